Source: an optimization exercise on an open RTL-to-GDS flow (aim: small area). Production flows keep margins and buffers that such runs may drop.
Only simulation tests tie the RTL to the original design; equivalence was not proved.
Runs are listed by start time; runs that overlapped did not see each other's results, and the first one shown may already differ from the original design.
The series may have gaps, and a smaller design here may also do less where the tests do not look.
The flow treats the clock pin as an ideal source. Dropping or thinning the clock tree relies on that and would not hold on a real chip.
Power figures rest on the tool's default switching activity, not on a simulated workload.

`flow/config.mk`:
```
export PLATFORM = sky130hd
export DESIGN_NAME = Topmodule
export DESIGN_NICKNAME = Topmodule
export VERILOG_FILES = /design/flow/design.v
export SDC_FILE = /design/flow/constraint.sdc
export NUM_CORES = 4
export LEC_CHECK = 0
export CAP_MARGIN = 20
export CORE_MARGIN = 2
export CORE_UTILIZATION = 40
export SLEW_MARGIN = 20
```
`flow/constraint.sdc`:
```
create_clock -name core_clock -period 12.0 [get_ports {Clk}]
set_input_delay 2.4000 -clock core_clock [delete_from_list [all_inputs] [get_ports {Clk}]]
set_output_delay 2.4000 -clock core_clock [all_outputs]
set_load 0.01 [all_outputs]
```
`flow/design.v`:
```
`timescale 1ns / 1ps
module Scrambler(
    input wire Clk,
    input wire Reset,
	 input wire En,
    input MAC_Data,
    output wire Scrambled_data
    );
	 reg [6:0] seed;              
	 wire Xored_seed = seed[3] ^ seed [6];
	 assign Scrambled_data = Xored_seed ^ MAC_Data;	
	 always@ (posedge Clk)begin
		if (Reset || ~En) begin
			seed <= 7'b1111111; 			 
		end
		else if (En)begin
			seed <= {seed[5:0] , Xored_seed};
		end
	 end
endmodule
`timescale 1ns / 1ps
module Scrambler_control(
    input wire Clk,
    input wire MAC_Data,
    input wire Reset,
	 input wire En,
    output reg Out
    );
	 wire Scrambled_data;
	 reg start_scramble ;
	 reg [6:0] Preamble_signal_length;
	 reg [11:0] FIFO;
	 Scrambler scrambler (
    .Clk(Clk), 
    .Reset(Reset), 
    .En(start_scramble), 
    .MAC_Data(FIFO[0]), 
    .Scrambled_data(Scrambled_data)
    );
	 always@(posedge Clk) begin
		 if (~En || Reset ) begin
			Out <= 1'b0;	 
			Preamble_signal_length <= 7'b0;
			start_scramble <= 1'b0;
			FIFO <= 12'b0; 
		 end
		 else if ( Preamble_signal_length < 7'd12 )begin
			Out <= 1'b1;
			FIFO[Preamble_signal_length] <= MAC_Data;
			Preamble_signal_length <= Preamble_signal_length + 1'b1;
		 end
		 else if ( Preamble_signal_length < 7'd36 ) begin
			Out <= FIFO[0];
			FIFO <= {MAC_Data,FIFO[11:1]};
			Preamble_signal_length <= Preamble_signal_length + 1'b1; 
		 end
		 else if ( Preamble_signal_length < 7'd84 ) begin
			start_scramble <= 1'b1;	 
			Out <= Scrambled_data;
			FIFO <={MAC_Data,FIFO[11:1]};
			Preamble_signal_length <= Preamble_signal_length + 1'b1; 
		 end 
		 else begin 
			Out <= 1'b0;
			FIFO <= 12'b0;	 
		 end
	 end
endmodule
`timescale 1ns / 1ps
module Encoder(
    input wire Data,
    input wire Clk,
    input wire Reset,
	 input wire EN,
    output wire Out
    );
	 parameter datalen = 48;
	 parameter indexsize = $clog2(2*datalen); 
	 parameter FIFOsize =100;
	 reg [FIFOsize:1] FIFO,NextFIFO;  
	 reg [6:1] shift;
	 reg [indexsize:1] in_index;
    always@ (Data , FIFO , shift , in_index)begin	
			NextFIFO = FIFO >> 1;
			if (in_index >= 1 && in_index <= FIFOsize)
				NextFIFO[in_index] = (Data ^ shift[1] ^ shift[2] ^ shift[4] ^ shift[5 ]);
			if (in_index+1 <= FIFOsize)
				NextFIFO[in_index+1] = (Data ^ shift[1] ^ shift[4] ^ shift[5] ^ shift[6]);
	 end
	 always@ (posedge Clk)begin
		if(Reset == 1'b1 || ~EN)begin
			shift <= 6'b0;  
			FIFO <= {FIFOsize{1'b0}};
			in_index <= {indexsize{1'b0}};
		end
		else begin
			FIFO <= NextFIFO;
			in_index <= in_index + 1'b1;
			shift <= {Data,shift[6:2]};
		end
	 end
	 assign Out = FIFO[1];
endmodule
`timescale 1ns / 1ps
module convencoder_control(
    input Clk,
    input Reset,
    input En,
	 input Data,
    output kout
    );
	 wire encoded_data;
	 reg start_endcode ;
	 reg [5:0] Signal_length;
	 reg [3:0] Preamble_detection;
	 reg [8:0] Data_lenght;
	 wire enable;
	 Encoder conv (
    .Data(Data), 
    .Clk(Clk), 
    .Reset(Reset), 
    .EN(start_endcode), 
    .Out(encoded_data));
	 always@ (posedge Clk)begin
		if (Reset || ~En)begin 
			start_endcode <= 1'b0;
			Preamble_detection <= 4'b0;
			Signal_length <= 6'b0;
		   Data_lenght <= 9'b0;
		end
		else if (Preamble_detection < 4'd12 && Preamble_detection != 12 )begin
			if (Data)begin
				Preamble_detection <= Preamble_detection + 1'b1;
			end
			else begin
				Preamble_detection <= 4'b0;
				end
		end
		else if (Signal_length < 5'd24) begin
			Signal_length <=  Signal_length + 1'b1;
		end	
		else if(Data_lenght < 96 ) begin
			start_endcode <=1;
			Data_lenght <= Data_lenght + 1'b1;
		end
		else
			start_endcode <=0;
	 end
	 assign enable = (Signal_length == 24)? 1'b1: 1'b0;
	 assign kout = (Reset || ~En)? 1'b0 :
						(Preamble_detection < 4'd12)?((Data)?1'b1:1'b0):
						(Signal_length < 5'd24)? Data:
						(Data_lenght < 96)?encoded_data:1'b0;
endmodule
`timescale 1ns / 1ps
module interleaver(
	 input wire Clk,
	 input wire Data,
	 input wire Reset,
	 input wire EN,
	 input wire [11:0] Size,
	 output wire Out
	 );
	 parameter Ncbps = 48;
	 parameter Nbpsc = 1;
	 parameter coding_rate = 1/2;
	 parameter OFDM_symbol = 1/2;
	 reg [96:1] in_data;			 
	 wire [2:0] sym_size;		 
	 wire [8:0] index;			 
	 reg [7:0] counter;			 
	 reg [6:0] index_out;		 
	 wire [1:0] s;					 
	 reg [6:0]temp_k;				 
	 reg [6:0]temp_x;				 
	 reg [6:0]temp_i;				 
	 integer j;
	 assign s = (Nbpsc/2 > 1)?Nbpsc/2:1;     
	 assign sym_size = (counter < 95)? 2'd0:   
							 (counter < 143)? 2'd1:
							 (counter < 191)? 2'd2:2'd3;
	 always@ (posedge Clk) begin
		if (~EN || Reset)begin															 
			in_data <= 96'b0;
			counter <= 8'b0;
			index_out <= 7'b0;
			temp_k <= 7'b0;
		end
		else if(counter < 192) begin			 
			if (counter < 96)												 
				in_data[counter+1] <= Data;													 
			if(counter >= 47)
				index_out <= index_out + 1'b1;  
			else
				temp_k <= temp_k + 1'b1;  													  
			counter <= counter + 1'b1;
		end	
		else
			counter <= 8'd200; 																 
	 end  
	 assign index = lut(index_out-48*sym_size) + 48*sym_size +1; 	 
	 assign Out = (counter < 40) ? 1'b0:												 
					  (counter < 143)? in_data[index] : 1'b0;
	 function [6:0] lut;
		input [6:0] a;
		reg [6:0] f_i;
		reg [6:0] f_x;
		begin
			f_i = (Ncbps>>4)*(a[3:0])+(a>>4);
			f_x = (s == 1)? 1'b0:(f_i+Ncbps-((86*Ncbps)/256));
			lut = (a < 48) ? s*(f_i>>(s-1))+f_x : 7'd0;
		end
	 endfunction
endmodule
`timescale 1ns / 1ps
module control_interleaver(
    input Clk,
    input Reset,
    input En,
	 input Data,
    output reg Out
    );
	 wire interleaved_data ;
	 reg start_Interleaver ;
	 reg [5:0] Signal_length;
	 reg [3:0] Preamble_detection;
	 reg [8:0] Data_lenght;
	 reg [8:0] counter;
	 wire enable;
	 reg [35:0] shiftreg; 
	 wire [11:0] size;
	 assign size = 96;
	 reg [5:0] out_index;
	interleaver interleaver (
    .Clk(Clk), 
    .Data(Data), 
    .Reset(Reset), 
    .EN(start_Interleaver), 
    .Size(size), 
    .Out(interleaved_data)
    );
	 always@ (posedge Clk)begin
		if (Reset || ~En)begin 
			start_Interleaver <= 1'b0;
			Preamble_detection <= 4'b0;
			Signal_length <= 6'b0;
		   Data_lenght <= 9'b0;
			counter <= 9'b0;
			shiftreg <= 36'b0;
			Out <= 1'b0;
			out_index <= 6'b0;
		end
		else if (Preamble_detection < 4'd12 )begin
			if (Data)begin
				Preamble_detection <= Preamble_detection + 1'b1;
				Out <= 1'b0;
				shiftreg[Preamble_detection] <= 1'b1;
			end
			else begin
				Preamble_detection <= 4'b0;
				Out <= 1'b0;
				shiftreg[Preamble_detection] <= 1'b0;
				end
		end
		else if (Signal_length < 5'd24) begin
			Signal_length <=  Signal_length + 1'b1;
			shiftreg[Preamble_detection + Signal_length] <= Data;
			if (Signal_length > 5'd1)begin
				Out <= shiftreg[out_index];
				out_index <= out_index + 1'b1;
			end
		end	
		else if (Data_lenght < 9'd96 && counter < 14)begin
			counter <= counter + 1'b1;
			start_Interleaver <=1;
			Out <= shiftreg[out_index];
			out_index <= out_index + 1'b1;
		end
		else if(Data_lenght < 9'd96 && counter < 192 ) begin
			Out <= interleaved_data ;
			start_Interleaver <=1;
			Data_lenght <= Data_lenght + 1'b1;
		end
		else
			Out <= 1'b0;
	 end
	 assign enable = (Signal_length == 24)? 1'b1: 1'b0;
endmodule
`timescale 1ns / 1ps
module deinterleaver(
	 input wire Clk,
	 input wire Data,
	 input wire Reset,
	 input wire EN,
	 input wire [11:0] Size,
	 output wire Out
	 );
	 parameter Ncbps = 48;
	 parameter Nbpsc = 1;
	 parameter x = 16/Ncbps;
	 reg [96:1] in_data;
	 wire [2:0] sym_size;
	 wire [8:0] index;
	 reg [7:0] counter;
	 reg [6:0] k;
	 reg [6:0] index_out;
	 wire [1:0] s;
	 reg [6:0]temp_k;
	 reg [6:0]temp_x;
	 reg [6:0]temp_i;
	 integer j;
	 assign s = (Nbpsc/2 > 1)?Nbpsc/2:1;     
	 assign sym_size = (counter < 95)? 2'd0:
							 (counter < 143)? 2'd1:
							 (counter < 191)? 2'd2:2'd3;
	 always@ (posedge Clk) begin
		if (~EN || Reset)begin
			in_data <= 96'b0;
			counter <= 8'b0;
			index_out <= 7'b0;
			temp_k <= 7'b0;
		end
		else if(counter < 192) begin
			if (counter < 96)												 
				in_data[counter+1] <= Data;
			if(counter >= 47)
				index_out <= index_out + 1'b1;
			else
				temp_k <= temp_k + 1'b1; 
			counter <= counter + 1'b1;
		end	
		else
			counter <= 8'd200;
	 end  
	 assign index = (counter < 160)? lut(index_out-48*sym_size) + 48*sym_size +1 : 1'b0; 
	 assign Out = (counter < 40) ? 1'b0:
					  (counter < 143)? in_data[index] : 1'b0;
	 function [6:0] lut;
		input [6:0] a;
		begin
			lut = (a < 48) ? 16*a - (Ncbps-1)*((a*86)/256) : 7'd0;
		end
	 endfunction
endmodule
`timescale 1ns / 1ps
module control_deinterleaver(
    input Clk,
    input Reset,
    input En,
	 input Data,
    output reg Out
    );
	 wire deinterleaved_data ;
	 reg start_Denterleaver ;
	 reg [5:0] Signal_length;
	 reg [3:0] Preamble_detection;
	 reg [8:0] Data_lenght;
	 reg [8:0] counter;
	 wire enable;
	 reg [35:0] shiftreg; 
	 wire [11:0] size;
	 assign size = 96;
	 reg [5:0] out_index;
	 deinterleaver deinterleaver (
    .Clk(Clk), 
    .Data(Data), 
    .Reset(Reset), 
    .EN(start_Denterleaver), 
    .Size(size), 
    .Out(deinterleaved_data)
    );
	 always@ (posedge Clk)begin
		if (Reset || ~En)begin 
			start_Denterleaver <= 1'b0;
			Preamble_detection <= 4'b0;
			Signal_length <= 6'b0;
		   Data_lenght <= 9'b0;
			counter <= 9'b0;
			shiftreg <= 36'b0;
			Out <= 1'b0;
			out_index <= 6'b0;
		end
		else if (Preamble_detection < 4'd12 )begin
			if (Data)begin
				Preamble_detection <= Preamble_detection + 1'b1;
				Out <= 1'b0;
				shiftreg[Preamble_detection] <= 1'b1;
			end
			else begin
				Preamble_detection <= 4'b0;
				Out <= 1'b0;
				shiftreg[Preamble_detection] <= 1'b0;
				end
		end
		else if (Signal_length < 5'd24) begin
			Signal_length <=  Signal_length + 1'b1;
			shiftreg[Preamble_detection + Signal_length] <= Data;
			end
		else if (Data_lenght < 9'd96 && counter < 48)begin
			counter <= counter + 1'b1;
			start_Denterleaver <=1;
			if (counter > 12)begin
				Out <= shiftreg[out_index];
				out_index <= out_index + 1'b1;
			end
		end
		else if(Data_lenght < 9'd96 && counter < 192 ) begin
			Out <= deinterleaved_data ;
			start_Denterleaver <=1;
			Data_lenght <= Data_lenght + 1'b1;
		end
		else
			Out <= 1'b0;
	 end
	 assign enable = (Signal_length == 24)? 1'b1: 1'b0;
endmodule
`timescale 1ns / 1ps
module Viterbidecoder(
    input wire Data,
    input wire Clk,
	 input wire EN,
    input wire Reset,
    output wire Out
    );
	 parameter in_size = 96;
	 parameter out_sise = 48;
	 reg flag_outputmod;									 
	 reg [47:0] outreg;     							 
	 reg [10:1] counter; 								 
	 reg [in_size-1:0] FIFO;							 
	 reg [6:1] CS,NS;        
	 reg [2:1] out0,out1,cost0,cost1;   			  
	 reg flag;												  
	 always@ (posedge Clk) begin
		if (Reset == 1'b1 || ~EN)	begin
			CS <= 6'b0;
			outreg <=48'b0;
			flag_outputmod <=0;
			counter <= 10'b0;
			FIFO <= {in_size{1'b0}};
			flag <=0;
		end
		else if ( counter < in_size && flag == 0 ) begin
			FIFO[counter] <= Data;
			if (counter == in_size -1)
				flag <=1;
			else	
				counter <= counter + 1'b1;
		end
		else if ( counter < 2*in_size && flag == 1)begin
					if (counter >= in_size && counter < in_size + 48)	 
						outreg[counter-in_size] <= CS[6];
					CS <= NS;
				   FIFO <= FIFO >> 2;
					counter <= counter + 1;
		end
		else if ( counter < (2*in_size+out_sise) && flag == 1) begin
			 flag_outputmod <=1;
			 outreg <= outreg>>1;
		end
	 end
	always@(*) begin
			out0[1] = 1'b0 ^ CS[1] ^ CS[2] ^ CS[4] ^ CS[5];
			out0[2] = 1'b0 ^ CS[1] ^ CS[4] ^ CS[5] ^ CS[6];
			cost0 = (FIFO[1]^out0[1]) + (FIFO[2]^out0[2]);
			out1[1] = 1'b1 ^ CS[1] ^ CS[2] ^ CS[4] ^ CS[5];
			out1[2] = 1'b1 ^ CS[1] ^ CS[4] ^ CS[5] ^ CS[6];
			cost1 = (FIFO[1]^out1[1]) + (FIFO[2]^out1[2]); 
			if(cost0 <= cost1)
				NS = {1'b0,CS[6:2]};
			else
				NS = {1'b1,CS[6:2]};
	end
	 assign Out = outreg[0];
endmodule
`timescale 1ns / 1ps
module viterbicontrol(
    input Clk,
    input Reset,
    input En,
	 input Data,
    output reg Out
    );
	 wire viterbied_data ;
	 reg start_Viterbi ;
	 reg [5:0] Signal_length;
	 reg [3:0] Preamble_detection;
	 reg [8:0] Data_lenght;
	 reg [8:0] counter;
	 wire enable;
	 reg [35:0] shiftreg; 
	 Viterbidecoder Viterbi (
    .Data(Data), 
    .Clk(Clk), 
    .EN(start_Viterbi), 
    .Reset(Reset), 
    .Out(viterbied_data)
    );
	 always@ (posedge Clk)begin
		if (Reset || ~En)begin 
			start_Viterbi <= 1'b0;
			Preamble_detection <= 4'b0;
			Signal_length <= 6'b0;
		   Data_lenght <= 9'b0;
			counter <= 9'b0;
			shiftreg <= 36'b0;
			Out <= 1'b0;
		end
		else if (Preamble_detection < 4'd12 )begin
			if (Data)begin
				Preamble_detection <= Preamble_detection + 1'b1;
				Out <= 1'b0;
				shiftreg[Preamble_detection] <= 1'b1;
			end
			else begin
				Preamble_detection <= 4'b0;
				Out <= 1'b0;
				shiftreg[Preamble_detection] <= 1'b0;
				end
		end
		else if (Signal_length < 5'd24) begin
			Signal_length <=  Signal_length + 1'b1;
			Out <= 1'b0;
			shiftreg[Preamble_detection + Signal_length] <= Data;
		end	
		else if (Data_lenght < 9'd96 && counter < 156)begin
			Out <= 1'b0;
			start_Viterbi <=1;
			Data_lenght <= Data_lenght + 1'b1;
			counter <= counter + 1'b1;
		end
		else if(counter < 156)
			counter <= counter + 1'b1;
		else if (Signal_length == 5'd24 && counter < 192) begin
			Out <= shiftreg[0];
			shiftreg <= shiftreg >> 1 ;
			counter <= counter + 1'b1;
			Data_lenght <= 9'b0;		
		end
		else if(Data_lenght < 9'd96 && counter == 192 ) begin
			Out <= viterbied_data ;
			start_Viterbi <=1;
			Data_lenght <= Data_lenght + 1'b1;
		end
		else
			Out <= 1'b0;
	 end
	 assign enable = (Signal_length == 24)? 1'b1: 1'b0;
endmodule
`timescale 1ns / 1ps
module Descrambler(
    input wire Clk,
    input wire Reset,
    input wire Scrambled_Data,
    input wire En,
    output wire Descrambled_Data
    );
	 reg [2:0] counter_intial_seed;
	 reg [6:0] seed;
	 assign Descrambled_Data = (counter_intial_seed > 7'd6)?Scrambled_Data^seed[6]^seed[3]:1'b0;
	 always@(posedge Clk)begin
		if( ~En || Reset )begin
			seed <= 7'b0;
			counter_intial_seed <= 3'b0;
		end
		else if ( En )begin 
			if (counter_intial_seed < 3'd7)begin
				seed <= {seed[5:0],Scrambled_Data};
				counter_intial_seed <= counter_intial_seed+1;
			end 
			else 
				seed <= { seed[5:0] , seed[6]^seed[3] };
		end
	 end
endmodule
`timescale 1ns / 1ps
module Descrambler_control(
    input Clk,
    input Reset,
    input En,
	 input Data,
    output reg Out
    );
	 wire Descrambled_data;
	 reg start_Descramble ;
	 reg [5:0] Signal_length;
	 reg [3:0] Preamble_detection;
	 reg [6:0] Data_lenght;
	Descrambler descrambler (
		 .Clk(Clk), 
		 .Reset(Reset), 
		 .Scrambled_Data(Data), 
		 .En(start_Descramble), 
		 .Descrambled_Data(Descrambled_data)
		 ); 
	 always@ (posedge Clk)begin
		if (Reset || ~En)begin 
			start_Descramble <= 1'b0;
			Preamble_detection <= 4'b0;
			Signal_length <= 6'b0;
		   Data_lenght <= 7'b0;
			Out <= 1'b0;
		end
		else if (Preamble_detection < 4'd12 )begin
			if (Data)begin
				Preamble_detection <= Preamble_detection + 1'b1;
				Out <= 1'b0;
			end
			else
				Preamble_detection <= 4'b0;
		end
		else if (Signal_length < 5'd24) begin
			Signal_length <=  Signal_length + 1'b1;
			Out <= Data;
		end	
		else if(Data_lenght < 6'd48 ) begin
			Out <= Descrambled_data;
			start_Descramble <=1;
			Data_lenght <= Data_lenght + 1'b1;
		end
		else
			Out <= 1'b0;
	 end
endmodule
`timescale 1ns / 1ps
module Topmodule(
    input wire Clk,
    input wire Data,
    input wire Reset,
    input wire En,
    output reg Out
    );
	 wire Out_scrambler;
	 wire Out_descrambler;
	 wire Out_convendcoder;
	 wire Out_viterbi;
	 wire Out_interleaver;
	 wire Out_deinterleaver;
	 reg [9:0] counter;
	 Scrambler_control Scrambler (
    .Clk(Clk), 
    .MAC_Data(Data), 
    .Reset(Reset), 
    .En(En), 
    .Out(Out_scrambler)
    );
	 convencoder_control convendcoder (
    .Clk(Clk), 
    .Reset(Reset), 
    .En(En), 
    .Data(Out_scrambler), 
    .kout(Out_convendcoder)
    );
	 control_interleaver interleaved (
    .Clk(Clk), 
    .Reset(Reset), 
    .En(En), 
    .Data(Out_convendcoder), 
    .Out(Out_interleaver)
    );
	 control_deinterleaver deinterleaved (
    .Clk(Clk), 
    .Reset(Reset), 
    .En(En), 
    .Data(Out_interleaver), 
    .Out(Out_deinterleaver) 
    );
	 viterbicontrol vit (
    .Data(Out_deinterleaver), 
    .Clk(Clk), 
    .En(En), 
    .Reset(Reset), 
    .Out(Out_viterbi)
    );
	 Descrambler_control Descrambler (
    .Clk(Clk),  
    .Reset(Reset), 
    .En(En), 
    .Data(Out_viterbi), 
    .Out(Out_descrambler)
    );
	always@ (posedge Clk)begin
		if(~En || Reset) begin
			Out <= 1'b0;
			counter <= 10'b0;
		end
		else 
			Out <= Out_descrambler;
	end
endmodule
```
`flow/run.sh`:
```
#!/bin/bash
# synth_recipe.tcl (not shown) runs the flow's synth.tcl, then flattens the netlist and writes it again
# the make line also repeats each setting of config.mk as NAME=value (left out here)
make -C /OpenROAD-flow-scripts/flow DESIGN_CONFIG=/design/flow/config.mk WORK_HOME=/design/flow/orfs CLKGATE_MAP_FILE= SYNTH_SCRIPT=/design/flow/synth_recipe.tcl finish
```
==> summary.txt, run 1 <==
I/O pins: 5
worst hold start: Scrambler.scrambler.seed[1]
First-pass DRT Iterations: 6
WL/cell: 18.0 um
drt total wl: 130 mm
worst min path class: reg -> reg
Slew @ Worst Pin: 1.20 ns
Yosys cell types: 103
hold-fix buffers at CTS: 0
nets: 5789
Max Cap Viol: 0
Synth Area in Compound Gates: 0.212
I/O Buffers: 4
post-place setup slack: 0.931 ns
post-synthesis mux area share: 0.0823
largest family of logic cells by synthesized area: simple AND/OR/NAND/NOR gates
total grt overflow: 0
crit share post-route: 0.915
DP HPWL: 83.0 mm
critical path launch point type: flip-flop
vias: 42300
share of flip-flops with an asynchronous set or reset: 0
via-per-instance ratio: 5.88
final hold vios: 0
Post-Synth Simple-Gate Area: 0.224
placed cells: 7011
Initial Util: 0.404
CTS Root Cell: clkbuf_16
Crit. End Element: flip-flop
post-synthesis cell count: 5866
post-synth net total: 6054
Crit Path Max Fanout: 14
largest net degree at the start of global routing: 98
crit path kind: reg -> reg
antenna-violating nets left: 0
Clock transition at path regs: 0.06 ns
sequential area share after synthesis: 0.338
cell mode on critical path: ha_1
clock skew: 0.0210 ns
Total GRT Usage: 0.211
CTS buffer count: 94
Seq cells post-synth: 783
max_slew headroom: 0.188
Hold Path Cell Cnt: 1
post-CTS resize count: 0
non-filler cells, final: 7190
filler instances: 11300
num rows: 124
setup TNS: 0 ns
Synth Area in Adders: 0.0536
TritonCTS clock tree: built
synthesis-to-layout area growth: 9.01%
WP buf/inv: 7
Synth Area in XOR/XNOR: 0.0413
Endpoint, Worst Hold: Scrambler.scrambler.seed[2]
Worst Slack Setup Final: 1.01 ns
reg2reg start: deinterleaved.deinterleaver.counter[0]
status: finished clean
Ys Warns: 13
Worst R2R Path Depth: 44
EDFF count, synth: 0
die height: 344 um
Top Family by Delay on Critical Path: adder cells
r2r setup slk: 1.01 ns
initial antenna violation count: 1
share of cells above drive strength 1: 0.0766
Most used DFF post-synth: dfxtp_1
crit path DAT: 11.55 ns
H-Tree Depth: 3
clock latency on the worst-skew pair: 0.67 ns
unrepaired setup endpoints after global routing: false
Core Area: 115000 um2
Worst path max stage delay: 0.59 ns
synthesized cell area: 46300 um2
Max Freq: 0.0910 GHz
first-pass GRT wire length: 210 mm
vias in the first global route: 38600
clock sink count: 783
final setup vio count: 0
slowest CP cell: dfxtp_1
Worst R2R End: deinterleaved.Out
Detailed Route Iter0 Violations: 3715
Critical Path RT: 12.57 ns
Post-CTS Setup Inserts: 0
full die area: 119000 um2
minimum clock period: 10.99 ns
Slew Viols, Final: 0
Mapped Avg Cell Area: 7.90 um2
CTS max path bufs: 3
die width: 344 um
gpl congestion: 0.884
DRC: 0
## worst reg2reg max path: cells and delay by family (launching register included)
| family | cells | cell delay, ns |
|---|---|---|
| XOR/XNOR | 4 | 1.28 |
| AO/OA/AOI/OAI | 5 | 1.23 |
| buffers and inverters | 7 | 0.42 |
| flip-flops | 1 | 0.59 |
| AND/OR/NAND/NOR | 15 | 2.57 |
| adder cells (fa/ha/maj) | 13 | 4.78 |
## how the worst max path moves through the flow
stage	start	depth (start not counted)	end
after detailed placement	deinterleaved.deinterleaver.counter[0]	44	deinterleaved.Out
after global placement	deinterleaved.deinterleaver.counter[0]	44	deinterleaved.Out
after CTS	deinterleaved.deinterleaver.counter[0]	44	deinterleaved.Out
final	deinterleaved.deinterleaver.counter[0]	44	deinterleaved.Out
after floorplan	deinterleaved.deinterleaver.counter[0]	44	deinterleaved.Out
after global routing	deinterleaved.deinterleaver.counter[0]	44	deinterleaved.Out
## cell usage in the layout (no fill, tap or decap), drive strengths merged, types with 112 or more instances in the layout
| cell | synthesis | final |
|---|---|---|
| dfxtp | 783 | 783 |
| nand2 | 780 | 780 |
| nor2 | 540 | 540 |
| a21oi | 520 | 520 |
| o21ai | 414 | 414 |
| nand3 | 248 | 248 |
| mux2i | 229 | 229 |
| ha | 160 | 160 |
| inv | 140 | 146 |
| nor3 | 137 | 137 |
| clkbuf | 372 | 133 |
| a31oi | 122 | 122 |
| xnor2 | 112 | 112 |
## registers in the layout, indices dropped and copies added, names as in the netlist, 10 cells and up, named ones only
| name | count |
|---|---|
| Scrambler.FIFO | 12 |
| convendcoder.conv.FIFO | 100 |
| deinterleaved.deinterleaver.in_data | 96 |
| deinterleaved.shiftreg | 19 |
| interleaved.interleaver.in_data | 96 |
| interleaved.shiftreg | 19 |
| vit.Viterbi.FIFO | 95 |
| vit.Viterbi.counter | 10 |
| vit.Viterbi.outreg | 48 |
| vit.shiftreg | 19 |
## kinds of logic after synthesis
group / Yosys count
and+or+nand+nor: 2211
AOI/OAI and AO/OA: 1580
DFF: 783
buffers and inverters: 574
muxes: 326
xor gates and xnor gates: 208
adders and majority gates: 184
## per-stage QoR
stage               cell area [um2]   util  hold slack (ns)
global route                  50500  0.440            0.423
CTS                           50400  0.439            0.407
finish                        50500  0.440            0.406
floorplan                     46300      -            0.386
detailed placement            47200  0.412            0.396
global placement              47200  0.411            0.390
## cells in the mapped netlist (14+ instances only)
library cell,number,area share
o21a_1,18,0.0029
clkbuf_1,372,0.030
and3_1,41,0.0055
a21o_1,38,0.0062
o21ai_0,400,0.043
and2_1,57,0.0077
nor4_1,35,0.0047
nor2b_1,32,0.0043
inv_1,139,0.011
mux2_2,57,0.014
nand2_1,779,0.063
nor4_2,20,0.0054
nor2_1,535,0.043
buf_1,28,0.0023
dfxtp_1,783,0.34
nand4_1,103,0.014
mux4_2,38,0.018
nor3_1,130,0.014
a31oi_1,122,0.016
mux2i_1,229,0.049
o221ai_1,20,0.0038
fa_1,24,0.010
nand3b_1,14,0.0023
o211ai_1,39,0.0063
buf_2,20,0.0022
nand3_1,248,0.027
a21oi_1,519,0.056
a32o_1,15,0.0032
nand2b_1,52,0.0070
or3_1,87,0.012
a221oi_1,56,0.011
a211oi_1,84,0.014
a32oi_1,16,0.0030
ha_1,160,0.043
xnor2_1,110,0.021
o22ai_1,19,0.0026
o31ai_1,55,0.0089
xor2_1,90,0.017
## per-layer routing
| metal | global-route usage | vias to the layer above | share of wire |
|---|---|---|---|
| li1 | - | 20600 | - |
| met2 | 0.332 | 1192 | 0.45 |
| met4 | 0.0567 | 0 | 0.023 |
| met1 | 0.303 | 20200 | 0.48 |
| met5 | 0 | - | 0 |
| met3 | 0.0284 | 214 | 0.056 |
## area by class of cell
type,instances,area [um2],share of cell area
Multi-Input combinational cell,4509,28600,0.567
Sequential cell,783,15700,0.310
Clock buffer,133,2740,0.0543
Tap cell,1512,1890,0.0375
Timing Repair Buffer,70,588,0.0116
Inverter,143,537,0.0106
Clock inverter,39,450,0.00892
Antenna cell,1,2.50,0.0000496
Power of run 1 is not shown: the default activity estimate is doubtful for this run.
==> run 2: changes to the inputs <==
==> flow/design.v (replaced) <==
module Topmodule(
    input wire Clk,
    input wire Data,
    input wire Reset,
    input wire En,
    output reg Out
    );
    wire rst = Reset | ~En;
    reg [8:0] cnt;
    wire sat = cnt[8] & cnt[7];             
    always @(posedge Clk)
        if (rst) cnt <= 9'd0;
        else if (!sat) cnt <= cnt + 1'b1;
    reg [68:0] r;
    wire ins = (cnt < 9'd69);
    wire clr = (cnt >= 9'd276) && (cnt <= 9'd300);
    always @(posedge Clk)
        r <= {r[67:0], ins ? Data : (r[68] & ~clr)};
    reg [4:0] q;                            
    always @(posedge Clk)
        q <= {q[3:0], Out};
    wire cs6 = Out, cs5 = q[0], cs4 = q[1], cs2 = q[3], cs1 = q[4];
    wire o1 = cs1 ^ cs2 ^ cs4 ^ cs5;
    wire o2 = cs1 ^ cs4 ^ cs5 ^ cs6;
    wire [4:0] u = cnt[4:0];
    wire sigw = (cnt >= 9'd272) && (cnt <= 9'd294);
    wire datw = (cnt >= 9'd320) && (cnt <= 9'd343);
    wire l26 = r[65], l25 = r[66], l24 = r[67], l23 = r[68];
    wire l22 = r[0],  l21 = r[1],  l20 = r[2],  l19 = r[3];
    wire e3 = r[19], e2 = r[20], e1 = r[21], e0 = r[22];
    wire em1 = r[23], em2 = r[24], em3 = r[25], em4 = r[26];
    wire A25 = l25 ^ l23 ^ l22 ^ l20 ^ l19;
    wire B25 = l25 ^ l24 ^ l23 ^ l22 ^ l19;
    wire A26 = l26 ^ l24 ^ l23 ^ l21 ^ l20;
    wire B26 = l26 ^ l25 ^ l24 ^ l23 ^ l20;
    wire A3  = e3 ^ e1 ^ e0 ^ em2 ^ em3;
    wire B2  = e2 ^ e1 ^ e0 ^ em1 ^ em4;
    localparam [23:0] K1 = 24'b110000010011111100000011;
    localparam [23:0] K2 = 24'b101111000111011001110010;
    reg p1, p2;                             
    always @(*) begin
        case (u)
            5'd0, 5'd3, 5'd6, 5'd9, 5'd12, 5'd15, 5'd18, 5'd21: begin p1 = 1'b1; p2 = 1'b0; end
            5'd1, 5'd4, 5'd7, 5'd10, 5'd13, 5'd16, 5'd19, 5'd22: begin p1 = 1'b0; p2 = 1'b1; end
            default: begin p1 = 1'b0; p2 = 1'b0; end
        endcase
    end
    wire F1 = ((u == 5'd1) ? A26 : p1 ? A25 : B2) ^ K1[u];
    wire F2 = ((u == 5'd0 || u == 5'd1) ? B26 : p2 ? B25 : A3) ^ K2[u];
    wire b  = (F1 ^ o1) & (F2 ^ o2);
    always @(posedge Clk)
        Out <= ~rst & ((sigw & r[64]) | (datw & b));
endmodule
==> run 2 against run 1 <==
Effect of this change:
- die area down 94%
- wire length down 97%
- first-iteration DRC count fell by 99%
- synthesized area down 94%
- register-to-register slack improved by 8.8 ns
- flip-flop and latch count down 697
- clock skew shrank 0.011 ns
- synthesized cell count down 96%
- maximum frequency increased to 2.7 times the previous value
- via count is 96% lower
- highest routed layer unchanged
==> summary.txt, run 2 <==
status: finished clean
num rows: 30
sequential area share after synthesis: 0.621
synthesis-to-layout area growth: 10.7%
Leak: 0.00122 uW
drt total wl: 3.95 mm
CTS Root Cell: clkbuf_8
Most used DFF post-synth: dfxtp_1
cell with the most instances after synthesis: dfxtp_1
Ys Warns: 1
Crit Path Max Fanout: 11
post-place setup slack: 7.55 ns
placed cells: 305
top cells by area, synth: dfxtp_1, xnor2_1, ha_1
total grt overflow: 0
Mapped Avg Cell Area: 12.2 um2
first-pass GRT wire length: 7.00 mm
post-synth top area cell: dfxtp_1
EDFF count, synth: 0
Worst path max stage delay: 0.41 ns
nets: 247
WL/cell: 12.3 um
hold-fix buffers at CTS: 0
synthesized cell area: 2770 um2
cells along the critical path: clkdlybuf4s50_1 > nand2b_1 > a21oi_1 > inv_1 > ha_1 > nor4_1 > a211o_1 > o22ai_2
Post-DP Area: 2870 um2
Critical Path RT: 12.22 ns
biggest registers after layout: r (69), cnt (9), q (5)
Worst R2R Path Depth: 9
post-synthesis cell count: 228
share of cells above drive strength 1: 0.108
non-filler cells, final: 321
r2r setup slk: 9.78 ns
clock skew: 0.0103 ns
Max Freq: 0.244 GHz
post-CTS resize count: 0
full die area: 7610 um2
final instance area: 3070 um2
crit share post-route: 0.341
# diodes: 0
Worst Setup EP: p1
vias in the first global route: 1468
setup TNS: 0 ns
I/O pins: 5
die width: 87.2 um
gpl congestion: 0.752
Detailed Route Iter0 Violations: 51
top post-synthesis cells by count: dfxtp_1, xnor2_1, nand2_1, nor2_1, xor2_1
DRC: 0
final setup vio count: 0
Initial Util: 0.410
antenna-violating nets left: 0
max_slew headroom: 0.528
clock sink count: 86
CTS buffer count: 9
Seq cells post-synth: 86
clock latency on the worst-skew pair: 0.35 ns
Worst VDD drop: 0.0558 mV
critical path launch point type: input pin
crit path kind: in -> reg
Largest Register: r
most common cell after layout, fill and taps aside: dfxtp_1
share of flip-flops with an asynchronous set or reset: 0
CTS max path bufs: 2
vias: 1528
reg2reg start: cnt[1]
minimum clock period: 4.10 ns
worst min path class: reg -> reg
initial antenna violation count: 0
Crit. End Element: flip-flop
die height: 87.2 um
post-synth net total: 239
Crit path depth: 8
final design utilization: 0.454
unrepaired setup endpoints after global routing: false
PD cells: 168 nW/um2
Slew Viols, Final: 0
Top Family by Delay on Critical Path: simple AND/OR/NAND/NOR gates
leading cell types in the layout, fill and taps excluded: dfxtp_1, xnor2_1, nand2_1, nor2_1
final hold vios: 0
TritonCTS clock tree: built
Worst R2R End: p1
share of the synthesized area in the top cell type: 0.621
max FFs per register: 69
Core Area: 6760 um2
Worst Setup SP: Reset
via-per-instance ratio: 4.76
Clock transition at path regs: 0.09 ns
largest net degree at the start of global routing: 16
DP HPWL: 2.65 mm
Worst Slack Setup Final: 7.90 ns
Total GRT Usage: 0.123
Slew @ Worst Pin: 0.691 ns
Post-CTS Setup Inserts: 0
WP buf/inv: 2
First-pass DRT Iterations: 4
H-Tree Depth: 3
Yosys cell types: 48
I/O Buffers: 4
slowest CP cell: clkdlybuf4s50_1
Max Cap Viol: 0
crit path DAT: 4.32 ns
-- run 2: cell type report --
cell class / instances / area [um2]
Clock buffer: 10 / 128
Clock inverter: 6 / 71.3
Fill cell: 620 / 3690
Inverter: 8 / 30.0
Multi-Input combinational cell: 127 / 978
Sequential cell: 86 / 1720
Tap cell: 80 / 100
Timing Repair Buffer: 4 / 40.0
-- run 2: worst register-to-register path, cell delays in order (launching register included) --
cell and delay, ns:
dfxtp_1 0.53, inv_1 0.15, ha_1 0.34, nand2_1 0.08
a21oi_1 0.21, inv_1 0.07, ha_1 0.22, nor4_1 0.28
a211o_1 0.14, o22ai_2 0.07
-- run 2: power breakdown --
part | internal [uW] | total, uW | switching [uW] | leakage (uW)
clock network | 97.6 | 196 | 98.9 | 0.0000931
logic | 10.5 | 19.0 | 8.52 | 0.000411
registers | 295 | 299 | 4.29 | 0.000714
-- run 2: worst min-delay path by stage --
| stage | endpoint | depth (start not counted) | from |
|---|---|---|---|
| after floorplan | q[3] | 0 | q[2] |
| after global placement | r[34] | 0 | r[33] |
| after detailed placement | r[51] | 0 | r[50] |
| after CTS | r[18] | 0 | r[17] |
| after global routing | r[59] | 0 | r[58] |
| final | r[28] | 0 | r[27] |
-- run 2: kinds of logic after synthesis --
| family | after synthesis | share of synthesized area |
|---|---|---|
| simple gates | 55 | 0.111 |
| compound gates | 31 | 0.0813 |
| xor+xnor | 28 | 0.107 |
| fa+ha+maj | 7 | 0.0316 |
| flops | 86 | 0.621 |
| buf+inv | 15 | 0.0257 |
| mux | 6 | 0.0226 |
-- run 2: routing by layer --
metal | GRT usage | part of all wire | up-vias
li1 | - | - | 794
met1 | 0.172 | 0.53 | 704
met2 | 0.167 | 0.41 | 22
met3 | 0.0427 | 0.036 | 8
met4 | 0.0629 | 0.022 | 0
met5 | 0 | 0 | -
-- run 2: stage by stage --
step	hold slack [ns]	total power [uW]
5_1_grt	0.331	537
4_1_cts	0.326	522
2_1_floorplan	0.310	320
6_report	0.321	515
3_5_place_dp	0.312	325
3_3_place_gp	0.311	325
==> run 3: changes to the inputs <==
==> flow/design.v (replaced) <==
module Topmodule(
    input wire Clk,
    input wire Data,
    input wire Reset,
    input wire En,
    output reg Out
    );
    wire rst = Reset | ~En;
    reg [8:0] cnt;
    wire sat = cnt[8] & cnt[7];
    always @(posedge Clk)
        if (rst) cnt <= 9'd0;
        else if (!sat) cnt <= cnt + 1'b1;
    reg [6:0] L;
    always @(posedge Clk)
        L <= {L[5:0], Data};
    reg [53:0] r;
    wire ins0  = (cnt <= 9'd47);
    wire in0   = Data & (cnt >= 9'd25);
    wire ins6  = (cnt <= 9'd22);
    wire ins30 = (cnt >= 9'd47) && (cnt <= 9'd70);
    wire b;
    always @(posedge Clk)
        r <= {r[52:30], ins30 ? b : r[29], r[28:6], ins6 ? Data : r[5], r[4:0], ins0 ? in0 : r[53]};
    wire l26 = Data, l25 = L[0], l24 = L[1], l23 = L[2];
    wire l22 = L[3], l21 = L[4], l20 = L[5], l19 = L[6];
    wire e3  = r[22], e2  = r[23], e1  = r[24], e0  = r[25];
    wire em1 = r[26], em2 = r[27], em3 = r[28], em4 = r[29];
    wire A25 = l25 ^ l23 ^ l22 ^ l20 ^ l19;
    wire B25 = l25 ^ l24 ^ l23 ^ l22 ^ l19;
    wire A26 = l26 ^ l24 ^ l23 ^ l21 ^ l20;
    wire B26 = l26 ^ l25 ^ l24 ^ l23 ^ l20;
    wire A3  = e3 ^ e1 ^ e0 ^ em2 ^ em3;
    wire B2  = e2 ^ e1 ^ e0 ^ em1 ^ em4;
    wire cs6 = r[30] & (cnt >= 9'd48);
    wire cs5 = r[31] & (cnt >= 9'd49);
    wire cs4 = r[32] & (cnt >= 9'd50);
    wire cs2 = r[34] & (cnt >= 9'd52);
    wire cs1 = r[35] & (cnt >= 9'd53);
    wire o1 = cs1 ^ cs2 ^ cs4 ^ cs5;
    wire o2 = cs1 ^ cs4 ^ cs5 ^ cs6;
    wire [8:0] jj = cnt - 9'd47;           
    wire [4:0] u = jj[4:0];
    localparam [23:0] K1 = 24'b110000010011111100000011;
    localparam [23:0] K2 = 24'b101111000111011001110010;
    reg p1, p2;                             
    always @(*) begin
        case (u)
            5'd0, 5'd3, 5'd6, 5'd9, 5'd12, 5'd15, 5'd18, 5'd21: begin p1 = 1'b1; p2 = 1'b0; end
            5'd1, 5'd4, 5'd7, 5'd10, 5'd13, 5'd16, 5'd19, 5'd22: begin p1 = 1'b0; p2 = 1'b1; end
            default: begin p1 = 1'b0; p2 = 1'b0; end
        endcase
    end
    wire F1 = ((u == 5'd1) ? A26 : p1 ? A25 : B2) ^ K1[u];
    wire F2 = ((u == 5'd0 || u == 5'd1) ? B26 : p2 ? B25 : A3) ^ K2[u];
    assign b = (F1 ^ o1) & (F2 ^ o2);
    always @(*)
        Out = ((cnt >= 9'd273) && (cnt <= 9'd295) && r[8]) |
              ((cnt >= 9'd321) && (cnt <= 9'd344) && r[33]);
endmodule
==> run 3 against run 2 <==
Effect of this change:
- still clean on timing, DRC and antenna
- clock skew is 0.0055 ns lower
- first-iteration DRC count is 55% higher
- synthesized area is 1.9% lower
- flip-flop and latch count is 16 lower
- core utilization is 0.11 points lower
==> summary.txt, run 3 <==
critical path launch point type: flip-flop
post-synth net total: 272
setup TNS: 0 ns
Power, Total: 506 uW
Initial Util: 0.407
Yosys cell types: 55
M3 GR Usage: 0.0429
clock sink count: 70
top cells by area, synth: dfxtp_1, xnor2_1, xor2_1
leading cell types in the layout, fill and taps excluded: dfxtp_1, xnor2_1, nand2_1, nor2_1, xor2_1
crit path kind: reg -> out
Detailed Route Iter0 Violations: 79
register area: 1400 um2
crit share post-route: 0.441
largest net degree at the start of global routing: 26
Most used DFF post-synth: dfxtp_1
minimum clock period: 5.29 ns
met1 Usage GRT: 0.196
met2 capacity usage during global routing: 0.201
H-Tree Depth: 3
Worst R2R End: r[30]
Largest Register: r
clock skew: 0.00478 ns
cell with the most instances after synthesis: dfxtp_1
Worst Setup EP: Out
Worst Setup SP: cnt[0]
final hold vios: 0
First-pass DRT Iterations: 5
post-synth top area cell: dfxtp_1
top post-synthesis cells by count: dfxtp_1, xnor2_1, nand2_1, nor2_1, xor2_1
CTS buffer count: 9
sequential area share after synthesis: 0.515
most common cell after layout, fill and taps aside: dfxtp_1
initial antenna violation count: 0
non-filler cells, final: 344
EDFF count, synth: 0
WL/cell: 13.7 um
die height: 86.5 um
Critical Path RT: 9.60 ns
area occupied by multi-input gates: 1220 um2
Crit. End Element: primary output
Slew Viols, Final: 0
full die area: 7480 um2
Mapped Avg Cell Area: 10.4 um2
vias in the first global route: 1679
I/O pins: 5
num rows: 30
filler instances: 642
DP HPWL: 3.22 mm
gpl congestion: 0.824
max FFs per register: 54
post-synthesis cell count: 261
PD cells: 167 nW/um2
vias: 1763
die width: 86.5 um
Ys Warns: 1
share of cells above drive strength 1: 0.0795
Slew @ Worst Pin: 0.880 ns
first-pass GRT wire length: 8.08 mm
Max Freq: 0.189 GHz
Leak: 0.00114 uW
drt total wl: 4.70 mm
Crit Path Max Fanout: 16
Clock transition at path regs: 0.07 ns
Seq cells post-synth: 70
biggest registers after layout: r (54), cnt (9), L (7)
Post-CTS Setup Inserts: 0
hold-fix buffers at CTS: 0
via-per-instance ratio: 5.13
Worst R2R Path Depth: 9
crit path DAT: 2.89 ns
Worst VDD drop: 0.0953 mV
nets: 270
r2r setup slk: 8.51 ns
TritonCTS clock tree: built
worst min path class: reg -> reg
placed cells: 328
most used routing layer in global routing: met2
max_slew headroom: 0.413
CTS Root Cell: clkbuf_8
share of the synthesized area in the top cell type: 0.515
status: finished clean
share of flip-flops with an asynchronous set or reset: 0
total grt overflow: 0
Max Cap Viol: 0
I/O Buffers: 4
synthesized cell area: 2720 um2
synthesis-to-layout area growth: 11.3%
Core Area: 6680 um2
# diodes: 0
CTS max path bufs: 2
reg2reg start: cnt[0]
Total GRT Usage: 0.143
DRC: 0
unrepaired setup endpoints after global routing: false
clock latency on the worst-skew pair: 0.34 ns
antenna-violating nets left: 0
Hold WS: 0.327 ns
final setup vio count: 0
post-CTS resize count: 0
-- run 3: worst min path at each step --
stage                     startpoint     to  cells after the start
final                          r[14]  r[15]                      0
after global routing           r[11]  r[12]                      0
after CTS                      r[14]  r[15]                      0
after detailed placement       r[40]  r[41]                      0
after global placement          r[0]   r[1]                      0
after floorplan                 r[9]  r[10]                      0
-- run 3: final cells by class --
class / count / share of cell area
clock buffer: 11 / 0.0467
tap: 80 / 0.0331
timing repair buffer: 4 / 0.0132
sequential: 70 / 0.463
inverter: 5 / 0.00620
multi-input combinational: 169 / 0.403
clock inverter: 5 / 0.0351
-- run 3: power by group --
| part | switching [uW] | internal [uW] | leakage [uW] |
|---|---|---|---|
| combinational | 14.3 | 16.7 | 0.000440 |
| sequential | 5.58 | 243 | 0.000585 |
| clock | 83.0 | 144 | 0.000120 |
-- run 3: cell families after synthesis --
logic type | count (synthesis) | share of synthesized area
adder cells (fa/ha/maj) | 7 | 0.0322
multiplexers | 4 | 0.0152
flip-flops | 70 | 0.515
AO/OA/AOI/OAI | 50 | 0.125
AND/OR/NAND/NOR | 71 | 0.147
XOR/XNOR | 37 | 0.129
buffers and inverters | 22 | 0.0363
-- run 3: critical path, stage by stage (launching register included) --
cell	delay, ns
dfxtp_1	0.67
ha_1	0.35
or4_4	0.18
nor2_4	0.04
or3b_2	0.46
a21o_1	0.18
o211ai_1	0.10
clkdlybuf4s50_1	0.57
-- run 3: metrics by stage --
step	util	setup slack, ns	area, um2
finish	0.453	6.71	3030
global route	0.453	6.56	3030
CTS	0.453	6.68	3030
detailed placement	0.416	7.09	2780
global placement	0.416	7.11	2780
floorplan	-	7.72	2720
-- run 3: layer usage --
metal | share of wire | up-vias | wire length (um)
li1 | - | 913 | -
met1 | 0.51 | 818 | 2400
met2 | 0.44 | 24 | 2070
met3 | 0.032 | 8 | 152
met4 | 0.017 | 0 | 78
met5 | 0 | - | 0
==> run 4: changes to the inputs <==
--- a/flow/design.v
+++ b/flow/design.v
@@ -6,19 +6,20 @@
     output reg Out
     );
     wire rst = Reset | ~En;
+    localparam [8:0] X = 9'd9;
     reg [8:0] cnt;
     wire sat = cnt[8] & cnt[7];
     always @(posedge Clk)
-        if (rst) cnt <= 9'd0;
+        if (rst) cnt <= X;
         else if (!sat) cnt <= cnt + 1'b1;
     reg [6:0] L;
     always @(posedge Clk)
         L <= {L[5:0], Data};
     reg [53:0] r;
-    wire ins0  = (cnt <= 9'd47);
-    wire in0   = Data & (cnt >= 9'd25);
-    wire ins6  = (cnt <= 9'd22);
-    wire ins30 = (cnt >= 9'd47) && (cnt <= 9'd70);
+    wire ins0  = (cnt <= X+9'd47);
+    wire in0   = Data & (cnt >= X+9'd25);
+    wire ins6  = (cnt <= X+9'd22);
+    wire ins30 = (cnt >= X+9'd47) && (cnt <= X+9'd70);
     wire b;
     always @(posedge Clk)
         r <= {r[52:30], ins30 ? b : r[29], r[28:6], ins6 ? Data : r[5], r[4:0], ins0 ? in0 : r[53]};
@@ -32,14 +33,14 @@
     wire B26 = l26 ^ l25 ^ l24 ^ l23 ^ l20;
     wire A3  = e3 ^ e1 ^ e0 ^ em2 ^ em3;
     wire B2  = e2 ^ e1 ^ e0 ^ em1 ^ em4;
-    wire cs6 = r[30] & (cnt >= 9'd48);
-    wire cs5 = r[31] & (cnt >= 9'd49);
-    wire cs4 = r[32] & (cnt >= 9'd50);
-    wire cs2 = r[34] & (cnt >= 9'd52);
-    wire cs1 = r[35] & (cnt >= 9'd53);
+    wire cs6 = r[30] & (cnt >= X+9'd48);
+    wire cs5 = r[31] & (cnt >= X+9'd49);
+    wire cs4 = r[32] & (cnt >= X+9'd50);
+    wire cs2 = r[34] & (cnt >= X+9'd52);
+    wire cs1 = r[35] & (cnt >= X+9'd53);
     wire o1 = cs1 ^ cs2 ^ cs4 ^ cs5;
     wire o2 = cs1 ^ cs4 ^ cs5 ^ cs6;
-    wire [8:0] jj = cnt - 9'd47;           
+    wire [8:0] jj = cnt - X - 9'd47;           
     wire [4:0] u = jj[4:0];
     localparam [23:0] K1 = 24'b110000010011111100000011;
     localparam [23:0] K2 = 24'b101111000111011001110010;
@@ -55,6 +56,6 @@
     wire F2 = ((u == 5'd0 || u == 5'd1) ? B26 : p2 ? B25 : A3) ^ K2[u];
     assign b = (F1 ^ o1) & (F2 ^ o2);
     always @(*)
-        Out = ((cnt >= 9'd273) && (cnt <= 9'd295) && r[8]) |
-              ((cnt >= 9'd321) && (cnt <= 9'd344) && r[33]);
+        Out = ((cnt >= X+9'd273) && (cnt <= X+9'd295) && r[8]) |
+              ((cnt >= X+9'd321) && (cnt <= X+9'd344) && r[33]);
 endmodule
==> flow/flow/run.sh (new file) <==
#!/bin/bash
# Standard ORFS layout with three changes:
#  - the combinational part of the standard synthesis is re-mapped for area
#    (registers, their names and cell types untouched) before floorplanning;
#  - clock tree synthesis uses small clock buffers and no dummy loads;
#  - port buffers are the smallest buffer.
# Each tool's output goes to a log file of its own in the work folder.
set -euo pipefail
W=$(pwd)
R=$W/orfs/results/$FLOW_PLATFORM/Topmodule/base
export CTS_ARGS="-sink_clustering_enable -repair_clock_nets -dont_use_dummy_load -sink_clustering_size 30 -sink_clustering_max_diameter 200 -buf_list \"sky130_fd_sc_hd__clkbuf_2 sky130_fd_sc_hd__clkbuf_4\""
export BUFFER_PORTS_ARGS="-buffer_cell sky130_fd_sc_hd__buf_1"
bash standard.sh synth > $W/flow_synth.log 2>&1
cp $R/1_2_yosys.v $W/standard_1_2_yosys.v
REMAP_NETLIST=$R/1_2_yosys.v REMAP_ABC=$W/flow/remap.abc \
  yosys -c $W/flow/remap.tcl > $W/flow_remap.log 2>&1
touch $R/1_2_yosys.v
bash standard.sh finish > $W/flow_finish.log 2>&1
==> flow/flow/remap.abc (new file) <==
strash
&get -n
&deepsyn -T 30
&put
&get -n
&st
&dch
&nf -R 1000
&put
==> flow/flow/remap.tcl (new file) <==
# Re-map the combinational logic of the standard synthesis for area.
# The registers (their instances, names and cell types) are kept as they are.
yosys -import
set lib $::env(FLOW_HOME)/platforms/sky130hd/lib/sky130_fd_sc_hd__tt_025C_1v80.lib
set net $::env(REMAP_NETLIST)
read_liberty -ignore_miss_func $lib
read_verilog $net
hierarchy -top $::env(FLOW_TOP)
blackbox sky130_fd_sc_hd__dfxtp_1
flatten
opt_clean -purge
tee -o remap_before.stat stat -liberty $lib
abc -liberty $lib -dont_use *lpflow* -dont_use *probe* -script $::env(REMAP_ABC)
opt_clean -purge
hilomap -singleton -hicell sky130_fd_sc_hd__conb_1 HI -locell sky130_fd_sc_hd__conb_1 LO
insbuf -buf sky130_fd_sc_hd__buf_4 A X
opt_clean -purge
tee -o remap_after.stat stat -liberty $lib
write_verilog -noattr -nohex -nodec $net
==> flow/standard.sh (new file) <==
#!/bin/bash
# synth_recipe.tcl (not shown) runs the flow's synth.tcl, then flattens the netlist and writes it again
# the make line also repeats each setting of config.mk as NAME=value (left out here)
make -C /OpenROAD-flow-scripts/flow DESIGN_CONFIG=/design/flow/config.mk WORK_HOME=/design/flow/orfs CLKGATE_MAP_FILE= SYNTH_SCRIPT=/design/flow/synth_recipe.tcl "${@:-finish}"
removed: flow/run.sh
==> run 4 against run 3 <==
Effect of this change:
- synthesized area fell by 23%
- clock skew grew 0.025 ns
- die area down 22%
- worst hold slack worse by 0.015 ns
- final cell count shrank 23%
- core utilization shrank 0.89 points
- sequential share of layout area rose by 16 points
- largest cell class unchanged
- setup slack better by 0.98 ns
- clock power fell by 57%
- first-iteration DRC count increased by 1.3%
- count of clock-buffer cells in the layout shrank 2
- critical path type unchanged
==> summary.txt, run 4 <==
status: finished clean
first-pass GRT wire length: 5.54 mm
final instance area: 2250 um2
H-Tree Depth: 3
Mapped Avg Cell Area: 11.4 um2
Detailed Route Iter0 Violations: 80
post-synthesis cell count: 183
filler instances: 506
via-per-instance ratio: 4.65
CTS buffer count: 9
worst hold start: r[44]
post-CTS resize count: 0
post-synth net total: 187
synthesis-to-layout area growth: 8.16%
First-pass DRT Iterations: 4
WP buf/inv: 1
Worst VDD drop: 0.0952 mV
largest net degree at the start of global routing: 15
crit path DAT: 1.92 ns
area occupied by multi-input gates: 676 um2
Total GRT Usage: 0.125
most common cell after layout, fill and taps aside: dfxtp_1
clock latency on the worst-skew pair: 0.40 ns
WL/cell: 11.6 um
gpl congestion: 0.813
CTS Root Cell: clkbuf_4
# diodes: 0
crit share post-route: 0.360
total grt overflow: 0
Ys Warns: 1
Worst Setup SP: cnt[2]
Clock transition at path regs: 0.08 ns
share of cells above drive strength 1: 0.0459
vias: 1238
Max Freq: 0.232 GHz
final hold vios: 0
drt total wl: 3.09 mm
crit path kind: reg -> out
Largest Register: r
Slew Viols, Final: 0
register area: 1400 um2
DP HPWL: 2.03 mm
minimum clock period: 4.32 ns
PD cells: 165 nW/um2
TritonCTS clock tree: built
nets: 202
clock skew: 0.0303 ns
die height: 76.2 um
worst min path class: reg -> reg
num rows: 26
max_slew headroom: 0.617
Hold WS: 0.312 ns
Core Area: 5070 um2
Top Family by Delay on Critical Path: simple AND/OR/NAND/NOR gates
initial antenna violation count: 0
Worst path max stage delay: 0.42 ns
Max Cap Viol: 0
Leak: 0.000844 uW
antenna-violating nets left: 0
cells along the critical path: or2_0 > o21ai_0 > a222oi_1 > nor4b_1 > buf_1
slowest CP cell: dfxtp_1
hold-fix buffers at CTS: 0
Post-DP Area: 2190 um2
CTS max path bufs: 2
vias in the first global route: 1207
Crit. End Element: primary output
final setup vio count: 0
I/O Buffers: 4
setup TNS: 0 ns
Critical Path RT: 9.60 ns
DRC: 0
Slew @ Worst Pin: 0.567 ns
Crit Path Max Fanout: 12
clock sink count: 70
I/O pins: 5
reg2reg start: cnt[0]
max FFs per register: 54
Post-CTS Setup Inserts: 0
unrepaired setup endpoints after global routing: false
full die area: 5800 um2
Initial Util: 0.411
biggest registers after layout: r (54), cnt (9), L (7)
critical path launch point type: flip-flop
leading cell types in the layout, fill and taps excluded: dfxtp_1, nand2_1, nor2_1, xnor2_1
die width: 76.2 um
synthesized cell area: 2080 um2
run 4: through the flow:
stage	util	instances	setup slack [ns]	power, uW
2_1_floorplan	-	183	8.21	275
3_3_place_gp	0.431	257	8.14	281
3_5_place_dp	0.431	257	8.11	281
4_1_cts	0.444	266	7.67	380
5_1_grt	0.444	266	7.53	393
6_report	0.444	266	7.68	372
run 4: final cells by class:
class,instances,share of cell area
tap,70,0.0388
sequential,70,0.622
timing repair buffer,4,0.00666
inverter,2,0.00333
clock buffer,9,0.0300
multi-input combinational,111,0.300
run 4: power by group:
part | internal (uW) | switching [uW] | total (uW)
registers | 243 | 6.00 | 249
clock network | 34.8 | 61.9 | 96.8
logic | 13.3 | 13.2 | 26.5
run 4: path summary, 6_finish.rpt:
path              endpoint  slack (ns)  cells past startpoint
setup / recovery       Out        7.68                      5
hold reg to reg      r[45]        0.31                      0
hold / removal       r[45]        0.31                      0
setup reg to reg     r[30]        9.77                     11
run 4: layer usage:
| layer | GRT usage | part of all wire | up-vias | wire length (um) |
|---|---|---|---|---|
| met5 | 0 | 0 | - | 0 |
| met4 | 0.0709 | 0.029 | 0 | 89 |
| met3 | 0.0616 | 0.049 | 9 | 152 |
| met2 | 0.171 | 0.41 | 25 | 1270 |
| met1 | 0.160 | 0.51 | 557 | 1580 |
| li1 | - | - | 647 | - |
==> run 5: changes to the inputs <==
--- a/flow/flow/run.sh
+++ b/flow/flow/run.sh
@@ -8,7 +8,7 @@
 set -euo pipefail
 W=$(pwd)
 R=$W/orfs/results/$FLOW_PLATFORM/Topmodule/base
-export CTS_ARGS="-sink_clustering_enable -repair_clock_nets -dont_use_dummy_load -sink_clustering_size 30 -sink_clustering_max_diameter 200 -buf_list \"sky130_fd_sc_hd__clkbuf_2 sky130_fd_sc_hd__clkbuf_4\""
+export CTS_ARGS="-sink_clustering_enable -repair_clock_nets -dont_use_dummy_load -sink_clustering_size 30 -sink_clustering_max_diameter 200 -buf_list sky130_fd_sc_hd__clkbuf_4"
 export BUFFER_PORTS_ARGS="-buffer_cell sky130_fd_sc_hd__buf_1"
 bash standard.sh synth > $W/flow_synth.log 2>&1
 cp $R/1_2_yosys.v $W/standard_1_2_yosys.v
==> run 5 against run 4 <==
Effect of this change:
- clock skew did not move
- register-to-register slack barely moved
- core utilization did not move
- synthesized area did not move
- count of clock-buffer cells in the layout did not move
- largest power group unchanged
- still clean on timing, DRC and antenna
==> summary.txt, run 5 <==
r2r setup slk: 9.77 ns
Slew @ Worst Pin: 0.567 ns
slowest CP cell: dfxtp_1
TritonCTS clock tree: built
CTS Root Cell: clkbuf_4
clock skew: 0.0303 ns
met3 WL post-DR: 152 um
Core Area: 5070 um2
status: finished clean
share of cells above drive strength 1: 0.0459
vias in the first global route: 1207
via-per-instance ratio: 4.65
die width: 76.2 um
post-CTS resize count: 0
Worst VDD drop: 0.0952 mV
max FFs per register: 54
final hold vios: 0
Largest Register: r
Ys Warns: 1
CTS buffer count: 9
Leak: 0.000844 uW
synthesized cell area: 2080 um2
antenna-violating nets left: 0
first-pass GRT wire length: 5.54 mm
Post-CTS Setup Inserts: 0
Worst path max stage delay: 0.42 ns
I/O Buffers: 4
crit path kind: reg -> out
final setup vio count: 0
full die area: 5800 um2
# diodes: 0
Top Family by Delay on Critical Path: simple AND/OR/NAND/NOR gates
largest net degree at the start of global routing: 15
First-pass DRT Iterations: 4
leading cell types in the layout, fill and taps excluded: dfxtp_1, nand2_1, nor2_1, xnor2_1
critical path launch point type: flip-flop
I/O pins: 5
routed metal-1 wire length: 1.58 mm
max_slew headroom: 0.617
non-filler cells, final: 266
H-Tree Depth: 3
synthesis-to-layout area growth: 8.16%
total grt overflow: 0
minimum clock period: 4.32 ns
WP buf/inv: 1
WL/cell: 11.6 um
hold-fix buffers at CTS: 0
drt total wl: 3.09 mm
biggest registers after layout: r (54), cnt (9), L (7)
Critical Path RT: 9.60 ns
Max Freq: 0.232 GHz
Crit. End Element: primary output
Clock transition at path regs: 0.08 ns
unrepaired setup endpoints after global routing: false
Mapped Avg Cell Area: 11.4 um2
DRC: 0
num rows: 26
Initial Util: 0.411
Crit Path Max Fanout: 12
clock sink count: 70
vias: 1238
crit share post-route: 0.360
DP HPWL: 2.03 mm
crit path DAT: 1.92 ns
Hold Path Cell Cnt: 0
clock latency on the worst-skew pair: 0.40 ns
met2 wire len: 1.27 mm
gpl congestion: 0.813
initial antenna violation count: 0
worst min path class: reg -> reg
post-synthesis cell count: 183
CTS max path bufs: 2
placed cells: 257
Crit path depth: 5
PD cells: 165 nW/um2
most common cell after layout, fill and taps aside: dfxtp_1
post-synth net total: 187
Worst R2R Path Depth: 11
Top Metal Used: met4
nets: 202
cells along the critical path: or2_0 > o21ai_0 > a222oi_1 > nor4b_1 > buf_1
Slew Viols, Final: 0
Total GRT Usage: 0.125
Max Cap Viol: 0
Detailed Route Iter0 Violations: 80
die height: 76.2 um
setup TNS: 0 ns
==> run 5: where the power goes <==
part | switching (uW) | internal [uW] | total [uW]
Combinational | 13.2 | 13.3 | 26.5
Clock | 61.9 | 34.8 | 96.8
Sequential | 6.00 | 243 | 249
==> run 5: cell type report <==
class | instances | area [um2]
fill | 506 | 2820
timing repair buffer | 4 | 15.0
tap | 70 | 87.6
clock buffer | 9 | 67.6
sequential | 70 | 1400
inverter | 2 | 7.51
multi-input combinational | 111 | 676
==> run 5: per-layer routing <==
layer	global-route usage	up-vias
met4	0.0709	0
met1	0.160	557
met2	0.171	25
met5	0	-
met3	0.0616	9
li1	-	647
==> run 5: through the flow <==
stage	util	cell area, um2	setup slack [ns]	hold slack (ns)	total power, uW
after floorplan	-	2080	8.21	0.310	275
after global placement	0.431	2190	8.14	0.310	281
after detailed placement	0.431	2190	8.11	0.312	281
after CTS	0.444	2250	7.67	0.310	380
after global routing	0.444	2250	7.53	0.315	393
final	0.444	2250	7.68	0.312	372
==> run 5: worst paths after layout <==
path / startpoint / endpoint
min: r[44] / r[45]
min reg2reg: r[44] / r[45]
max: cnt[2] / Out
max reg2reg: cnt[0] / r[30]
==> run 6: changes to the inputs <==
--- a/flow/design.v
+++ b/flow/design.v
@@ -6,15 +6,15 @@
     output reg Out
     );
     wire rst = Reset | ~En;
-    localparam [8:0] X = 9'd9;
+    localparam [8:0] X = 9'd23;
     reg [8:0] cnt;
     wire sat = cnt[8] & cnt[7];
     always @(posedge Clk)
         if (rst) cnt <= X;
         else if (!sat) cnt <= cnt + 1'b1;
-    reg [6:0] L;
+    reg [5:0] L;
     always @(posedge Clk)
-        L <= {L[5:0], Data};
+        L <= {L[4:0], Data};
     reg [53:0] r;
     wire ins0  = (cnt <= X+9'd47);
     wire in0   = Data & (cnt >= X+9'd25);
@@ -24,13 +24,16 @@
     always @(posedge Clk)
         r <= {r[52:30], ins30 ? b : r[29], r[28:6], ins6 ? Data : r[5], r[4:0], ins0 ? in0 : r[53]};
     wire l26 = Data, l25 = L[0], l24 = L[1], l23 = L[2];
-    wire l22 = L[3], l21 = L[4], l20 = L[5], l19 = L[6];
+    wire l22 = L[3], l21 = L[4], l20 = L[5];
     wire e3  = r[22], e2  = r[23], e1  = r[24], e0  = r[25];
     wire em1 = r[26], em2 = r[27], em3 = r[28], em4 = r[29];
-    wire A25 = l25 ^ l23 ^ l22 ^ l20 ^ l19;
-    wire B25 = l25 ^ l24 ^ l23 ^ l22 ^ l19;
     wire A26 = l26 ^ l24 ^ l23 ^ l21 ^ l20;
     wire B26 = l26 ^ l25 ^ l24 ^ l23 ^ l20;
+    reg A25, B25;
+    always @(posedge Clk) begin
+        A25 <= A26;
+        B25 <= B26;
+    end
     wire A3  = e3 ^ e1 ^ e0 ^ em2 ^ em3;
     wire B2  = e2 ^ e1 ^ e0 ^ em1 ^ em4;
     wire cs6 = r[30] & (cnt >= X+9'd48);
==> run 6 against run 5 <==
Effect of this change:
- still clean on timing, DRC and antenna
- die area fell by 2.2%
- synthesized area fell by 2.3%
- design area fell by 2.3%
- core utilization rose by 1.3 points
- maximum frequency fell by 7.6%
- count of clock-buffer cells in the layout did not move
==> summary.txt, run 6 <==
clock latency on the worst-skew pair: 0.41 ns
max FFs per register: 54
Worst R2R Path Depth: 10
synthesized cell area: 2040 um2
P_sw: 91.6 uW
final hold vios: 0
vias in the first global route: 1146
cell internal pwr: 302 uW
clock sink count: 71
Sw Ratio: 0.233
clock skew: 0.0371 ns
minimum clock period: 4.67 ns
Max Freq: 0.214 GHz
Post-CTS Setup Inserts: 0
final setup vio count: 0
CTS buffer count: 9
CTS max path bufs: 2
nets: 192
Max Cap Viol: 0
biggest registers after layout: r (54), cnt (9), L (6)
worst min path class: reg -> reg
crit path DAT: 2.27 ns
largest net degree at the start of global routing: 17
Worst R2R End: r[30]
PD cells: 179 nW/um2
full die area: 5680 um2
WL/cell: 12.2 um
TritonCTS clock tree: built
gpl congestion: 0.825
Leak: 0.000858 uW
DRC: 0
reg2reg start: cnt[4]
Hold Path Cell Cnt: 0
worst hold start: r[41]
share of cells above drive strength 1: 0.0484
unrepaired setup endpoints after global routing: false
Crit. End Element: primary output
First-pass DRT Iterations: 4
Endpoint, Worst Hold: r[42]
CTS Root Cell: clkbuf_4
Largest Register: r
status: finished clean
post-synthesis cell count: 173
hold-fix buffers at CTS: 0
leading cell types in the layout, fill and taps excluded: dfxtp_1, nand2_1, a21oi_1, o21ai_0, xnor2_1
total grt overflow: 0
die height: 75.3 um
final design utilization: 0.457
setup TNS: 0 ns
drt total wl: 3.09 mm
via-per-instance ratio: 4.66
critical path launch point type: flip-flop
num rows: 25
crit path kind: reg -> out
Worst VDD drop: 0.0858 mV
Ys Warns: 1
Detailed Route Iter0 Violations: 24
post-synth net total: 177
Mapped Avg Cell Area: 11.8 um2
synthesis-to-layout area growth: 8.17%
most common cell after layout, fill and taps aside: dfxtp_1
Clock transition at path regs: 0.12 ns
die width: 75.3 um
# diodes: 0
H-Tree Depth: 3
antenna-violating nets left: 0
max_slew headroom: 0.665
Total GRT Usage: 0.136
clock network power share: 0.255
I/O pins: 5
DP HPWL: 2.03 mm
combinational share of power: 0.085
initial antenna violation count: 0
Critical Path RT: 9.60 ns
Seq pwr share: 0.659
crit share post-route: 0.389
Core Area: 4820 um2
I/O Buffers: 4
Slew Viols, Final: 0
non-filler cells, final: 253
r2r setup slk: 9.48 ns
vias: 1179
first-pass GRT wire length: 5.31 mm
Slew @ Worst Pin: 0.501 ns
Crit Path Max Fanout: 9
placed cells: 244
Initial Util: 0.423
post-CTS resize count: 0
==> run 6: stage by stage <==
stage               hold WS [ns]  setup slack [ns]  power [uW]  area (um2)
floorplan                  0.310              8.03         290        2040
global route               0.321              7.10         414        2200
CTS                        0.312              7.35         399        2200
finish                     0.312              7.33         394        2200
detailed placement         0.312              7.67         298        2130
global placement           0.310              7.80         296        2130
==> run 6: power groups by stage <==
stage | clock [uW] | combinational, uW | sequential (uW)
6_report | 101 | 33.6 | 259
5_1_grt | 114 | 38.2 | 261
4_1_cts | 105 | 33.6 | 260
3_5_place_dp | 0 | 33.2 | 265
3_3_place_gp | 0 | 31.9 | 264
2_1_floorplan | 0 | 27.9 | 262
==> run 6: how the worst max path moves through the flow <==
stage | to | slack (ns) | from | cells past startpoint
final | Out | 7.33 | cnt[0] | 7
after global routing | Out | 7.10 | cnt[0] | 7
after CTS | Out | 7.35 | cnt[0] | 7
after detailed placement | r[30] | 7.67 | Data | 12
after global placement | r[30] | 7.80 | Data | 12
after floorplan | r[30] | 8.03 | Data | 11
==> run 6: area by class of cell <==
type | count | area [um2]
Timing Repair Buffer | 4 | 15.0
Fill cell | 476 | 2620
Tap cell | 67 | 83.8
Inverter | 2 | 7.51
Sequential cell | 71 | 1420
Multi-Input combinational cell | 100 | 607
Clock buffer | 9 | 67.6
==> run 6: routing by layer <==
layer	GRT usage	up-vias	share of wire
li1	-	610	-
met1	0.169	542	0.49
met2	0.188	19	0.45
met3	0.0635	8	0.042
met4	0.0877	0	0.025
met5	0	-	0
==> run 6: worst max-delay path: stages, from the launching register on <==
cell and delay [ns]:
dfxtp_1 0.51, clkinv_1 0.17, a21oi_1 0.28, and3_1 0.34
nand2_1 0.12, nor2_1 0.23, nor4b_1 0.10, buf_1 0.14
==> run 7: changes to the inputs <==
==> flow/design.v (replaced) <==
module Topmodule(
    input wire Clk,
    input wire Data,
    input wire Reset,
    input wire En,
    output reg Out
    );
    wire rst = Reset | ~En;
    reg [6:0] hi;
    reg [1:0] lo;
    wire sat = (hi >= 7'd122);
    always @(posedge Clk)
        if (rst) begin
            hi <= 7'd6;
            lo <= 2'd1;
        end else if (!sat) begin
            if (lo == 2'd2) begin
                lo <= 2'd0;
                hi <= hi + 1'b1;
            end else
                lo <= lo + 1'b1;
        end
    reg [5:0] L;
    always @(posedge Clk)
        L <= {L[4:0], Data};
    reg [53:0] r;
    wire ins0  = ((hi < 7'd22) || (hi == 7'd22 && lo <= 2'd0));
    wire in0   = Data & ((hi > 7'd14) || (hi == 7'd14 && lo >= 2'd2));
    wire ins6  = ((hi < 7'd13) || (hi == 7'd13 && lo <= 2'd2));
    wire ins30 = (((hi > 7'd22) || (hi == 7'd22 && lo >= 2'd0)) && ((hi < 7'd29) || (hi == 7'd29 && lo <= 2'd2)));
    wire b;
    always @(posedge Clk)
        r <= {r[52:30], ins30 ? b : r[29], r[28:6], ins6 ? Data : r[5], r[4:0], ins0 ? in0 : r[53]};
    wire l26 = Data, l25 = L[0], l24 = L[1], l23 = L[2];
    wire l21 = L[4], l20 = L[5];
    wire e3  = r[22], e2  = r[23], e1  = r[24], e0  = r[25];
    wire em1 = r[26], em2 = r[27], em3 = r[28], em4 = r[29];
    wire A26 = l26 ^ l24 ^ l23 ^ l21 ^ l20;
    wire B26 = l26 ^ l25 ^ l24 ^ l23 ^ l20;
    reg A25, B25;
    always @(posedge Clk) begin
        A25 <= A26;
        B25 <= B26;
    end
    wire A3  = e3 ^ e1 ^ e0 ^ em2 ^ em3;
    wire B2  = e2 ^ e1 ^ e0 ^ em1 ^ em4;
    wire cs6 = r[30] & ((hi > 7'd22) || (hi == 7'd22 && lo >= 2'd1));
    wire cs5 = r[31] & ((hi > 7'd22) || (hi == 7'd22 && lo >= 2'd2));
    wire cs4 = r[32] & ((hi > 7'd23) || (hi == 7'd23 && lo >= 2'd0));
    wire cs2 = r[34] & ((hi > 7'd23) || (hi == 7'd23 && lo >= 2'd2));
    wire cs1 = r[35] & ((hi > 7'd24) || (hi == 7'd24 && lo >= 2'd0));
    wire o1 = cs1 ^ cs2 ^ cs4 ^ cs5;
    wire o2 = cs1 ^ cs4 ^ cs5 ^ cs6;
    reg K1;
    always @(*) begin
        K1 = 1'b0;
        case ({hi, lo})
            {7'd22, 2'd0}: K1 = 1'b1;
            {7'd22, 2'd1}: K1 = 1'b1;
            {7'd24, 2'd2}: K1 = 1'b1;
            {7'd25, 2'd0}: K1 = 1'b1;
            {7'd25, 2'd1}: K1 = 1'b1;
            {7'd25, 2'd2}: K1 = 1'b1;
            {7'd26, 2'd0}: K1 = 1'b1;
            {7'd26, 2'd1}: K1 = 1'b1;
            {7'd27, 2'd1}: K1 = 1'b1;
            {7'd29, 2'd1}: K1 = 1'b1;
            {7'd29, 2'd2}: K1 = 1'b1;
            default: ;
        endcase
    end
    reg K2;
    always @(*) begin
        K2 = 1'b0;
        case ({hi, lo})
            {7'd22, 2'd1}: K2 = 1'b1;
            {7'd23, 2'd1}: K2 = 1'b1;
            {7'd23, 2'd2}: K2 = 1'b1;
            {7'd24, 2'd0}: K2 = 1'b1;
            {7'd25, 2'd0}: K2 = 1'b1;
            {7'd25, 2'd1}: K2 = 1'b1;
            {7'd26, 2'd0}: K2 = 1'b1;
            {7'd26, 2'd1}: K2 = 1'b1;
            {7'd26, 2'd2}: K2 = 1'b1;
            {7'd28, 2'd0}: K2 = 1'b1;
            {7'd28, 2'd1}: K2 = 1'b1;
            {7'd28, 2'd2}: K2 = 1'b1;
            {7'd29, 2'd0}: K2 = 1'b1;
            {7'd29, 2'd2}: K2 = 1'b1;
            default: ;
        endcase
    end
    reg u0;
    always @(*) begin
        u0 = 1'b0;
        case ({hi, lo})
            {7'd22, 2'd0}: u0 = 1'b1;
            default: ;
        endcase
    end
    reg u1;
    always @(*) begin
        u1 = 1'b0;
        case ({hi, lo})
            {7'd22, 2'd1}: u1 = 1'b1;
            default: ;
        endcase
    end
    wire p1 = (lo == 2'd0);    
    wire p2 = (lo == 2'd1);    
    wire F1 = (u1 ? A26 : p1 ? A25 : B2) ^ K1;
    wire F2 = ((u0 | u1) ? B26 : p2 ? B25 : A3) ^ K2;
    assign b = (F1 ^ o1) & (F2 ^ o2);
    always @(*)
        Out = ((((hi > 7'd97) || (hi == 7'd97 && lo >= 2'd1)) && ((hi < 7'd104) || (hi == 7'd104 && lo <= 2'd2))) && r[8]) |
              ((((hi > 7'd113) || (hi == 7'd113 && lo >= 2'd1)) && ((hi < 7'd121) || (hi == 7'd121 && lo <= 2'd0))) && r[33]);
endmodule
==> run 7 against run 6 <==
Effect of this change:
- design area is 0.68% lower
- total power shrank 5.7%
- largest cell class unchanged
- combinational power decreased by 41%
- flip-flop and latch count stayed put
- sequential share of layout area increased by 0.44 points
- sequential power down 2%
- clock skew is 0.0079 ns lower
- critical path depth is 2 lower
- worst hold slack better by 0.0079 ns
- global-route usage is 0.28 points lower
- setup slack better by 0.21 ns
==> summary.txt, run 7 <==
CTS max path bufs: 2
Post-DP Area: 2120 um2
post-synth net total: 180
crit share post-route: 0.372
Mapped Avg Cell Area: 11.5 um2
WL/cell: 11.4 um
biggest registers after layout: r (54), hi (7), L (6)
clock latency on the worst-skew pair: 0.39 ns
Worst path max stage delay: 0.55 ns
unrepaired setup endpoints after global routing: false
status: finished clean
Crit path depth: 5
H-Tree Depth: 3
Leak: 0.000834 uW
minimum clock period: 4.46 ns
nets: 195
hold-fix buffers at CTS: 0
synthesized cell area: 2020 um2
antenna-violating nets left: 0
gpl congestion: 0.804
crit path kind: reg -> out
slowest CP cell: dfxtp_1
via-per-instance ratio: 4.68
synthesis-to-layout area growth: 8.24%
post-synthesis cell count: 176
Crit Path Max Fanout: 13
Hold Path Cell Cnt: 0
final design utilization: 0.457
largest net degree at the start of global routing: 14
max_slew headroom: 0.714
Max Cap Viol: 0
leading cell types in the layout, fill and taps excluded: dfxtp_1, o21ai_0, a21oi_1, nand2_1
vias: 1197
crit path DAT: 2.06 ns
most common cell after layout, fill and taps aside: dfxtp_1
first-pass GRT wire length: 5.14 mm
final setup vio count: 0
WP buf/inv: 1
clock sink count: 71
Detailed Route Iter0 Violations: 30
I/O Buffers: 4
num rows: 25
First-pass DRT Iterations: 4
critical path launch point type: flip-flop
Hold WS: 0.319 ns
Worst VDD drop: 0.0966 mV
CTS Root Cell: clkbuf_4
worst min path class: reg -> reg
PD cells: 170 nW/um2
Crit. End Element: primary output
final hold vios: 0
die height: 75.1 um
clock skew: 0.0291 ns
Initial Util: 0.422
max FFs per register: 54
vias in the first global route: 1163
total grt overflow: 0
r2r setup slk: 9.93 ns
Max Freq: 0.224 GHz
Slew Viols, Final: 0
initial antenna violation count: 0
Worst R2R Path Depth: 10
final instance area: 2190 um2
I/O pins: 5
share of cells above drive strength 1: 0.0476
DRC: 0
Core Area: 4790 um2
Slew @ Worst Pin: 0.419 ns
TritonCTS clock tree: built
post-CTS resize count: 0
# diodes: 0
Top Family by Delay on Critical Path: flip-flops
DP HPWL: 1.99 mm
Ys Warns: 1
drt total wl: 2.92 mm
cells along the critical path: nor2b_1 > or3_1 > a21oi_1 > a2111oi_0 > buf_1
die width: 75.1 um
Post-CTS Setup Inserts: 0
Critical Path RT: 9.60 ns
Largest Register: r
Total GRT Usage: 0.133
Clock transition at path regs: 0.09 ns
full die area: 5640 um2
setup TNS: 0 ns
CTS buffer count: 9
==> run 7: worst paths after layout <==
path,start,to
max,lo[1],Out
min,r[10],r[11]
max reg2reg,lo[0],r[30]
min reg2reg,r[10],r[11]
==> run 7: layout make-up <==
cell class	count	area (um2)
Clock buffer	9	67.6
Fill cell	460	2600
Inverter	3	11.3
Multi-Input combinational cell	102	588
Sequential cell	71	1420
Tap cell	67	83.8
Timing Repair Buffer	4	15.0
==> run 7: report_power, final <==
group          internal [uW]  switching (uW)  total, uW  leakage [uW]
registers                248            5.43        253      0.000594
clock network           34.8            63.7       98.6     0.0000414
logic                   9.85            9.86       19.7      0.000199
total                    292            79.0        371      0.000834
==> run 7: worst register-to-register path, cell delays in order (launching register included) <==
cell,delay (ns)
dfxtp_1,0.53
o21ai_0,0.14
a21oi_1,0.19
nor3_1,0.06
a21oi_1,0.17
xnor2_1,0.13
nor2_1,0.07
xnor2_1,0.20
mux2i_1,0.20
nor2_1,0.05
a22o_1,0.19
==> run 7: routing by layer <==
layer  vias to the layer above  global-route usage  wire, um
met5                         -                   0         0
met2                        22               0.187      1280
met4                         0              0.0694        59
met1                       548               0.149      1430
met3                         6              0.0937       137
li1                        621                   -         -
==> run 7: metrics by stage <==
| stage | setup slack [ns] | power [uW] | instances |
|---|---|---|---|
| 3_5_place_dp | 7.80 | 278 | 247 |
| 5_1_grt | 7.30 | 392 | 256 |
| 6_report | 7.54 | 371 | 256 |
| 2_1_floorplan | 8.04 | 273 | 176 |
| 4_1_cts | 7.48 | 378 | 256 |
| 3_3_place_gp | 7.84 | 278 | 247 |
==> run 8: changes to the inputs <==
==> flow/flow/run.sh (replaced) <==
#!/bin/bash
# Standard ORFS layout with three changes:
#  - the combinational part of the standard synthesis is re-mapped for area
#    (registers, their names and cell types untouched) before floorplanning;
#  - the clock tree is four leaf buffers, one per quarter of the
#    flip-flops, driven by the clock port (flow/clock.tcl, run after CTS);
#  - port buffers are the smallest buffer.
# Each tool's output goes to a log file of its own in the work folder.
set -euo pipefail
W=$(pwd)
R=$W/orfs/results/$FLOW_PLATFORM/Topmodule/base
export CTS_ARGS="-sink_clustering_enable -repair_clock_nets -dont_use_dummy_load -sink_clustering_size 30 -sink_clustering_max_diameter 200 -buf_list sky130_fd_sc_hd__clkbuf_4"
export BUFFER_PORTS_ARGS="-buffer_cell sky130_fd_sc_hd__buf_1"
export POST_CTS_TCL=$W/flow/clock.tcl
export CLOCK_LEAF_BUF=sky130_fd_sc_hd__buf_6
bash standard.sh synth > $W/flow_synth.log 2>&1
cp $R/1_2_yosys.v $W/standard_1_2_yosys.v
REMAP_NETLIST=$R/1_2_yosys.v REMAP_ABC=$W/flow/remap.abc \
  yosys -c $W/flow/remap.tcl > $W/flow_remap.log 2>&1
touch $R/1_2_yosys.v
bash standard.sh finish > $W/flow_finish.log 2>&1
==> flow/flow/clock.tcl (new file) <==
# Run after clock tree synthesis (POST_CTS_TCL). The design has few
# flip-flops, so the tree CTS built (a root and eight leaf buffers) is
# replaced by four leaf buffers, each driving the flip-flops of one quarter
# of the placement; the clock port drives the four buffers.
set block [ord::get_db_block]
set dbu [$block getDbUnitsPerMicron]
set tree {}
foreach inst [$block getInsts] {
  if {[string match "clkbuf_*_Clk" [$inst getName]]} { lappend tree [$inst getName] }
}
puts "clock.tcl: removing [llength $tree] clock tree buffers"
remove_buffers [get_cells $tree]
set flops {}
foreach pin [get_pins -of_objects [get_nets Clk]] {
  set it [sta::sta_to_db_pin $pin]
  if {$it eq "NULL"} { continue }
  set loc [[$it getInst] getLocation]
  lappend flops [list $pin [lindex $loc 0] [lindex $loc 1]]
}
set n [llength $flops]
puts "clock.tcl: $n clock sinks"
set sx [lsort -integer -index 1 $flops]
set h [expr {$n / 2}]
set groups {}
foreach half [list [lrange $sx 0 [expr {$h - 1}]] [lrange $sx $h end]] {
  set sy [lsort -integer -index 2 $half]
  set m [expr {[llength $sy] / 2}]
  lappend groups [lrange $sy 0 [expr {$m - 1}]] [lrange $sy $m end]
}
set i 0
foreach g $groups {
  set pins {}
  set cx 0
  set cy 0
  foreach f $g {
    lappend pins [lindex $f 0]
    set cx [expr {$cx + [lindex $f 1]}]
    set cy [expr {$cy + [lindex $f 2]}]
  }
  set k [llength $g]
  set x [expr {double($cx) / $k / $dbu}]
  set y [expr {double($cy) / $k / $dbu}]
  puts "clock.tcl: leaf $i drives $k flip-flops from $x $y"
  insert_buffer -buffer_cell $::env(CLOCK_LEAF_BUF) -net [get_nets Clk] -load_pins $pins \
    -location [list $x $y] -buffer_name clkleaf_$i -net_name clknet_leaf_$i
  incr i
}
foreach net [$block getNets] {
  if {[string match "clknet_*" [$net getName]] || [$net getName] eq "Clk"} { $net setSigType CLOCK }
}
detailed_placement
check_placement -verbose
estimate_parasitics -placement
report_clock_skew
==> run 8 against run 7 <==
Effect of this change:
- still clean on timing, DRC and antenna
- critical path depth decreased by 1
- final cell count fell by 3.5%
- via count rose by 0.84%
- synthesized area did not move
- global-route usage is 2.2 points higher
- die area unchanged
- critical endpoint unchanged
- largest power group unchanged
==> summary.txt, run 8 <==
initial antenna violation count: 0
status: finished clean
Hold WS: 0.333 ns
biggest registers after layout: r (54), hi (7), L (6)
I/O pins: 5
Leak: 0.000812 uW
crit path kind: reg -> out
unrepaired setup endpoints after global routing: false
Worst VDD drop: 0.0940 mV
die width: 75.1 um
crit path DAT: 2.02 ns
drt total wl: 2.93 mm
total grt overflow: 0
Mapped Avg Cell Area: 11.5 um2
post-synthesis cell count: 176
final setup vio count: 0
DRC: 0
# diodes: 0
final design utilization: 0.449
synthesis-to-layout area growth: 6.38%
cells along the critical path: nor2b_1 > or3_1 > a21oi_1 > a2111oi_0
Crit. End Element: primary output
Max Freq: 0.226 GHz
post-place setup slack: 7.80 ns
Top Family by Delay on Critical Path: compound AO/OA/AOI/OAI gates
share of cells above drive strength 1: 0.0222
Total GRT Usage: 0.155
Core Area: 4790 um2
filler instances: 458
Max Cap Viol: 0
most common cell after layout, fill and taps aside: dfxtp_1
WL/cell: 11.9 um
gpl congestion: 0.804
first-pass GRT wire length: 5.04 mm
I/O Buffers: 4
PD cells: 163 nW/um2
largest net degree at the start of global routing: 19
antenna-violating nets left: 0
Ys Warns: 1
First-pass DRT Iterations: 4
die height: 75.1 um
full die area: 5640 um2
Initial Util: 0.422
WP buf/inv: 0
synthesized cell area: 2020 um2
num rows: 25
leading cell types in the layout, fill and taps excluded: dfxtp_1, o21ai_0, a21oi_1, nand2_1
slowest CP cell: a2111oi_0
minimum clock period: 4.42 ns
worst min path class: reg -> reg
Clock transition at path regs: 0.11 ns
Slew Viols, Final: 0
Worst path max stage delay: 0.82 ns
crit share post-route: 0.368
clock latency on the worst-skew pair: 0.14 ns
max_slew headroom: 0.355
final hold vios: 0
Largest Register: r
via-per-instance ratio: 4.89
critical path launch point type: flip-flop
Worst Slack Setup Final: 7.58 ns
clock skew: 0.0103 ns
max FFs per register: 54
Crit Path Max Fanout: 13
clock sink count: 71
setup TNS: 0 ns
nets: 186
Detailed Route Iter0 Violations: 120
Slew @ Worst Pin: 0.943 ns
vias: 1207
vias in the first global route: 1113
DP HPWL: 1.99 mm
post-synth net total: 180
Critical Path RT: 9.60 ns
-- run 8: cell count changes in the layout (fill, tap and decap cells not counted) --
cell	before	now
buf_1	4	0
clkbuf_4	9	0
buf_6	0	4
-- run 8: layout make-up, clock buffers not listed --
class | instances | area (um2) | area share
inverter | 3 | 11.3 | 0.00524
multi-input combinational | 102 | 588 | 0.274
sequential | 71 | 1420 | 0.661
tap | 67 | 83.8 | 0.0390
-- run 8: worst paths after layout --
kind,slack (ns),end,start,cells after the start
max,7.58,Out,lo[1],4
min,0.33,r[48],r[47],0
max reg2reg,9.90,r[30],hi[0],11
min reg2reg,0.33,r[48],r[47],0
-- run 8: report_power, final --
| group | internal [uW] | total, uW | leakage [uW] | switching (uW) |
|---|---|---|---|---|
| sequential | 248 | 253 | 0.000594 | 5.46 |
| clock | 26.9 | 78.6 | 0.0000242 | 51.7 |
| combinational | 9.65 | 19.3 | 0.000194 | 9.62 |
| total | 284 | 351 | 0.000812 | 66.7 |
-- run 8: worst reg2reg max path, delay by kind of cell (launching register included) --
family | cells | cell delay (ns)
compound gates | 4 | 0.52
flops | 1 | 0.53
mux | 1 | 0.20
buf+inv | 1 | 0.16
simple gates | 3 | 0.31
xor+xnor | 2 | 0.28
-- run 8: metal layers --
metal / wire length [um] / vias to the layer above / GRT usage
met1: 1370 / 574 / 0.220
met5: 0 / - / 0
met2: 1360 / 27 / 0.228
li1: - / 601 / -
met4: 24 / 0 / 0.0456
met3: 174 / 5 / 0.0469
-- run 8: per-stage QoR --
step / instance area [um2] / power [uW] / cells
floorplan: 2020 / 273 / 176
global placement: 2120 / 278 / 247
detailed placement: 2120 / 278 / 247
global route: 2150 / 369 / 247
finish: 2150 / 351 / 247
==> run 9: changes to the inputs <==
--- a/flow/flow/run.sh
+++ b/flow/flow/run.sh
@@ -1,7 +1,8 @@
 #!/bin/bash
 # Standard ORFS layout with three changes:
 #  - the combinational part of the standard synthesis is re-mapped for area
-#    (registers, their names and cell types untouched) before floorplanning;
+#    (registers, their names and cell types untouched) before floorplanning:
+#    four ABC runs with different seeds, the smallest result is kept;
 #  - the clock tree is four leaf buffers, one per quarter of the
 #    flip-flops, driven by the clock port (flow/clock.tcl, run after CTS);
 #  - port buffers are the smallest buffer.
@@ -15,7 +16,12 @@
 export CLOCK_LEAF_BUF=sky130_fd_sc_hd__buf_6
 bash standard.sh synth > $W/flow_synth.log 2>&1
 cp $R/1_2_yosys.v $W/standard_1_2_yosys.v
-REMAP_NETLIST=$R/1_2_yosys.v REMAP_ABC=$W/flow/remap.abc \
-  yosys -c $W/flow/remap.tcl > $W/flow_remap.log 2>&1
-touch $R/1_2_yosys.v
+for s in 1 2 3 4; do
+  REMAP_IN=$W/standard_1_2_yosys.v REMAP_OUT=$W/remap$s.v REMAP_STAT=$W/remap$s.stat \
+  REMAP_ABC=$W/flow/remap$s.abc yosys -c $W/flow/remap.tcl > $W/flow_remap$s.log 2>&1 &
+done
+wait
+best=$(for s in 1 2 3 4; do echo "$(awk '/Chip area/ {print $NF}' $W/remap$s.stat) $s"; done | sort -g | head -1 | cut -d' ' -f2)
+echo "remap: areas $(grep -h 'Chip area' $W/remap?.stat | awk '{print $NF}' | tr '\n' ' '), keeping $best" > $W/flow_remap.log
+cp $W/remap$best.v $R/1_2_yosys.v
 bash standard.sh finish > $W/flow_finish.log 2>&1
==> flow/flow/remap.tcl (replaced) <==
# Re-map the combinational logic of the standard synthesis for area.
# The registers (their instances, names and cell types) are kept as they are.
# Reads REMAP_IN, writes REMAP_OUT and REMAP_STAT (its area), using the ABC
# script REMAP_ABC.
yosys -import
set lib $::env(FLOW_HOME)/platforms/sky130hd/lib/sky130_fd_sc_hd__tt_025C_1v80.lib
read_liberty -ignore_miss_func $lib
read_verilog $::env(REMAP_IN)
hierarchy -top $::env(FLOW_TOP)
blackbox sky130_fd_sc_hd__dfxtp_1
flatten
opt_clean -purge
abc -liberty $lib -dont_use *lpflow* -dont_use *probe* -script $::env(REMAP_ABC)
opt_clean -purge
hilomap -singleton -hicell sky130_fd_sc_hd__conb_1 HI -locell sky130_fd_sc_hd__conb_1 LO
insbuf -buf sky130_fd_sc_hd__buf_4 A X
opt_clean -purge
tee -o $::env(REMAP_STAT) stat -liberty $lib
write_verilog -noattr -nohex -nodec $::env(REMAP_OUT)
==> flow/flow/remap1.abc (new file) <==
strash
&get -n
&deepsyn -T 30 -S 1
&put
&get -n
&st
&dch
&nf -R 1000
&put
==> flow/flow/remap2.abc (new file) <==
strash
&get -n
&deepsyn -T 30 -S 2
&put
&get -n
&st
&dch
&nf -R 1000
&put
==> flow/flow/remap3.abc (new file) <==
strash
&get -n
&deepsyn -T 30 -S 3
&put
&get -n
&st
&dch
&nf -R 1000
&put
==> flow/flow/remap4.abc (new file) <==
strash
&get -n
&deepsyn -T 30 -S 4
&put
&get -n
&st
&dch
&nf -R 1000
&put
removed: flow/flow/remap.abc
==> run 9 against run 8 <==
Effect of this change:
- still clean
- total power down 0.88%
- die area up 0.12%
- sequential share of layout area down 0.077 points
- core utilization up 0.052 points
- final cell count up 2.0%
- critical path type unchanged
==> summary.txt, run 9 <==
status: finished clean
Crit. End Element: primary output
cells along the critical path: o21ai_0 > nand2_1 > or2_0 > a21oi_1 > a211oi_1
Crit Path Max Fanout: 11
reg2reg start: r[25]
die height: 75.1 um
most common cell after layout, fill and taps aside: dfxtp_1
Max Cap Viol: 0
total grt overflow: 0
Leak: 0.000841 uW
Total GRT Usage: 0.157
clock latency on the worst-skew pair: 0.13 ns
minimum clock period: 4.01 ns
DRC: 0
First-pass DRT Iterations: 5
# diodes: 0
num rows: 25
crit path DAT: 1.61 ns
I/O Buffers: 4
unrepaired setup endpoints after global routing: false
r2r setup slk: 9.78 ns
worst hold start: r[14]
nets: 191
DP HPWL: 2.12 mm
antenna-violating nets left: 0
P_sw: 65.5 uW
via-per-instance ratio: 4.85
crit path kind: reg -> out
worst min path class: reg -> reg
cell internal pwr: 282 uW
Worst R2R End: r[30]
Slew Viols, Final: 0
crit share post-route: 0.334
vias: 1223
initial antenna violation count: 0
post-synthesis cell count: 181
Worst VDD drop: 0.115 mV
slowest CP cell: dfxtp_1
share of cells above drive strength 1: 0.0216
biggest registers after layout: r (54), hi (7), L (6)
clock network power share: 0.224
gpl congestion: 0.828
clock skew: 0.00654 ns
post-synth net total: 185
Critical Path RT: 9.60 ns
leading cell types in the layout, fill and taps excluded: dfxtp_1, o21ai_0, nand2_1, nor2_1, a21oi_1
vias in the first global route: 1172
Ys Warns: 1
Worst R2R Path Depth: 10
largest net degree at the start of global routing: 19
combinational share of power: 0.049
WP buf/inv: 0
Worst path max stage delay: 0.56 ns
Detailed Route Iter0 Violations: 164
Hold Path Cell Cnt: 0
Largest Register: r
synthesized cell area: 2020 um2
Max Freq: 0.249 GHz
max FFs per register: 54
Top Family by Delay on Critical Path: compound AO/OA/AOI/OAI gates
die width: 75.1 um
Initial Util: 0.423
Seq pwr share: 0.727
final hold vios: 0
first-pass GRT wire length: 5.18 mm
clock sink count: 71
max_slew headroom: 0.716
Core Area: 4790 um2
PD cells: 162 nW/um2
setup TNS: 0 ns
drt total wl: 3.05 mm
Mapped Avg Cell Area: 11.2 um2
final setup vio count: 0
Slew @ Worst Pin: 0.424 ns
Worst Slack Setup Final: 7.99 ns
Endpoint, Worst Hold: r[15]
Sw Ratio: 0.188
post-place setup slack: 8.07 ns
full die area: 5640 um2
synthesis-to-layout area growth: 6.37%
critical path launch point type: flip-flop
WL/cell: 12.1 um
Clock transition at path regs: 0.10 ns
I/O pins: 5
## run 9: per-stage QoR
step / hold slack [ns] / instance area (um2) / total power [uW] / instances / util
floorplan: 0.310 / 2020 / 271 / 181 / -
global placement: 0.310 / 2120 / 275 / 252 / 0.443
detailed placement: 0.312 / 2120 / 276 / 252 / 0.443
global route: 0.346 / 2150 / 365 / 252 / 0.450
finish: 0.328 / 2150 / 348 / 252 / 0.450
## run 9: final cells by class, clock buffers not listed
| class | count | area, um2 |
|---|---|---|
| fill | 451 | 2630 |
| multi-input combinational | 105 | 583 |
| tap | 67 | 83.8 |
| sequential | 71 | 1420 |
| inverter | 5 | 18.8 |
## run 9: worst max-delay path by stage
stage / startpoint / to / cells past startpoint / slack [ns]
2_1_floorplan: Data / r[30] / 8 / 8.34
3_5_place_dp: Data / r[30] / 9 / 8.07
3_3_place_gp: Data / r[30] / 9 / 8.15
5_1_grt: lo[0] / Out / 5 / 7.81
6_report: lo[0] / Out / 5 / 7.99
## run 9: power groups by stage
stage / Sequential [uW] / Clock, uW / Combinational (uW)
finish: 253 / 77.9 / 17.0
global route: 254 / 91.6 / 19.2
detailed placement: 258 / 0 / 17.5
global placement: 258 / 0 / 16.7
floorplan: 256 / 0 / 14.4
## run 9: metal layers
layer	wire length [um]	track usage
met4	0	0.0417
met3	191	0.0402
met2	1480	0.232
met1	1380	0.229
met5	0	0
==> run 10: changes to the inputs <==
==> flow/design.v (replaced) <==
module Topmodule(
    input wire Clk,
    input wire Data,
    input wire Reset,
    input wire En,
    output reg Out
    );
    wire rst = Reset | ~En;
    reg [6:0] hi;
    reg [1:0] lo;
    wire sat = (hi >= 7'd124);
    always @(posedge Clk)
        if (rst) begin
            hi <= 7'd8;
            lo <= 2'd1;
        end else if (!sat) begin
            if (lo == 2'd2) begin
                lo <= 2'd0;
                hi <= hi + 1'b1;
            end else
                lo <= lo + 1'b1;
        end
    reg [5:0] L;
    always @(posedge Clk)
        L <= {L[4:0], Data};
    reg [53:0] r;
    wire ins0  = ((hi < 7'd24) || (hi == 7'd24 && lo <= 2'd0));
    wire in0   = Data & ((hi > 7'd16) || (hi == 7'd16 && lo >= 2'd2));
    wire ins6  = ((hi < 7'd15) || (hi == 7'd15 && lo <= 2'd2));
    wire ins30 = (((hi > 7'd24) || (hi == 7'd24 && lo >= 2'd0)) && ((hi < 7'd24) || (hi == 7'd24 && lo <= 2'd1)));
    wire ins29 = (((hi > 7'd24) || (hi == 7'd24 && lo >= 2'd1)) && ((hi < 7'd31) || (hi == 7'd31 && lo <= 2'd1)));
    wire b2223, b;
    always @(posedge Clk)
        r <= {r[52:30], ins30 ? b2223 : r[29], ins29 ? b : r[28], r[27:6], ins6 ? Data : r[5], r[4:0], ins0 ? in0 : r[53]};
    wire A = Data ^ L[1] ^ L[2] ^ L[4] ^ L[5];
    wire B = Data ^ L[0] ^ L[1] ^ L[2] ^ L[5];
    reg Ar;
    always @(posedge Clk)
        Ar <= A;
    wire j22 = (((hi > 7'd24) || (hi == 7'd24 && lo >= 2'd0)) && ((hi < 7'd24) || (hi == 7'd24 && lo <= 2'd0)));
    wire b23 = ~A & ~(B ^ r[30]);
    assign b2223 = j22 ? (~Ar & B) : b23;
    wire e3  = r[21], e2  = r[22], e1  = r[23], e0  = r[24];
    wire em1 = r[25], em2 = r[26], em3 = r[27], em4 = r[28];
    wire A3  = e3 ^ e1 ^ e0 ^ em2 ^ em3;
    wire B2  = e2 ^ e1 ^ e0 ^ em1 ^ em4;
    wire j24 = (((hi > 7'd24) || (hi == 7'd24 && lo >= 2'd1)) && ((hi < 7'd24) || (hi == 7'd24 && lo <= 2'd1)));
    wire cs6 = j24 ? b23 : r[29];
    wire cs5 = r[30];
    wire cs4 = r[31] & ((hi > 7'd24) || (hi == 7'd24 && lo >= 2'd2));
    wire cs2 = r[33] & ((hi > 7'd25) || (hi == 7'd25 && lo >= 2'd1));
    wire cs1 = r[34] & ((hi > 7'd25) || (hi == 7'd25 && lo >= 2'd2));
    wire o1 = cs1 ^ cs2 ^ cs4 ^ cs5;
    wire o2 = cs1 ^ cs4 ^ cs5 ^ cs6;
    reg K1;
    always @(*) begin
        K1 = 1'b0;
        case ({hi, lo})
            {7'd26, 2'd1}: K1 = 1'b1;
            {7'd26, 2'd2}: K1 = 1'b1;
            {7'd27, 2'd0}: K1 = 1'b1;
            {7'd27, 2'd1}: K1 = 1'b1;
            {7'd27, 2'd2}: K1 = 1'b1;
            {7'd28, 2'd0}: K1 = 1'b1;
            {7'd29, 2'd0}: K1 = 1'b1;
            {7'd31, 2'd0}: K1 = 1'b1;
            {7'd31, 2'd1}: K1 = 1'b1;
            default: ;
        endcase
    end
    reg K2;
    always @(*) begin
        K2 = 1'b0;
        case ({hi, lo})
            {7'd25, 2'd0}: K2 = 1'b1;
            {7'd25, 2'd1}: K2 = 1'b1;
            {7'd25, 2'd2}: K2 = 1'b1;
            {7'd26, 2'd2}: K2 = 1'b1;
            {7'd27, 2'd0}: K2 = 1'b1;
            {7'd27, 2'd2}: K2 = 1'b1;
            {7'd28, 2'd0}: K2 = 1'b1;
            {7'd28, 2'd1}: K2 = 1'b1;
            {7'd29, 2'd2}: K2 = 1'b1;
            {7'd30, 2'd0}: K2 = 1'b1;
            {7'd30, 2'd1}: K2 = 1'b1;
            {7'd30, 2'd2}: K2 = 1'b1;
            {7'd31, 2'd1}: K2 = 1'b1;
            default: ;
        endcase
    end
    wire p1 = (lo == 2'd2);    
    wire p2 = (lo == 2'd0);    
    wire F1 = (p1 ? A : B2) ^ K1;
    wire F2 = (p2 ? B : A3) ^ K2;
    assign b = (F1 ^ o1) & (F2 ^ o2);
    always @(*)
        Out = ((((hi > 7'd99) || (hi == 7'd99 && lo >= 2'd1)) && ((hi < 7'd106) || (hi == 7'd106 && lo <= 2'd2))) && r[8]) |
              ((((hi > 7'd115) || (hi == 7'd115 && lo >= 2'd1)) && ((hi < 7'd123) || (hi == 7'd123 && lo <= 2'd0))) && r[33]);
endmodule
==> run 10 against run 9 <==
Effect of this change:
- still clean on timing, DRC and antenna
- sequential share of layout area grew 0.54 points
- final cell count shrank 6.7%
- sequential power shrank 2%
- global-route usage shrank 1.0 points
- setup slack gained 0.031 ns
- synthesized cell count shrank 9.4%
- synthesized area shrank 2.4%
- register-to-register slack lost 0.21 ns
- critical path type unchanged
==> summary.txt, run 10 <==
status: finished clean
first-pass GRT wire length: 4.81 mm
met1 Usage GRT: 0.223
filler instances: 469
Hold Path Cell Cnt: 0
max FFs per register: 54
clock skew: 0.00559 ns
crit path DAT: 1.58 ns
Mapped Avg Cell Area: 12.0 um2
total grt overflow: 0
post-synthesis cell count: 164
Max Freq: 0.251 GHz
register area: 1400 um2
I/O Buffers: 4
minimum clock period: 3.98 ns
clock network power share: 0.228
I/O pins: 5
Seq pwr share: 0.719
Clock transition at path regs: 0.11 ns
vias: 1169
nets: 174
Worst VDD drop: 0.0921 mV
leading cell types in the layout, fill and taps excluded: dfxtp_1, xnor2_1, nor2_1, a21oi_1
reg2reg start: lo[1]
WP buf/inv: 0
WL/cell: 12.1 um
DP HPWL: 1.91 mm
Worst R2R End: r[29]
drt total wl: 2.85 mm
die height: 74.3 um
max_slew headroom: 0.661
# diodes: 0
final design utilization: 0.443
unrepaired setup endpoints after global routing: false
Power, Total: 346 uW
Ys Warns: 1
worst hold start: r[18]
PD cells: 164 nW/um2
gpl congestion: 0.808
cells along the critical path: nor2_1 > o21bai_1 > a311oi_1 > a211oi_1
vias in the first global route: 1013
worst min path class: reg -> reg
largest net degree at the start of global routing: 19
Endpoint, Worst Hold: r[19]
num rows: 25
slowest CP cell: dfxtp_1
Slew Viols, Final: 0
full die area: 5520 um2
M3 GR Usage: 0.0298
antenna-violating nets left: 0
cell internal pwr: 279 uW
post-synth net total: 168
Largest Register: r
combinational share of power: 0.053
r2r setup slk: 9.57 ns
setup TNS: 0 ns
critical path launch point type: flip-flop
met2 capacity usage during global routing: 0.205
via-per-instance ratio: 4.97
most common cell after layout, fill and taps aside: dfxtp_1
die width: 74.3 um
area occupied by multi-input gates: 571 um2
synthesis-to-layout area growth: 6.52%
Critical Path RT: 9.60 ns
crit share post-route: 0.332
Sw Ratio: 0.193
Crit. End Element: primary output
most used routing layer in global routing: met1
Worst R2R Path Depth: 8
biggest registers after layout: r (54), hi (7), L (6)
Initial Util: 0.416
DRC: 0
Top Family by Delay on Critical Path: compound AO/OA/AOI/OAI gates
Max Cap Viol: 0
final hold vios: 0
P_sw: 66.9 uW
crit path kind: reg -> out
Leak: 0.000785 uW
Core Area: 4750 um2
First-pass DRT Iterations: 6
share of cells above drive strength 1: 0.0238
synthesized cell area: 1980 um2
clock sink count: 70
initial antenna violation count: 0
Detailed Route Iter0 Violations: 125
final setup vio count: 0
Worst path max stage delay: 0.54 ns
Total GRT Usage: 0.147
Slew @ Worst Pin: 0.506 ns
Crit Path Max Fanout: 11
clock latency on the worst-skew pair: 0.13 ns
## run 10: cell types whose count changed in the layout (fill, tap and decap cells not counted), sizes merged, moves of 2 or more
cell | before | now
o21ai | 21 | 9
a21oi | 13 | 11
nor2 | 14 | 11
a31oi | 0 | 2
xnor2 | 10 | 14
clkinv | 5 | 1
nand3 | 5 | 3
o31ai | 0 | 2
nand2 | 17 | 9
## run 10: how the worst max path moves through the flow
stage / start / to / slack (ns) / depth (start not counted)
2_1_floorplan: Data / r[29] / 8.07 / 9
3_3_place_gp: Data / r[29] / 7.87 / 10
3_5_place_dp: Data / r[29] / 7.82 / 10
5_1_grt: lo[1] / Out / 7.86 / 4
6_report: lo[1] / Out / 8.02 / 4
## run 10: routing by layer
layer | up-vias | part of all wire | wire length [um]
met5 | - | 0 | 0
met4 | 0 | 0.011 | 30
met3 | 2 | 0.068 | 194
met2 | 45 | 0.47 | 1330
met1 | 556 | 0.45 | 1290
li1 | 566 | - | -
## run 10: area by class of cell, clock buffers not listed
| type | count | area share |
|---|---|---|
| Inverter | 1 | 0.00178 |
| Multi-Input combinational cell | 93 | 0.271 |
| Sequential cell | 70 | 0.666 |
| Tap cell | 67 | 0.0398 |
## run 10: stage by stage
step                hold slack [ns]  setup WS, ns  cells  area [um2]
detailed placement            0.313          7.82    235        2070
global placement              0.313          7.87    235        2070
floorplan                     0.310          8.07    164        1980
finish                        0.334          8.02    235        2100
global route                  0.344          7.86    235        2100
## run 10: worst register-to-register path, delay by kind of cell (launching register included)
kind / cells / cell delay [ns]
and+or+nand+nor: 4 / 1.26
AOI/OAI and AO/OA: 3 / 0.53
DFF: 1 / 0.43
xor gates and xnor gates: 1 / 0.15
## run 10: power groups by stage
stage / registers (uW) / clock network [uW] / logic, uW
finish: 249 / 78.9 / 18.4
global route: 250 / 89.9 / 20.6
detailed placement: 254 / 0 / 18.9
global placement: 254 / 0 / 18.4
floorplan: 252 / 0 / 16.0
==> run 11: changes to the inputs <==
--- a/flow/flow/clock.tcl
+++ b/flow/flow/clock.tcl
@@ -4,12 +4,26 @@
 # of the placement; the clock port drives the four buffers.
 set block [ord::get_db_block]
 set dbu [$block getDbUnitsPerMicron]
+# Take out the buffers CTS made (named clkbuf_*_Clk): each one's loads go
+# back on its input net. Nothing else (the port buffers in particular) is
+# touched.
 set tree {}
 foreach inst [$block getInsts] {
-  if {[string match "clkbuf_*_Clk" [$inst getName]]} { lappend tree [$inst getName] }
+  if {[string match "clkbuf_*_Clk" [$inst getName]]} { lappend tree $inst }
 }
 puts "clock.tcl: removing [llength $tree] clock tree buffers"
-remove_buffers [get_cells $tree]
+foreach inst $tree {
+  set in_net [[$inst findITerm A] getNet]
+  set out_net [[$inst findITerm X] getNet]
+  foreach it [$out_net getITerms] {
+    if {[[$it getInst] getName] ne [$inst getName]} {
+      $it disconnect
+      $it connect $in_net
+    }
+  }
+  odb::dbInst_destroy $inst
+  odb::dbNet_destroy $out_net
+}
 set flops {}
 foreach pin [get_pins -of_objects [get_nets Clk]] {
   set it [sta::sta_to_db_pin $pin]
==> run 11 against run 10 <==
Effect of this change:
- final cell count up 1.7%
- still clean
- clock power about the same
- critical path depth rose by 6
- global-route usage about the same
- design area up 0.71%
- register-to-register slack better by 0.02 ns
- via count up 1.8%
- synthesized cell count is the same
- worst hold slack gained 0.0019 ns
==> summary.txt, run 11 <==
minimum clock period: 4.03 ns
post-synth net total: 168
I/O pins: 5
Slew Viols, Final: 0
Worst VDD drop: 0.0923 mV
DRC: 0
# diodes: 0
r2r setup slk: 9.59 ns
Mapped Avg Cell Area: 12.0 um2
First-pass DRT Iterations: 5
leading cell types in the layout, fill and taps excluded: dfxtp_1, xnor2_1, nor2_1, a21oi_1
Largest Register: r
initial antenna violation count: 0
worst min path class: reg -> reg
Critical Path RT: 12.07 ns
die width: 74.3 um
DP HPWL: 1.91 mm
max_slew headroom: 0.738
die height: 74.3 um
synthesis-to-layout area growth: 7.28%
setup TNS: 0 ns
full die area: 5520 um2
Leak: 0.000790 uW
post-synthesis cell count: 164
PD cells: 163 nW/um2
Worst Setup SP: Data
Crit. End Element: flip-flop
met2 capacity usage during global routing: 0.205
Initial Util: 0.416
post-place setup slack: 7.82 ns
Max Freq: 0.248 GHz
final setup vio count: 0
filler instances: 468
I/O Buffers: 4
Total GRT Usage: 0.147
share of cells above drive strength 1: 0.0233
Slew @ Worst Pin: 0.390 ns
biggest registers after layout: r (54), hi (7), L (6)
Crit Path Max Fanout: 4
Max Cap Viol: 0
crit share post-route: 0.336
Worst Slack Setup Final: 7.97 ns
num rows: 25
total grt overflow: 0
Hold WS: 0.336 ns
vias in the first global route: 1028
crit path kind: in -> reg
worst hold start: r[43]
most used routing layer in global routing: met1
vias: 1190
M3 GR Usage: 0.0285
Ys Warns: 1
largest net degree at the start of global routing: 19
first-pass GRT wire length: 4.83 mm
WL/cell: 11.8 um
drt total wl: 2.82 mm
gpl congestion: 0.808
unrepaired setup endpoints after global routing: false
antenna-violating nets left: 0
reg2reg start: lo[1]
critical path launch point type: input pin
clock sink count: 70
final hold vios: 0
clock latency on the worst-skew pair: 0.13 ns
nets: 178
via-per-instance ratio: 4.98
Clock transition at path regs: 0.10 ns
met1 Usage GRT: 0.225
Detailed Route Iter0 Violations: 129
crit path DAT: 4.11 ns
status: finished clean
max FFs per register: 54
Core Area: 4750 um2
most common cell after layout, fill and taps aside: dfxtp_1
synthesized cell area: 1980 um2
clock skew: 0.00294 ns
-- run 11: per-stage QoR --
step            util  total power [uW]  area [um2]  instances
2_1_floorplan      -               268        1980        164
3_3_place_gp   0.436               272        2070        235
3_5_place_dp   0.436               273        2070        235
5_1_grt        0.446               361        2120        239
6_report       0.446               346        2120        239
-- run 11: worst paths after layout --
check             depth (start not counted)     to
hold / removal                            0  r[44]
hold reg to reg                           0  r[44]
setup reg to reg                          8  r[29]
setup / recovery                         10  r[29]
-- run 11: where the power goes --
part,leakage [uW],switching [uW],internal [uW]
logic,0.000180,9.92,9.15
clock network,0.0000242,51.6,26.9
registers,0.000585,5.40,243
-- run 11: cell type report, clock buffers not listed --
type / count / area [um2] / area share
Tap cell: 67 / 83.8 / 0.0396
Inverter: 1 / 3.75 / 0.00177
Multi-Input combinational cell: 93 / 571 / 0.269
Sequential cell: 70 / 1400 / 0.661
Timing Repair Buffer: 4 / 15.0 / 0.00708
-- run 11: critical path, cell delays in order --
cell and delay (ns):
buf_1 0.12, xor2_1 0.18, xnor2_1 0.24, xnor2_1 0.14
xor2_1 0.15, nor4_1 0.19, a21oi_1 0.10, xnor2_1 0.15
o31a_1 0.30, a21oi_1 0.13
-- run 11: routing by layer --
metal / routed length (um) / share of wire
met4: 32 / 0.011
met3: 206 / 0.073
met5: 0 / 0
met1: 1260 / 0.45
met2: 1330 / 0.47

[afterwards: timing with drivers on the ports]
The flow's constraints put no driver on any port. The routed layouts listed below were extracted and timed again, unchanged, in two steps. Step 1, drivers: a clkbuf_16 drives Clk and a buf_2 each remaining input, both assumed. Step 2 times the ports against the registers' clock, not the clock port: input delays grow and output delays shrink by t, the midpoint of the rising clock arrivals with the driver on. a / b / c = no drivers / after step 1 / after step 2; a / b = the first two.
run | t (ns) | setup slack, ns | slew at the worst register clock pin (ns)
run 1 | 0.735 | 1.015 / 1.015 / 1.015 | 0.06 / 0.06
run 2 | 0.369 | 7.904 / 7.910 / 7.541 | 0.09 / 0.09
run 3 | 0.364 | 6.709 / 6.681 / 7.045 | 0.07 / 0.07
run 4 | 0.402 | 7.685 / 7.661 / 8.063 | 0.11 / 0.11
run 5 | 0.402 | 7.685 / 7.661 / 8.063 | 0.11 / 0.11
run 6 | 0.413 | 7.332 / 7.309 / 7.701 | 0.12 / 0.12
run 7 | 0.403 | 7.540 / 7.517 / 7.809 | 0.10 / 0.10
run 8 | 0.185 | 7.583 / 7.528 / 7.713 | 0.11 / 0.11
run 9 | 0.181 | 7.990 / 7.937 / 8.119 | 0.10 / 0.10
run 10 | 0.180 | 8.021 / 7.970 / 7.935 | 0.11 / 0.11
run 11 | 0.181 | 7.967 / 8.000 / 7.819 | 0.10 / 0.10
After both steps every run listed still meets setup and hold. For run 2, which loses most, drivers alone change the setup slack by +0.006 ns; drivers and shift together by -0.363 ns.
